Context: an optimization exercise on an open-source flow, tuned for a short achievable clock period and few clock cycles per item. The choices shown serve that exercise and are no tape-out recipe. RTL that was checked went through simulation tests only; none was proved equivalent to the original. Runs are listed by start time; runs that overlapped did not see each other's results, and the first one shown may already differ from the original design. Not every run is shown, and edits may drop behaviour that the tests do not exercise. For run 2, only the layout was checked, not whether the RTL still works. No activity file was given, so power comes from the tool's default toggle rates.

### design.v
module alu(op1,op2,alu_op,zero,result);
    parameter [3:0]ALUOP_AND        = 4'b0000,  
                   ALUOP_OR         = 4'b0001,  
                   ALUOP_ADD        = 4'b0010,  
                   ALUOP_SUB        = 4'b0110,  
                   ALUOP_LESS       = 4'b0100,  
                   ALUOP_SHIFTR     = 4'b1000,  
                   ALUOP_SHIFTL     = 4'b1001,  
                   ALUOP_AR_SHIFTR  = 4'b1010,  
                   ALUOP_XOR        = 4'b0101;  
    output zero;
    output reg[31:0]result;
    input [31:0] op1,op2;
    input [3:0]alu_op;
    always @(*) begin
        case (alu_op)
            ALUOP_AND:      result = op1 & op2;
            ALUOP_OR:       result = op1 | op2;
            ALUOP_ADD:      result = op1 + op2;
            ALUOP_SUB:      result = op1 - op2;
            ALUOP_LESS:     result = ($signed(op1) < $signed(op2)) ? 32'b1 : 32'b0;
            ALUOP_SHIFTR:   result = op1 >> op2[4:0];
            ALUOP_SHIFTL:   result = op1 << op2[4:0];
            ALUOP_AR_SHIFTR: result = $signed(op1) >>> op2[4:0];
            ALUOP_XOR:      result = op1 ^ op2;
            default:        result = 32'b0;
        endcase
    end    
    assign zero = (result == 0) ? 1'b1 : 1'b0;
endmodule
module regfile (clk,readReg1,readReg2,writeReg,writeData,write,readData1,readData2);
    parameter DATAWIDTH = 32;
    input clk,write;
    input[4:0] readReg1,readReg2,writeReg;
    input[DATAWIDTH-1:0] writeData;
    output reg[DATAWIDTH-1:0] readData1,readData2;
    reg[DATAWIDTH-1:0] registers [31:0]; 
    always @(posedge clk)
        begin
            if(write && readReg1 == writeReg)begin
                registers[writeReg] <= writeData;
                readData1 <= writeData;
                readData2 <= registers[readReg2];
            end
            else if(write && readReg2 == writeReg)begin
                registers[writeReg] <= writeData;
                readData1 <= registers[readReg1];
                readData2 <= writeData;
            end
            else if(write)begin
                registers[writeReg] <= writeData;
                readData1 <= registers[readReg1];
                readData2 <= registers[readReg2];
            end
            else begin
                readData1 <= registers[readReg1];
                readData2 <= registers[readReg2];
            end
        end
endmodule
module datapath (clk,rst,instr,PCSrc,ALUSrc,RegWrite,MemToReg,ALUCtrl,
                loadPC,PC,Zero,dAddress,dWriteData,dReadData,WriteBackData);
    parameter INITIAL_PC = 32'h00400000;
    parameter instr_Rtype = 7'b0110011,
              instr_Itype = 7'b0010011,
              instr_Stype = 7'b0100011,
              instr_Btype = 7'b1100011;
    input clk,rst,PCSrc,ALUSrc,RegWrite,MemToReg,loadPC;
    input[31:0] instr,dReadData;
    input[3:0] ALUCtrl;
    output Zero;
    output[31:0] dAddress,dWriteData,WriteBackData;
    output reg[31:0] PC;
    wire[4:0] rs1,rs2,rd;
    wire[6:0] opcode;
    wire[31:0] read_data1,read_data2,ext_imm,alu_result,op2_alu;
    wire[11:0] imm;
    wire[31:0] branch_offset;
    always@(posedge clk)begin
        if(rst)
            PC <= INITIAL_PC; 
        else if(loadPC && PCSrc)
            PC <= PC + branch_offset  ; 
        else if(loadPC)
            PC <= PC + 4;
    end
    assign opcode = instr[6:0];
    assign rd = instr[11:7];
    assign rs1 = instr[19:15];
    assign rs2 = instr[24:20];
    assign imm = (opcode == instr_Stype) ? {instr[31:25],instr[11:7]} :
                 (opcode == instr_Itype || opcode == 7'b0000011) ? instr[31:20] :
                 (opcode == instr_Btype) ? {instr[31],instr[7],instr[30:25],instr[11:8]}:
                 12'b0;
    assign ext_imm = {{20{imm[11]}}, imm};
    assign branch_offset = ext_imm << 1;
    regfile regfile(.clk(clk),
               .readReg1(rs1),
               .readReg2(rs2),
               .writeReg(rd),
               .writeData(WriteBackData),
               .write(RegWrite),
               .readData1(read_data1),
               .readData2(read_data2));
    assign op2_alu = (ALUSrc == 0) ? read_data2 : ext_imm;
    alu alu(.op1(read_data1),
           .op2(op2_alu),
           .alu_op(ALUCtrl),
           .zero(Zero),
           .result(alu_result));
    assign dAddress = alu_result;
    assign dWriteData = read_data2;
    assign WriteBackData = (MemToReg == 0) ? alu_result : dReadData;
endmodule
module top_proc(clk,rst,instr,dReadData,PC,dAddress,dWriteData,MemRead,MemWrite,WriteBackData,RegWrite);
    parameter INITIAL_PC = 32'h00400000;
    parameter IF = 3'b000,
              ID = 3'b001,
              EX = 3'b010,
              MEM = 3'b100,
              WB = 3'b101;
    reg[2:0] current_state,next_state; 
    input clk,rst;
    input[31:0] instr,dReadData;
    output MemRead,MemWrite,RegWrite;
    output[31:0] PC,dAddress,dWriteData,WriteBackData;
    reg loadPC,RegWrite,MemToReg,MemRead,MemWrite,PCSrc;
    wire[3:0] ALUCtrl;
    wire ALUSrc;
    wire[4:0] rs1,rs2,rd;
    wire[2:0] funct3;
    wire[6:0] funct7;
    wire[6:0] opcode;
    wire zero;
    always@(posedge clk) 
        begin : STATE_MEMORY
            if(rst)
                current_state <= IF;
            else
                current_state <= next_state;
        end
    always@(*)
        begin : NEXT_STATE_LOGIC
            case (current_state)
                IF : next_state = ID;
                ID : next_state = EX;
                EX : next_state = MEM;
                MEM : next_state = WB;
                WB : next_state = IF; 
                default : next_state = IF;
            endcase
        end
    always @(*) 
        begin : OUTPUT_LOGIC
            loadPC = 0;
            RegWrite = 0;
            MemToReg = 0;
            MemRead = 0;
            MemWrite = 0;
            PCSrc = 0;
            case (current_state)
                MEM :begin
                        if(opcode == 7'b0000011)
                            MemRead = 1;
                        else if(opcode == 7'b0100011)
                            MemWrite = 1;
                        PCSrc =  (opcode == 7'b1100011 && funct3 == 3'b000 && zero == 1'b1) ? 1'b1:
                                  1'b0;
                     end 
                WB :begin 
                        loadPC = 1;
                        if(!(opcode == 7'b0100011 && funct3 == 3'b010)&&
                           !(opcode == 7'b1100011 && funct3 == 3'b000))
                                RegWrite = 1;
                        if(opcode == 7'b0000011 && funct3 == 3'b010)
                            MemToReg = 1;
                        PCSrc =  (opcode == 7'b1100011 && funct3 == 3'b000 && zero == 1'b1) ? 1'b1:
                                  1'b0;
                    end
                default : ;
            endcase
        end
    assign opcode = instr[6:0];
    assign rd = instr[11:7];
    assign funct3 = instr[14:12];
    assign rs1 = instr[19:15];
    assign rs2 = instr[24:20];
    assign funct7 = instr[31:25];
    assign ALUCtrl = (funct3 == 3'b111 && 
                     (opcode == 7'b0010011 || (opcode == 7'b0110011 && funct7 == 7'b0000000))) ? 4'b0000:  
                     (funct3 == 3'b110 &&
                     (opcode == 7'b0010011 || (opcode == 7'b0110011 && funct7 == 7'b0000000))) ? 4'b0001:  
                     (funct3 == 3'b000 &&  
                     (opcode == 7'b0010011 || (opcode == 7'b0110011 && funct7 == 7'b0000000))) ? 4'b0010:  
                     (funct3 == 3'b000 &&
                     (opcode == 7'b1100011 || (opcode == 7'b0110011 && funct7 == 7'b0100000))) ? 4'b0110:  
                     (funct3 == 3'b010 &&
                     (opcode == 7'b0010011 || (opcode == 7'b0110011 && funct7 == 7'b0000000))) ? 4'b0100:  
                     (funct3 == 3'b101 && funct7 == 7'b0000000 &&
                     (opcode == 7'b0010011 || opcode == 7'b0110011)) ? 4'b1000:  
                     (funct3 == 3'b001 && funct7 == 7'b0000000 &&
                     (opcode == 7'b0010011 || opcode == 7'b0110011)) ? 4'b1001:  
                     (funct3 == 3'b101 && funct7 == 7'b0100000 &&
                     (opcode == 7'b0010011 || opcode == 7'b0110011)) ? 4'b1010:  
                     (funct3 == 3'b100  &&
                     (opcode == 7'b0010011 || (opcode == 7'b0110011 && funct7 == 7'b0000000))) ? 4'b0101:  
                     (funct3 == 3'b010 &&
                     (opcode == 7'b0000011 || opcode == 7'b0100011)) ? 4'b0010:  
                     4'b1111;
    assign ALUSrc = (opcode == 7'b0000011 ||
                     opcode == 7'b0100011 ||
                     opcode == 7'b0010011) ? 1'b1:
                    1'b0;
    datapath #(INITIAL_PC) datapath (
                .clk(clk),
                .rst(rst),
                .instr(instr),
                .PCSrc(PCSrc),
                .ALUSrc(ALUSrc),
                .RegWrite(RegWrite),
                .MemToReg(MemToReg),
                .ALUCtrl(ALUCtrl),
                .loadPC(loadPC),
                .PC(PC),
                .Zero(zero),
                .dAddress(dAddress),
                .dReadData(dReadData),
                .dWriteData(dWriteData),
                .WriteBackData(WriteBackData));
endmodule
### run.sh
#!/bin/bash
# synth_recipe.tcl (not shown) runs the flow's synth.tcl, then flattens the netlist and writes it again
# the make line also repeats each setting of config.mk as NAME=value (left out here)
make -C /OpenROAD-flow-scripts/flow DESIGN_CONFIG=/design/flow/config.mk WORK_HOME=/design/flow/orfs CLKGATE_MAP_FILE= SYNTH_SCRIPT=/design/flow/synth_recipe.tcl finish
### config.mk
export PLATFORM = sky130hd
export DESIGN_NAME = top_proc
export DESIGN_NICKNAME = top_proc
export VERILOG_FILES = /design/flow/design.v
export SDC_FILE = /design/flow/constraint.sdc
export NUM_CORES = 4
export LEC_CHECK = 0
export CAP_MARGIN = 20
export CORE_MARGIN = 2
export CORE_UTILIZATION = 40
export SLEW_MARGIN = 20
### constraint.sdc
create_clock -name core_clock -period 12.0 [get_ports {clk}]
set_input_delay 2.4000 -clock core_clock [delete_from_list [all_inputs] [get_ports {clk}]]
set_output_delay 2.4000 -clock core_clock [all_outputs]
set_load 0.01 [all_outputs]
==> results.json, run 1 <==
{
  "numPortBuffers": 195,
  "ys_async_sr_fraction_pct": 0,
  "drv_slew": 0,
  "cts_setup_buffers": 0,
  "die_w_um": 408,
  "fin_worst_skew_ns": 0.0558,
  "synth_compound_area_share_pct": 12.3,
  "wl_met1_um": 103000,
  "clock-root-buffer": "clkbuf_16",
  "grt_use_total_pct": 32.7,
  "gr-total-overflow": 0,
  "status": "complete, no violations",
  "area.growth.synth_to_final_pct": 13.2,
  "hpwl_um": 188000,
  "period_needed_ns": 11.85,
  "crit_start": "instr[2]",
  "setup_viol": 0,
  "clk_path_buf_depth": 3,
  "finalHoldViolCount": 0,
  "crit_fanout": 19,
  "p_leak_nw": 26.2,
  "netlist_area_mm2": 0.0652,
  "wl_met3_um": 34400,
  "yosys.area_share.simple_pct": 9.29,
  "pin_count": 197,
  "cts.clk_slew.worst_paths_ns": 0.07,
  "period_share_pct": 98.8,
  "first_global_vias": 49800,
  "tns_ns": 0,
  "grt_first_pass_wirelength_um": 388000,
  "vias": 51600,
  "drive_gt1_share_pct": 19.1,
  "critPathRequiredTime_ns": 9.60,
  "h-tree-depth": 3,
  "drtPass1Iterations": 10,
  "tightestPinTransition_ns": 1.28,
  "gp_congestion": 1.06,
  "clock-sinks": 1095,
  "die_area_mm2": 0.166,
  "register_area_mm2": 0.0322,
  "syn_avg_cell_area_um2": 12.8,
  "initial_core_util_pct": 40.2,
  "synth_top_family_by_area": "multiplexers",
  "fill_cells": 14500,
  "cts_inserted_buffers": 108,
  "wl_per_cell_um": 37.2,
  "yosys_warnings": 4,
  "chipHeight_um": 408,
  "cp-start-kind": "input port",
  "clk_latency_ns": 0.77,
  "slew_headroom_pct": 14.4,
  "core-area_mm2": 0.162,
  "synth.area.mux_share_pct": 22.3,
  "drt-initial-drc-count": 8411,
  "arrival_ns": 9.45,
  "maxCapViolCount": 0,
  "yosysSeqAreaShare_pct": 49.4,
  "rows": 148,
  "highest_layer": "met5",
  "hold_path_class": "reg -> reg",
  "vdd_drop_max_mv": 0.115,
  "fmax_mhz": 84.4,
  "drc": 0,
  "synth_ff_type": "edfxtp_1",
  "synth_most_common_cell": "edfxtp_1",
  "antenna_found_initial": 7,
  "ys_ff_latch": 1095,
  "finalNetCount": 5426,
  "critPathKind": "in -> out",
  "multi_input_area_mm2": 0.0311,
  "grt_max_degree": 83,
  "vias_per_cell": 6.88,
  "yosysUniqueCellTypes": 108,
  "cellPowerDensity_mw_per_mm2": 134,
  "synth_edf_count": 1024,
  "end_kind": "primary output",
  "hold_start": "current_state[2]$_SDFF_PP0_",
  "totalWireLength_um": 279000,
  "rsz0062_at_grt": "no",
  "yosysTopAreaCell": "edfxtp_1",
  "holdWs_ns": 0.513,
  "synth-xor-area-share_pct": 0.672,
  "synth_area_leaders": "edfxtp_1, mux4_2, mux2i_1, ha_1, dfxtp_1",
  "syn_inst": 5084,
  "synth_top_area_share_pct": 47.2,
  "postRouteAntennaNets": 0,
  "wl_met2_um": 123000,
  "synth-adder-area-share_pct": 2.54,
  "cts_tree": "yes",
  "synth_common_cells": "edfxtp_1, mux4_2, mux2i_1, nor2_1, nand2_1"
}
==> report_power, final <==
| part | internal, W | leakage (nW) | switching [W] |
|---|---|---|---|
| Combinational | 0.000693 | 14.0 | 0.00138 |
| Clock | 0.00196 | 1.73 | 0.00151 |
| Sequential | 0.00429 | 10.5 | 0.0000537 |
==> critical path: stages <==
cell             delay (ns)
clkdlybuf4s50_1        0.47
nand4bb_1              0.54
nor3_4                 0.58
buf_4                  0.32
and2_1                 0.24
buf_4                  0.33
a21oi_1                0.14
ha_1                   0.46
inv_1                  0.14
nor2_1                 0.22
nand2_1                0.12
or4_1                  0.45
a211oi_1               0.64
o31ai_1                0.25
a31oi_1                0.24
a221oi_1               0.12
o21ai_0                0.35
nor2_1                 0.12
nor2_2                 0.63
clkdlybuf4s50_1        0.68
==> logic make-up after synthesis <==
logic type,Yosys count
AOI/OAI and AO/OA,1159
xor gates and xnor gates,50
adders and majority gates,131
buffers and inverters,516
DFF,1095
muxes,899
other,1
and+or+nand+nor,1233
==> cell type report <==
cell class | count | share of cell area (%)
Sequential cell | 1095 | 43.6
Multi-Input combinational cell | 3473 | 42.2
Timing Repair Buffer | 425 | 5.02
Clock buffer | 137 | 3.96
Tap cell | 2175 | 3.69
Clock inverter | 63 | 0.868
Inverter | 128 | 0.651
Antenna cell | 4 | 0.0136
==> registers in the layout, indices dropped and copies added, names as in the netlist, named ones only <==
register	flops
datapath.regfile.registers	1024
datapath.regfile.readData2	32
datapath.PC	31
current_state	3
==> layer usage <==
metal	vias to the layer above	global-route usage (%)
met4	4	18.9
met2	3849	49.9
met5	-	0
met3	879	8.76
li1	20800	-
met1	26100	42.1
==> metrics by stage <==
stage | util [%] | setup slack [ns] | total power (W) | instances | instance area, µm²
after floorplan | - | 0.872 | 0.00559 | 5084 | 65200
after global placement | 43.3 | 0.335 | 0.00642 | 7296 | 70200
after detailed placement | 43.3 | 0.170 | 0.00642 | 7296 | 70200
after CTS | 45.5 | 0.145 | 0.00985 | 7496 | 73800
after global routing | 45.5 | 0.0269 | 0.0102 | 7496 | 73800
final | 45.5 | 0.146 | 0.00989 | 7500 | 73800
==> cell usage in the layout (no fill, tap or decap), types with 66 or more instances in the layout <==
cell,n
a21o_1,66
a21oi_1,188
a22oi_1,137
buf_4,230
clkbuf_16,111
clkdlybuf4s50_1,189
dfxtp_1,66
edfxtp_1,1024
ha_1,126
inv_1,121
mux2i_1,425
mux4_2,437
nand2_1,283
nand3_1,148
nor2_1,321
nor3_1,88
o21ai_0,159
o22ai_1,102
==> worst paths after layout <==
path	slack, ns	depth (start not counted)	endpoint
max	0.15	20	WriteBackData[27]
min	0.51	1	current_state[1]$_SDFF_PP0_
min reg2reg	0.51	1	current_state[1]$_SDFF_PP0_
max reg2reg	2.66	26	datapath.PC[24]$_SDFFE_PP0P_
==> repair_timing <==
item,4_1_cts,5_1_grt
hold buffers,0,0
resized for setup,0,1
endpoints found under the setup margin,0,5
Testbench counts, summed over its fixed seeds: cycles 125,162, instrs 25,042.
==> run 2, diff against run 1 <==
==> design.v (replaced) <==
module alu (op1, op2, sel_xor, sel_or, sel_and, sel_sra,
            sum, diff, shl, shr, lres, lt);
    input  [31:0] op1, op2;
    input         sel_xor, sel_or, sel_and, sel_sra;
    output [31:0] sum, diff, shl, shr, lres;
    output        lt;
    assign sum   = ks32(op1, op2, 1'b0);
    assign diff  = ks32(op1, ~op2, 1'b1);
    assign lt    = (op1[31] ^ op2[31]) ? op1[31] : diff[31];
    assign shl   = op1 << op2[4:0];
    wire [32:0] ext = {sel_sra & op1[31], op1};
    wire [32:0] sh  = $signed(ext) >>> op2[4:0];
    assign shr   = sh[31:0];
    assign lres = ({32{sel_xor}} & (op1 ^ op2))
                 | ({32{sel_or}}  & (op1 | op2))
                 | ({32{sel_and}} & (op1 & op2));
    function [31:0] ks32;
        input [31:0] a, b;
        input        cin;
        reg [31:0] g, p, gg, pp;
        integer i, d;
        begin
            g = a & b;
            p = a | b;
            g[0] = g[0] | (p[0] & cin);
            gg = g;
            pp = p;
            for (d = 1; d < 32; d = d * 2) begin
                for (i = 31; i >= d; i = i - 1) begin
                    gg[i] = gg[i] | (pp[i] & gg[i-d]);
                    pp[i] = pp[i] & pp[i-d];
                end
            end
            ks32 = (a ^ b) ^ {gg[30:0], cin};
        end
    endfunction
endmodule
module regfile (clk, raddr1, raddr2, rdata1, rdata2,
                wea, waddra, wdataa, web, waddrb, wdatab);
    input          clk;
    input  [2:0]   raddr1, raddr2;
    output [127:0] rdata1, rdata2;    
    input          wea, web;
    input  [4:0]   waddra, waddrb;
    input  [31:0]  wdataa, wdatab;
    reg [31:0] registers [0:31];
    integer i;
    always @(posedge clk) begin
        for (i = 0; i < 32; i = i + 1) begin
            if (wea && waddra == i)
                registers[i] <= wdataa;
            else if (web && waddrb == i)
                registers[i] <= wdatab;
        end
    end
    genvar g;
    generate
        for (g = 0; g < 4; g = g + 1) begin : grp
            assign rdata1[32*g +: 32] = registers[{g[1:0], raddr1}];
            assign rdata2[32*g +: 32] = registers[{g[1:0], raddr2}];
        end
    endgenerate
endmodule
module datapath (clk, rst, instr, dReadData, PC, dAddress, dWriteData,
                 MemRead, MemWrite, WriteBackData, RegWrite);
    parameter INITIAL_PC = 32'h00400000;
    input             clk, rst;
    input      [31:0] instr, dReadData;
    output reg [31:0] PC;
    output reg [31:0] dAddress, dWriteData, WriteBackData;
    output reg        MemRead, MemWrite, RegWrite;
    reg        vD;
    reg [31:0] pcD, pc4D;
    wire [4:0] rs1 = instr[19:15];
    wire [4:0] rs2 = instr[24:20];
    wire [4:0] rd  = instr[11:7];
    wire [2:0] f3  = instr[14:12];
    wire       f7b = instr[30];
    wire d_br  = instr[6];
    wire d_ld  = ~instr[6] & ~instr[5] & ~instr[4];
    wire d_st  = ~instr[6] &  instr[5] & ~instr[4];
    wire d_r   = ~instr[6] &  instr[5] &  instr[4];
    wire d_alu = ~instr[6] & instr[4];
    wire d_wr  = ~instr[6] & ~(instr[5] & ~instr[4]);
    wire use2  = d_r | d_st | d_br;
    wire [31:0] imm_i = {{20{instr[31]}}, instr[31:20]};
    wire [31:0] imm_s = {{20{instr[31]}}, instr[31:25], instr[11:7]};
    wire [12:0] imm_b = {instr[31], instr[7], instr[30:25], instr[11:8], 1'b0};
    wire         wea, web;
    wire [4:0]   waddra, waddrb;
    wire [31:0]  wdataa;
    wire [127:0] rf1, rf2;
    regfile rf (.clk(clk), .raddr1(rs1[2:0]), .raddr2(rs2[2:0]), .rdata1(rf1), .rdata2(rf2),
                .wea(wea), .waddra(waddra), .wdataa(wdataa),
                .web(web), .waddrb(waddrb), .wdatab(dReadData));
    reg        vE, ldE, wrE, stE, brE, ptE;
    reg [4:0]  rdE;
    reg        redirE;
    reg [31:0] tgtE;
    reg        vM, ldM, wrM;
    reg [4:0]  rdM;
    reg        vW, ldW, wrW;
    reg [4:0]  rdW;
    wire ldE_hit = vE & ldE & ((rdE == rs1) | (use2 & (rdE == rs2)));
    wire ldM_hit = vM & ldM & ((rdM == rs1) | (use2 & (rdM == rs2)));
    wire haz     = ldE_hit | ldM_hit;
    wire pt      = d_br & (instr[31] | (rs1 == rs2));
    wire go      = vD & ~redirE;
    localparam NB = 4;
    reg [NB-1:0] bv;
    reg [29:0]   btag [0:NB-1];
    reg [31:0]   btgt [0:NB-1];
    reg [1:0]    bptr;
    reg          bD;             
    reg          ins;
    reg [29:0]   insPC;
    reg [31:0]   insTgt;
    reg          hit;
    reg [31:0]   hit_tgt;
    integer k;
    always @(*) begin
        hit = 1'b0;
        hit_tgt = 32'd0;
        for (k = 0; k < NB; k = k + 1)
            if (bv[k] && btag[k] == PC[31:2]) begin
                hit = 1'b1;
                hit_tgt = hit_tgt | btgt[k];
            end
    end
    reg        rpE, bE;
    reg [31:0] pcE, bimmE, pc4E;
    wire [31:0] tgtB;
    wire        insE;
    always @(posedge clk) begin
        pcD   <= PC;
        pc4D  <= PC + 32'd4;
        if (rst) begin
            PC <= INITIAL_PC;
            vD <= 1'b0;
            bD <= 1'b0;
            bv <= {NB{1'b0}};
            bptr <= 2'd0;
            ins <= 1'b0;
        end else begin
            vD <= ~redirE;
            bD <= hit & ~redirE;
            if (redirE)      PC <= tgtE;
            else if (hit)    PC <= hit_tgt;
            else             PC <= PC + 32'd4;
            ins <= insE;
            if (ins) begin
                bv[bptr] <= 1'b1;
                bptr <= bptr + 2'd1;
            end
        end
        insPC  <= pcE[31:2];
        insTgt <= tgtB;
        if (ins) begin
            btag[bptr] <= insPC;
            btgt[bptr] <= insTgt;
        end
    end
    reg [127:0] G1, G2;
    reg [31:0]  IE;
    reg [11:0]  selA, selS, selB;
    reg         immB;
    reg [5:0]   tE, tM;
    reg         s_xor, s_or, s_and, s_sra;
    reg [31:0]  PA, PS, PL, PR, PX;
    reg         PT;
    reg [31:0]  RW;
    wire m1a = vE & wrE & (rdE == rs1);
    wire m2a = vM & wrM & (rdM == rs1);
    wire m3a = vW & wrW & (rdW == rs1);
    wire m1s = vE & wrE & (rdE == rs2);
    wire m2s = vM & wrM & (rdM == rs2);
    wire m3s = vW & wrW & (rdW == rs2);
    wire [3:0] g1 = 4'b0001 << rs1[4:3];
    wire [3:0] g2 = 4'b0001 << rs2[4:3];
    wire [11:0] nsA = {g1 & {4{~m1a & ~m2a & ~m3a}}, m3a & ~m1a & ~m2a, m2a & ~m1a, tE & {6{m1a}}};
    wire [11:0] nsS = {g2 & {4{~m1s & ~m2s & ~m3s}}, m3s & ~m1s & ~m2s, m2s & ~m1s, tE & {6{m1s}}};
    wire d_add = ~d_alu | (f3 == 3'b000 & ~(d_r & f7b));
    wire d_sub = d_alu & f3 == 3'b000 & d_r & f7b;
    wire d_sll = d_alu & f3 == 3'b001;
    wire d_sr  = d_alu & f3 == 3'b101;
    wire d_log = d_alu & f3[2] & (f3[1] | ~f3[0]);
    wire d_slt = d_alu & f3 == 3'b010;
    always @(posedge clk) begin
        if (rst) begin
            vE  <= 1'b0;
            rpE <= 1'b0;
        end else begin
            vE  <= go & ~haz;
            rpE <= go & haz;
        end
        bE    <= bD;
        pcE   <= pcD;
        bimmE <= {{19{instr[31]}}, instr[31], instr[7], instr[30:25], instr[11:8], 1'b0};
        ldE  <= d_ld;
        stE  <= d_st;
        brE  <= d_br;
        wrE  <= d_wr;
        ptE  <= pt;
        rdE  <= rd;
        G1   <= rf1;
        G2   <= rf2;
        IE   <= d_st ? imm_s : imm_i;
        immB <= ~d_r;
        selA <= nsA;
        selS <= nsS;
        selB <= nsS & {12{d_r}};
        pc4E  <= pc4D;
        tE    <= {d_slt, d_log, d_sr, d_sll, d_sub, d_add};
        s_xor <= f3 == 3'b100;
        s_or  <= f3 == 3'b110;
        s_and <= f3 == 3'b111;
        s_sra <= f7b;
    end
    function [31:0] pick;
        input [11:0]  sel;
        input [127:0] g;
        input [31:0]  a, s, l, r, x;
        input         t;
        input [31:0]  r2, r3;
        pick = ({32{sel[0]}} & a) | ({32{sel[1]}} & s) | ({32{sel[2]}} & l)
             | ({32{sel[3]}} & r) | ({32{sel[4]}} & x) | {31'b0, sel[5] & t}
             | ({32{sel[6]}} & r2) | ({32{sel[7]}} & r3)
             | ({32{sel[8]}} & g[31:0])  | ({32{sel[9]}}  & g[63:32])
             | ({32{sel[10]}} & g[95:64]) | ({32{sel[11]}} & g[127:96]);
    endfunction
    wire [31:0] opA = pick(selA, G1, PA, PS, PL, PR, PX, PT, RW, WriteBackData);
    wire [31:0] opS = pick(selS, G2, PA, PS, PL, PR, PX, PT, RW, WriteBackData);
    wire [31:0] opB = pick(selB, G2, PA, PS, PL, PR, PX, PT, RW, WriteBackData) | ({32{immB}} & IE);
    wire [31:0] sum, diff, shl, shr, lres;
    wire        lt;
    alu alu (.op1(opA), .op2(opB), .sel_xor(s_xor), .sel_or(s_or), .sel_and(s_and),
             .sel_sra(s_sra), .sum(sum), .diff(diff), .shl(shl), .shr(shr),
             .lres(lres), .lt(lt));
    wire eq = (opA == opS);
    assign tgtB = ks32(pcE, bimmE, 1'b0);
    assign insE = vE & brE & eq & ptE & ~bE;
    always @(*) begin
        redirE = rpE | (vE & (brE ? (eq ^ bE) : bE));
        tgtE   = rpE ? pcE : (brE & eq) ? tgtB : pc4E;
    end
    always @(posedge clk) begin
        if (rst) begin
            vM <= 1'b0;
            MemRead <= 1'b0;
            MemWrite <= 1'b0;
        end else begin
            vM <= vE;
            MemRead <= vE & ldE;
            MemWrite <= vE & stE;
        end
        ldM <= ldE;
        wrM <= wrE;
        rdM <= rdE;
        tM  <= tE;
        PA  <= sum;
        PS  <= diff;
        PL  <= shl;
        PR  <= shr;
        PX  <= lres;
        PT  <= lt;
        dAddress <= sum;
        dWriteData <= opS;
    end
    wire [31:0] RM = ({32{tM[0]}} & PA) | ({32{tM[1]}} & PS) | ({32{tM[2]}} & PL)
                   | ({32{tM[3]}} & PR) | ({32{tM[4]}} & PX) | {31'b0, tM[5] & PT};
    assign wea    = vM & wrM & ~ldM;
    assign waddra = rdM;
    assign wdataa = RM;
    always @(posedge clk) begin
        if (rst) vW <= 1'b0;
        else     vW <= vM;
        ldW <= ldM;
        wrW <= wrM;
        rdW <= rdM;
        RW  <= RM;
    end
    assign web    = vW & ldW;
    assign waddrb = rdW;
    always @(posedge clk) begin
        if (rst) RegWrite <= 1'b0;
        else     RegWrite <= vW & wrW;
        WriteBackData <= ldW ? dReadData : RW;
    end
    function [31:0] ks32;
        input [31:0] a, b;
        input        cin;
        reg [31:0] g, p, gg, pp;
        integer i, d;
        begin
            g = a & b;
            p = a | b;
            g[0] = g[0] | (p[0] & cin);
            gg = g;
            pp = p;
            for (d = 1; d < 32; d = d * 2) begin
                for (i = 31; i >= d; i = i - 1) begin
                    gg[i] = gg[i] | (pp[i] & gg[i-d]);
                    pp[i] = pp[i] & pp[i-d];
                end
            end
            ks32 = (a ^ b) ^ {gg[30:0], cin};
        end
    endfunction
endmodule
module top_proc(clk,rst,instr,dReadData,PC,dAddress,dWriteData,MemRead,MemWrite,WriteBackData,RegWrite);
    parameter INITIAL_PC = 32'h00400000;
    input clk,rst;
    input[31:0] instr,dReadData;
    output MemRead,MemWrite,RegWrite;
    output[31:0] PC,dAddress,dWriteData,WriteBackData;
    datapath #(INITIAL_PC) datapath (
                .clk(clk),
                .rst(rst),
                .instr(instr),
                .dReadData(dReadData),
                .PC(PC),
                .dAddress(dAddress),
                .dWriteData(dWriteData),
                .MemRead(MemRead),
                .MemWrite(MemWrite),
                .WriteBackData(WriteBackData),
                .RegWrite(RegWrite));
endmodule
==> flow/run.sh (new file) <==
#!/bin/bash
set -euo pipefail
export SETUP_SLACK_MARGIN=${MARGIN:-8.5}
bash standard.sh > flow_make.log 2>&1
==> standard.sh (new file) <==
#!/bin/bash
# synth_recipe.tcl (not shown) runs the flow's synth.tcl, then flattens the netlist and writes it again
# the make line also repeats each setting of config.mk as NAME=value (left out here)
make -C /OpenROAD-flow-scripts/flow DESIGN_CONFIG=/design/flow/config.mk WORK_HOME=/design/flow/orfs CLKGATE_MAP_FILE= SYNTH_SCRIPT=/design/flow/synth_recipe.tcl "${@:-finish}"
--- a/config.mk
+++ b/config.mk
@@ -6,4 +6,5 @@
 export NUM_CORES = 4
 export LEC_CHECK = 0
+export ABC_CLOCK_PERIOD_IN_PS = 3500
 export CAP_MARGIN = 20
 export CORE_MARGIN = 2
removed: run.sh
==> results.json, run 2 <==
{
  "cp-start-kind": "flop",
  "end_kind": "flop",
  "dp_slack_ns": 5.82,
  "cts_inserted_buffers": 213,
  "clk_latency_ns": 0.93,
  "tns_ns": 0,
  "yosysUniqueCellTypes": 84,
  "gp_congestion": 1.01,
  "die_w_um": 500,
  "fin_total_pwr_w": 0.0198,
  "fin_worst_skew_ns": 0.0717,
  "yosysSeqAreaShare_pct": 55.7,
  "layout_common_cells": "edfxtp_1, a22oi_1, nand2_1, nor2_1, dfxtp_1",
  "drv_slew": 0,
  "drtPass1Iterations": 14,
  "synth_ff_type": "edfxtp_1",
  "grt_use_total_pct": 37.6,
  "path_cells": "buf_12, a222oi_1, nand2_8, inv_6, ha_4, inv_2, a21oi_2, o21bai_1, a221o_1, nor2_1, nand3_2, o21ai_4, buf_12, o21ai_4, a31oi_4, o21ai_4, a31oi_4, o21ba_4, fa_1, inv_1",
  "cts.clk_slew.worst_paths_ns": 0.07,
  "placed_cell_area_mm2": 0.104,
  "wl_per_cell_um": 37.1,
  "crit_fanout": 6,
  "final_common_cell": "edfxtp_1",
  "cts_tree": "yes",
  "finalNetCount": 9991,
  "cellPowerDensity_mw_per_mm2": 166,
  "holdWs_ns": 0.323,
  "drt-initial-drc-count": 16200,
  "period_needed_ns": 4.44,
  "netlist_area_mm2": 0.0986,
  "clock-sinks": 2107,
  "ys_ff_latch": 2107,
  "yosys_warnings": 4,
  "period_share_pct": 37.0,
  "postRouteAntennaNets": 0,
  "clock-root-buffer": "clkbuf_16",
  "critPathRequiredTime_ns": 12.79,
  "tightestPinTransition_ns": 1.23,
  "synth_most_common_cell": "edfxtp_1",
  "area.growth.synth_to_final_pct": 21.5,
  "numPortBuffers": 192,
  "synth_common_cells": "edfxtp_1, a22oi_1, nand2_1, nor2_1, dfxtp_1",
  "vias_per_cell": 6.67,
  "chipHeight_um": 500,
  "h-tree-depth": 4,
  "fmax_mhz": 225,
  "largest_register_ff_count": 1024,
  "critPathKind": "reg -> reg",
  "totalWireLength_um": 490000,
  "finalHoldViolCount": 0,
  "syn_inst": 9657,
  "worst-r2r-setup-slack_ns": 7.56,
  "clk_path_buf_depth": 3,
  "gr-total-overflow": 0,
  "pin_count": 197,
  "die_area_mm2": 0.250,
  "cp_common_cell": "o21ai_4",
  "grt_max_degree": 89,
  "vdd_drop_max_mv": 0.172,
  "synth_area_leaders": "edfxtp_1, dfxtp_1, a22oi_1, a21oi_1, nand2_1",
  "regMostFlops": "datapath.rf.registers",
  "antenna_found_initial": 62,
  "syn_avg_cell_area_um2": 10.2,
  "hpwl_um": 286000,
  "initial_core_util_pct": 40.2,
  "worst_slack_ns": 7.56,
  "fin_area_mm2": 0.120,
  "grt_first_pass_wirelength_um": 660000,
  "vias": 87900,
  "rows": 182,
  "p_leak_nw": 43.2,
  "crit_slowest_cell": "a222oi_1",
  "rsz0062_at_grt": "yes",
  "drive_gt1_share_pct": 19.5,
  "drc": 0,
  "worst_path_largest_cell_delay_ns": 0.84,
  "status": "complete, no violations",
  "yosysTopAreaCell": "edfxtp_1",
  "hold_path_class": "reg -> reg",
  "slew_headroom_pct": 18.2,
  "synth_edf_count": 1272,
  "ys_async_sr_fraction_pct": 0,
  "core-area_mm2": 0.245,
  "maxCapViolCount": 0,
  "first_global_vias": 80800,
  "synth_top_area_share_pct": 38.7,
  "setup_viol": 0,
  "arrival_ns": 5.24
}
==> run 2: power by group <==
group	internal, W	switching (W)	leakage, nW	total, W
Clock	0.00414	0.00309	3.72	0.00723
Combinational	0.00125	0.00246	21.0	0.00371
Sequential	0.00809	0.000806	18.5	0.00889
Total	0.0135	0.00635	43.2	0.0198
==> run 2: path summary, 6_finish.rpt <==
kind	end	startpoint	depth (start not counted)
worst max-delay path	datapath.PS[31]$_DFF_P_	datapath.selA[1]$_DFF_P_	20
worst min-delay path	datapath.pc4E[20]$_DFF_P_	datapath.pc4D[20]$_DFF_P_	0
worst max register to register	datapath.PS[31]$_DFF_P_	datapath.selA[1]$_DFF_P_	20
worst min register to register	datapath.pc4E[20]$_DFF_P_	datapath.pc4D[20]$_DFF_P_	0
==> run 2: worst max-delay path: cells and delay by family (launching register included) <==
| kind | cells | cell delay [ns] |
|---|---|---|
| buf+inv | 5 | 0.55 |
| fa+ha+maj | 2 | 0.62 |
| compound gates | 10 | 2.41 |
| flops | 1 | 0.36 |
| simple gates | 3 | 0.37 |
==> run 2: routing by layer <==
metal  track usage (%)  routed length [µm]  vias up
met2              52.2              196000     7545
met3              15.3               78000     1849
met1              47.1              173000    42300
met5             0.270                 204        -
met4              26.2               43100       26
li1                  -                   -    36100
==> run 2: logic make-up after synthesis <==
logic type                 count (synthesis)  share of synthesized area [%]
DFF                                     2107                           55.7
xor gates and xnor gates                 306                           2.73
buffers and inverters                   1181                           4.56
and+or+nand+nor                         2512                           11.1
muxes                                    222                           2.51
adders and majority gates                191                           2.43
AOI/OAI and AO/OA                       3138                           21.0
==> run 2: timing repair <==
item | in CTS | in global routing
gates cloned | 43 | 8
endpoints found under the setup margin | 822 | 492
pin swaps | 119 | 118
setup buffers | 264 | 90
hold endpoints to repair | 0 | 0
gates resized for setup | 1375 | 245
hold buffers | 0 | 0
==> run 2: layout make-up <==
| class | count | area [µm²] |
|---|---|---|
| repair buffers | 816 | 9100 |
| diodes | 41 | 103 |
| fillers | 21700 | 126000 |
| well taps | 3220 | 4030 |
| inverters | 222 | 875 |
| multi-input cells | 6377 | 42700 |
| clock buffers | 300 | 6130 |
| clock inverters | 104 | 1480 |
| flip-flops and latches | 2107 | 55300 |
==> run 2: through the flow <==
step | utilization (%) | cells
after floorplan | - | 9657
after global placement | 42.4 | 12300
after detailed placement | 42.4 | 12300
after CTS | 47.9 | 13000
after global routing | 48.8 | 13200
final | 48.8 | 13200
==> run 3, diff against run 2 <==
--- a/design.v
+++ b/design.v
@@ -36,4 +36,12 @@
     endfunction
 endmodule
+module brtarget (pc, hip1, him1, imm, tgt);
+    input  [31:0] pc;
+    input  [18:0] hip1, him1;
+    input  [12:0] imm;
+    output [31:0] tgt;
+    wire [13:0] lo = {1'b0, pc[12:0]} + {1'b0, imm};
+    assign tgt = {(lo[13] == imm[12]) ? pc[31:13] : (lo[13] ? hip1 : him1), lo[12:0]};
+endmodule
 module regfile (clk, raddr1, raddr2, rdata1, rdata2,
                 wea, waddra, wdataa, web, waddrb, wdatab);
@@ -94,8 +102,8 @@
                 .wea(wea), .waddra(waddra), .wdataa(wdataa),
                 .web(web), .waddrb(waddrb), .wdatab(dReadData));
-    reg        vE, ldE, wrE, stE, brE, ptE;
+    reg        vEr, kE, ldE, wrE, stE, brE, ptE;
+    wire       vE;
     reg [4:0]  rdE;
     reg        redirE;
-    reg [31:0] tgtE;
     reg        vM, ldM, wrM;
     reg [4:0]  rdM;
@@ -106,5 +114,8 @@
     wire haz     = ldE_hit | ldM_hit;
     wire pt      = d_br & (instr[31] | (rs1 == rs2));
-    wire go      = vD & ~redirE;
+    reg  [18:0] hiP1D, hiM1D;
+    wire [31:0] tgtD;
+    brtarget brt (.pc(pcD), .hip1(hiP1D), .him1(hiM1D),
+                  .imm({instr[31], instr[7], instr[30:25], instr[11:8], 1'b0}), .tgt(tgtD));
     localparam NB = 4;
     reg [NB-1:0] bv;
@@ -128,11 +139,18 @@
             end
     end
-    reg        rpE, bE;
-    reg [31:0] pcE, bimmE, pc4E;
-    wire [31:0] tgtB;
+    reg        bE;
+    wire       eq;
+    reg [31:0] pcE, tgtTE, pc4E;
     wire        insE;
+    wire d_rp  = vD & haz;
+    wire d_tk  = vD & ~haz & pt & ~bD;
+    wire d_bad = vD & ~haz & ~pt & bD;
+    wire [31:0] seqD = d_rp ? pcD : d_bad ? pc4D : hit ? hit_tgt : PC + 32'd4;
+    wire dred = d_rp | d_tk | d_bad;
     always @(posedge clk) begin
         pcD   <= PC;
         pc4D  <= PC + 32'd4;
+        hiP1D <= PC[31:13] + 19'd1;
+        hiM1D <= PC[31:13] - 19'd1;
         if (rst) begin
             PC <= INITIAL_PC;
@@ -143,9 +161,7 @@
             ins <= 1'b0;
         end else begin
-            vD <= ~redirE;
-            bD <= hit & ~redirE;
-            if (redirE)      PC <= tgtE;
-            else if (hit)    PC <= hit_tgt;
-            else             PC <= PC + 32'd4;
+            vD <= (eq ? ~red1 : ~red0) & ~dred;
+            bD <= hit;
+            PC <= (d_tk & ~redirE) ? tgtD : (eq ? pcn1 : pcn0);
             ins <= insE;
             if (ins) begin
@@ -155,5 +171,5 @@
         end
         insPC  <= pcE[31:2];
-        insTgt <= tgtB;
+        insTgt <= tgtTE;
         if (ins) begin
             btag[bptr] <= insPC;
@@ -169,5 +185,5 @@
     reg [31:0]  PA, PS, PL, PR, PX;
     reg         PT;
-    reg [31:0]  RW;
+    reg [31:0]  RW, RO;
     wire m1a = vE & wrE & (rdE == rs1);
     wire m2a = vM & wrM & (rdM == rs1);
@@ -188,13 +204,13 @@
     always @(posedge clk) begin
         if (rst) begin
-            vE  <= 1'b0;
-            rpE <= 1'b0;
+            vEr  <= 1'b0;
+            kE   <= 1'b0;
         end else begin
-            vE  <= go & ~haz;
-            rpE <= go & haz;
+            vEr  <= vD & ~haz;
+            kE   <= redirE;
         end
         bE    <= bD;
         pcE   <= pcD;
-        bimmE <= {{19{instr[31]}}, instr[31], instr[7], instr[30:25], instr[11:8], 1'b0};
+        tgtTE <= tgtD;
         ldE  <= d_ld;
         stE  <= d_st;
@@ -229,7 +245,7 @@
              | ({32{sel[10]}} & g[95:64]) | ({32{sel[11]}} & g[127:96]);
     endfunction
-    wire [31:0] opA = pick(selA, G1, PA, PS, PL, PR, PX, PT, RW, WriteBackData);
-    wire [31:0] opS = pick(selS, G2, PA, PS, PL, PR, PX, PT, RW, WriteBackData);
-    wire [31:0] opB = pick(selB, G2, PA, PS, PL, PR, PX, PT, RW, WriteBackData) | ({32{immB}} & IE);
+    wire [31:0] opA = pick(selA, G1, PA, PS, PL, PR, PX, PT, RW, RO);
+    wire [31:0] opS = pick(selS, G2, PA, PS, PL, PR, PX, PT, RW, RO);
+    wire [31:0] opB = pick(selB, G2, PA, PS, PL, PR, PX, PT, RW, RO) | ({32{immB}} & IE);
     wire [31:0] sum, diff, shl, shr, lres;
     wire        lt;
@@ -237,11 +253,14 @@
              .sel_sra(s_sra), .sum(sum), .diff(diff), .shl(shl), .shr(shr),
              .lres(lres), .lt(lt));
-    wire eq = (opA == opS);
-    assign tgtB = ks32(pcE, bimmE, 1'b0);
+    assign vE  = vEr & ~kE;
+    assign eq  = (opA == opS);
     assign insE = vE & brE & eq & ptE & ~bE;
     always @(*) begin
-        redirE = rpE | (vE & (brE ? (eq ^ bE) : bE));
-        tgtE   = rpE ? pcE : (brE & eq) ? tgtB : pc4E;
+        redirE = vE & brE & (eq ^ ptE);
     end
+    wire        red1 = vE & brE & ~ptE;
+    wire        red0 = vE & brE & ptE;
+    wire [31:0] pcn1 = red1 ? tgtTE : seqD;
+    wire [31:0] pcn0 = red0 ? pc4E : seqD;
     always @(posedge clk) begin
         if (rst) begin
@@ -264,6 +283,6 @@
         PX  <= lres;
         PT  <= lt;
-        dAddress <= sum;
-        dWriteData <= opS;
+        if (ldE | stE) dAddress <= sum;
+        if (stE)       dWriteData <= opS;
     end
     wire [31:0] RM = ({32{tM[0]}} & PA) | ({32{tM[1]}} & PS) | ({32{tM[2]}} & PL)
@@ -285,5 +304,6 @@
         if (rst) RegWrite <= 1'b0;
         else     RegWrite <= vW & wrW;
-        WriteBackData <= ldW ? dReadData : RW;
+        RO <= ldW ? dReadData : RW;
+        if (wrW) WriteBackData <= ldW ? dReadData : RW;
     end
     function [31:0] ks32;
==> flow/run.sh (replaced) <==
#!/bin/bash
# The standard layout with two changes to how it is made:
#  - timing repair aims at a period well below the 12 ns constraint
#    (SETUP_SLACK_MARGIN), so that the achieved period shrinks;
#  - synthesis leaves adders to ABC instead of extracting full/half-adder
#    cells first (ADDER_MAP_FILE empty), which gives faster carry logic.
# Registers are untouched: same synthesis script, names and cell types.
set -euo pipefail
export SETUP_SLACK_MARGIN=${MARGIN:-8.5}
bash standard.sh ADDER_MAP_FILE= finish > flow_make.log 2>&1
--- a/config.mk
+++ b/config.mk
@@ -6,7 +6,8 @@
 export NUM_CORES = 4
 export LEC_CHECK = 0
-export ABC_CLOCK_PERIOD_IN_PS = 3500
 export CAP_MARGIN = 20
 export CORE_MARGIN = 2
 export CORE_UTILIZATION = 40
 export SLEW_MARGIN = 20
+export SYNTH_HIERARCHICAL = 1
+export SYNTH_MINIMUM_KEEP_SIZE = 0
==> results.json, run 3 <==
{
  "status": "complete, no violations",
  "drc": 0,
  "crit_start": "datapath.selA[6]$_DFF_P_",
  "p_leak_nw": 47.3,
  "rsz0062_at_grt": "yes",
  "first_global_vias": 83000,
  "drv_slew": 0,
  "fin_worst_skew_ns": 0.132,
  "chipHeight_um": 526,
  "drive_gt1_share_pct": 38.5,
  "area.growth.synth_to_final_pct": 22.3,
  "antenna_found_initial": 92,
  "finalNetCount": 9042,
  "clk_path_buf_depth": 4,
  "cts.clk_slew.worst_paths_ns": 0.07,
  "final_common_cell": "edfxtp_1",
  "synth_ff_type": "edfxtp_1",
  "core-area_mm2": 0.271,
  "grt_max_degree": 96,
  "fin_total_pwr_w": 0.0206,
  "fin_area_mm2": 0.133,
  "synth_edf_count": 1368,
  "layout_common_cells": "edfxtp_1, mux2_2, dfxtp_1, nand2_1, buf_4",
  "pin_count": 197,
  "yosysSeqAreaShare_pct": 53.8,
  "ys_async_sr_fraction_pct": 0,
  "cp-start-kind": "flop",
  "crit_fanout": 7,
  "initial_core_util_pct": 40.2,
  "dp.cells": 11800,
  "h-tree-depth": 4,
  "fmax_mhz": 232,
  "die_w_um": 526,
  "tightestPinTransition_ns": 1.11,
  "yosysTopAreaCell": "edfxtp_1",
  "placed_cell_area_mm2": 0.115,
  "synth_most_common_cell": "edfxtp_1",
  "tns_ns": 0,
  "synth-adder-area-share_pct": 0.428,
  "grt_first_pass_wirelength_um": 683000,
  "wl_per_cell_um": 40.2,
  "synth_common_cells": "edfxtp_1, mux2_2, dfxtp_1, nand2_1, clkbuf_1",
  "syn_inst": 8669,
  "clock-root-buffer": "clkbuf_16",
  "slew_headroom_pct": 26.0,
  "drt-initial-drc-count": 15900,
  "synth_area_leaders": "edfxtp_1, dfxtp_1, mux2_2, mux4_2, a221oi_1",
  "fin_util_pct": 49.1,
  "synth_top_family_by_area": "multiplexers",
  "gp_congestion": 0.984,
  "finalHoldViolCount": 0,
  "fill_cells": 23200,
  "numPortBuffers": 192,
  "end_kind": "flop",
  "stdcell_count": 12800,
  "largest_register_ff_count": 1024,
  "cts_tree": "yes",
  "regMostFlops": "datapath.rf.registers",
  "ys_ff_latch": 2241,
  "vdd_drop_max_mv": 0.148,
  "synth_compound_area_share_pct": 13.6,
  "drtPass1Iterations": 17,
  "synth.area.mux_share_pct": 18.9,
  "period_needed_ns": 4.32,
  "totalWireLength_um": 514000,
  "arrival_ns": 4.98,
  "setup_viol": 0,
  "yosys.area_share.simple_pct": 6.48,
  "clk_latency_ns": 0.96,
  "die_area_mm2": 0.276,
  "critPathRequiredTime_ns": 12.66,
  "vias": 88800,
  "clock-sinks": 2241,
  "gr-total-overflow": 0,
  "yosysUniqueCellTypes": 111,
  "hpwl_um": 296000,
  "vias_per_cell": 6.94,
  "r2r-start": "datapath.selA[6]$_DFF_P_",
  "synth-xor-area-share_pct": 2.82,
  "grt_use_total_pct": 35.1,
  "syn_avg_cell_area_um2": 12.6,
  "cellPowerDensity_mw_per_mm2": 155,
  "synth_top_area_share_pct": 37.8,
  "hold_start": "datapath.pcE[31]$_DFF_P_",
  "netlist_area_mm2": 0.109,
  "yosys_warnings": 10,
  "critPathKind": "reg -> reg",
  "cts_inserted_buffers": 237,
  "hold_path_class": "reg -> reg",
  "period_share_pct": 36.0,
  "postRouteAntennaNets": 0,
  "maxCapViolCount": 0,
  "rows": 191
}
-- run 3: cell count changes after synthesis, moves of 175 or more --
cell,before,now
nand4_1,257,79
nor2_1,911,327
o21ai_0,678,183
buf_2,23,208
mux4_2,13,188
a221oi_1,125,464
a21oi_1,735,182
mux2_2,69,1219
ha_1,186,0
nand2_1,934,542
clkbuf_1,833,541
a22oi_1,1102,291
-- run 3: per-stage QoR --
stage	worst slack [ns]	hold WS [ns]
after global routing	7.62	0.276
after global placement	5.37	0.312
after CTS	7.85	0.266
after detailed placement	5.72	0.312
final	7.68	0.259
after floorplan	7.22	0.310
-- run 3: path summary, 6_finish.rpt --
path	to	slack, ns	cells after the start
max reg2reg	datapath.dAddress[28]$_DFFE_PP_	7.68	16
min	datapath.insPC[29]$_DFF_P_	0.26	0
min reg2reg	datapath.insPC[29]$_DFF_P_	0.26	0
max	datapath.dAddress[28]$_DFFE_PP_	7.68	16
-- run 3: where the power goes --
group	internal (W)	switching, W
Sequential	0.00864	0.000664
Clock	0.00437	0.00328
Combinational	0.00128	0.00234
-- run 3: area by class of cell --
cell class / instances / area (µm²) / area share, %
Antenna cell: 36 / 90.1 / 0.0677
Clock buffer: 315 / 6670 / 5.01
Clock inverter: 124 / 1240 / 0.934
Inverter: 74 / 330 / 0.248
Multi-Input combinational cell: 5476 / 50900 / 38.2
Sequential cell: 2241 / 58700 / 44.1
Tap cell: 3570 / 4470 / 3.36
Timing Repair Buffer: 946 / 10600 / 7.99
-- run 3: Yosys stat by module (local to each module, per instance), excerpt --
module	flops+latches	area [µm²]
brtarget	0	1440
alu	0	6640
regfile	1024	59100
-- run 3: critical path: stages (launching register included) --
cell and delay (ns):
dfxtp_4 0.43, buf_16 0.18, a22o_2 0.26, a221oi_2 0.17, and3_1 0.23, nand2_4 0.10
nor2_1 0.39, or3_4 0.22, o32ai_4 0.12, and4b_1 0.24, o311a_1 0.38, a311oi_4 0.25
buf_12 0.17, o21ai_4 0.07, maj3_2 0.33, maj3_2 0.31, xor2_1 0.15
-- run 3: cell families after synthesis --
family / Yosys count
buf+inv: 964
xor+xnor: 350
flops: 2241
simple gates: 1482
other cells: 1
mux: 1668
fa+ha+maj: 45
compound gates: 1918
-- run 3: layer usage --
layer / vias up / GRT usage [%] / part of all wire [%]
met3: 2175 / 15.1 / 16
li1: 34500 / - / -
met5: - / 0.0693 / 0.079
met1: 44000 / 44.5 / 35
met4: 58 / 20.8 / 7.8
met2: 8034 / 49.3 / 40
-- run 3: what timing repair did --
action | 4_1_cts | 5_1_grt
pin swaps | 187 | 132
buffers inserted | 291 | 131
gates resized for setup | 1332 | 375
hold buffers | 0 | 0
endpoints found under the hold margin | 0 | 0
endpoints found under the setup margin | 780 | 701
gates cloned | 48 | 25
Testbench counts for the RTL of run 3, summed over its fixed seeds: cycles 27,480, instrs 25,042.
==> run 4, diff against run 3 <==
--- a/design.v
+++ b/design.v
@@ -5,6 +5,6 @@
     output [31:0] sum, diff, shl, shr, lres;
     output        lt;
-    assign sum   = ks32(op1, op2, 1'b0);
-    assign diff  = ks32(op1, ~op2, 1'b1);
+    adder32 add (.a(op1), .b(op2), .cin(1'b0), .s(sum));
+    adder32 sub (.a(op1), .b(~op2), .cin(1'b1), .s(diff));
     assign lt    = (op1[31] ^ op2[31]) ? op1[31] : diff[31];
     assign shl   = op1 << op2[4:0];
@@ -44,4 +44,22 @@
     assign tgt = {(lo[13] == imm[12]) ? pc[31:13] : (lo[13] ? hip1 : him1), lo[12:0]};
 endmodule
+module adder32 (a, b, cin, s);
+    input  [31:0] a, b;
+    input         cin;
+    output [31:0] s;
+    reg [31:0] g, p;
+    integer i, d;
+    always @(*) begin
+        g = a & b;
+        p = a | b;
+        g[0] = g[0] | (p[0] & cin);
+        for (d = 1; d < 32; d = d * 2)
+            for (i = 31; i >= d; i = i - 1) begin
+                g[i] = g[i] | (p[i] & g[i-d]);
+                p[i] = p[i] & p[i-d];
+            end
+    end
+    assign s = (a ^ b) ^ {g[30:0], cin};
+endmodule
 module regfile (clk, raddr1, raddr2, rdata1, rdata2,
                 wea, waddra, wdataa, web, waddrb, wdatab);
@@ -283,5 +301,5 @@
         PX  <= lres;
         PT  <= lt;
-        if (ldE | stE) dAddress <= sum;
+        dAddress <= sum;
         if (stE)       dWriteData <= opS;
     end
==> flow/run.sh (replaced) <==
#!/bin/bash
set -euo pipefail
export SETUP_SLACK_MARGIN=${MARGIN:-8.5}
bash standard.sh > flow_make.log 2>&1
--- a/config.mk
+++ b/config.mk
@@ -8,5 +8,6 @@
 export CAP_MARGIN = 20
 export CORE_MARGIN = 2
-export CORE_UTILIZATION = 40
+export CORE_UTILIZATION = 50
+export PLACE_DENSITY = 0.65
 export SLEW_MARGIN = 20
 export SYNTH_HIERARCHICAL = 1
==> results.json, run 4 <==
{
  "p_int_w": 0.0146,
  "cellPowerDensity_mw_per_mm2": 157,
  "antenna_found_initial": 55,
  "worst_slack_ns": 7.95,
  "postRouteAntennaNets": 0,
  "path_cells": "clkbuf_16, a222oi_1, nand2_8, xnor2_4, nand4_1, nor4_2, buf_6, nand2_8, buf_12, a2111o_2, buf_12, buf_12, buf_16, o311a_1, a21oi_2",
  "cts_tree": "yes",
  "maxCapViolCount": 0,
  "yosysSeqAreaShare_pct": 51.4,
  "die_area_mm2": 0.228,
  "netlist_area_mm2": 0.112,
  "drt-initial-drc-count": 16200,
  "initial_core_util_pct": 50.4,
  "yosysTopAreaCell": "edfxtp_1",
  "vdd_drop_max_mv": 0.154,
  "synth_most_common_cell": "edfxtp_1",
  "p_clk_share_pct": 35.5,
  "finalNetCount": 9689,
  "hold_path_class": "reg -> reg",
  "arrival_ns": 4.89,
  "fmax_mhz": 247,
  "yosys_warnings": 10,
  "die_w_um": 478,
  "gr-total-overflow": 0,
  "syn_inst": 9019,
  "syn_avg_cell_area_um2": 12.4,
  "synth_common_cells": "edfxtp_1, mux2_2, dfxtp_1, clkbuf_1, nand2_1",
  "cp_common_cell": "buf_12",
  "worst_path_largest_cell_delay_ns": 0.77,
  "totalWireLength_um": 521000,
  "drtPass1Iterations": 11,
  "largest_register_ff_count": 1024,
  "dp_slack_ns": 5.77,
  "synth_area_leaders": "edfxtp_1, dfxtp_1, mux2_2, mux4_2, a221oi_1",
  "core-area_mm2": 0.223,
  "cts.clk_slew.worst_paths_ns": 0.06,
  "tns_ns": 0,
  "grt_max_degree": 63,
  "stdcell_count": 12600,
  "chipHeight_um": 478,
  "switchingPower_w": 0.00691,
  "critPathRequiredTime_ns": 12.83,
  "fin_worst_skew_ns": 0.0989,
  "critPathKind": "reg -> reg",
  "drv_slew": 0,
  "holdWs_ns": 0.319,
  "tightestPinTransition_ns": 1.12,
  "grt_first_pass_wirelength_um": 691000,
  "end_kind": "flop",
  "clk_latency_ns": 0.95,
  "clock-root-buffer": "clkbuf_16",
  "worst-r2r-setup-slack_ns": 7.95,
  "vias": 92300,
  "rows": 173,
  "drc": 0,
  "synth_edf_count": 1336,
  "finalHoldViolCount": 0,
  "ys_async_sr_fraction_pct": 0,
  "synth_ff_type": "edfxtp_1",
  "regMostFlops": "datapath.rf.registers",
  "crit_slowest_cell": "a222oi_1",
  "clk_path_buf_depth": 3,
  "period_share_pct": 33.8,
  "dp.cells": 11600,
  "ys_ff_latch": 2209,
  "rsz0062_at_grt": "yes",
  "combPwrFrac_pct": 21.3,
  "cts_inserted_buffers": 228,
  "first_global_vias": 85600,
  "p_leak_nw": 50.3,
  "drive_gt1_share_pct": 37.8,
  "postCtsHoldBufs": 0,
  "yosysUniqueCellTypes": 102,
  "final_common_cell": "edfxtp_1",
  "h-tree-depth": 4,
  "setup_viol": 0,
  "pin_count": 197,
  "synth_top_area_share_pct": 35.8,
  "hpwl_um": 309000,
  "status": "complete, no violations",
  "p_sw_share_pct": 32.2,
  "slew_headroom_pct": 25.3,
  "numPortBuffers": 192,
  "wl_per_cell_um": 41.3,
  "fin_util_pct": 61.6,
  "power.share.sequential_pct": 43.2,
  "grt_use_total_pct": 43.1,
  "area.growth.synth_to_final_pct": 22.3,
  "crit_fanout": 16,
  "gp_congestion": 1.04,
  "period_needed_ns": 4.05,
  "layout_common_cells": "edfxtp_1, mux2_2, dfxtp_1, buf_4, nand2_1",
  "cp-start-kind": "flop",
  "vias_per_cell": 7.32,
  "clock-sinks": 2209
}
run 4: changes by cell type in the layout (fill, tap and decap cells not counted), moves of 36 or more:
| cell | before | now |
|---|---|---|
| buf_4 | 465 | 510 |
| a22oi_1 | 284 | 326 |
| inv_1 | 54 | 243 |
| mux2_4 | 52 | 114 |
| buf_2 | 104 | 68 |
| nor2_1 | 273 | 198 |
| ha_1 | 0 | 171 |
| a221oi_1 | 302 | 236 |
| o22ai_1 | 105 | 60 |
| dfxtp_1 | 816 | 772 |
run 4: per-module statistics from Yosys, one instance, submodules excluded, excerpt:
| module | cells | times used | cell area [µm²] | flops+latches |
|---|---|---|---|---|
| regfile | 4242 | 1 | 59600 | 1024 |
| alu | 695 | 1 | 5900 | 0 |
| adder32 | 359 | 2 | 2430 | 0 |
| brtarget | 219 | 1 | 1420 | 0 |
run 4: layout make-up:
cell class / count / area [µm²]
inverters: 267 / 1070
flip-flops and latches: 2209 / 57900
clock inverters: 123 / 1610
multi-input cells: 5677 / 54600
clock buffers: 314 / 6390
diodes: 23 / 57.6
fillers: 17200 / 85300
repair inverters: 1 / 8.76
well taps: 2975 / 3720
repair buffers: 1024 / 11800
run 4: logic make-up after synthesis:
kind of cell	synth area share, %
flip-flops	51.4
AO/OA/AOI/OAI	14.3
multiplexers	19.2
AND/OR/NAND/NOR	5.87
buffers and inverters	4.40
XOR/XNOR	2.50
adder cells (fa/ha/maj)	2.43
other	0.0100
run 4: worst paths after layout:
kind,cells after the start,from,to
hold reg to reg,0,datapath.pcE[8]$_DFF_P_,datapath.insPC[6]$_DFF_P_
setup reg to reg,15,datapath.selA[9]$_DFF_P_,datapath.PC[10]$_SDFF_PP0_
setup / recovery,15,datapath.selA[9]$_DFF_P_,datapath.PC[10]$_SDFF_PP0_
hold / removal,0,datapath.pcE[8]$_DFF_P_,datapath.insPC[6]$_DFF_P_
run 4: repair_timing:
item | 4_1_cts | 5_1_grt
pin swaps | 150 | 166
gates cloned | 46 | 32
resized for setup | 1502 | 420
endpoints found under the setup margin | 1611 | 444
buffers inserted | 320 | 126
run 4: worst max-delay path: cells and delay by family (launching register included):
kind / cells / cell delay [ns]
DFF: 1 / 0.38
and+or+nand+nor: 4 / 0.67
xor gates and xnor gates: 1 / 0.43
AOI/OAI and AO/OA: 4 / 1.48
buffers and inverters: 6 / 1.00
run 4: power groups by stage:
| stage | clock network (W) | logic [W] | registers [W] |
|---|---|---|---|
| after floorplan | 0 | 0.00207 | 0.00902 |
| after global placement | 0 | 0.00340 | 0.00944 |
| after detailed placement | 0 | 0.00345 | 0.00944 |
| after CTS | 0.00760 | 0.00407 | 0.00919 |
| after global routing | 0.00790 | 0.00462 | 0.00928 |
| final | 0.00762 | 0.00457 | 0.00929 |
run 4: routing by layer:
| layer | GRT usage, % | vias up | wire length [µm] |
|---|---|---|---|
| met3 | 20.2 | 2148 | 90400 |
| met4 | 24.8 | 46 | 40700 |
| met5 | 0.0420 | - | 373 |
| met2 | 58.6 | 8332 | 206000 |
| li1 | - | 35900 | - |
| met1 | 55.7 | 45900 | 183000 |
run 4: metrics by stage:
stage               area, µm²  power [W]
floorplan              115000     0.0111
global placement       118000     0.0128
detailed placement     118000     0.0129
CTS                    133000     0.0209
global route           137000     0.0218
finish                 137000     0.0215
Testbench counts for the RTL of run 4, summed over its fixed seeds: cycles 27,480, instrs 25,042.
==> run 5, diff against run 4 <==
--- a/design.v
+++ b/design.v
@@ -62,4 +62,9 @@
     assign s = (a ^ b) ^ {g[30:0], cin};
 endmodule
+module inc30 (a, y);
+    input  [29:0] a;
+    output [29:0] y;
+    assign y = a + 30'd1;
+endmodule
 module regfile (clk, raddr1, raddr2, rdata1, rdata2,
                 wea, waddra, wdataa, web, waddrb, wdatab);
@@ -164,9 +169,12 @@
     wire d_tk  = vD & ~haz & pt & ~bD;
     wire d_bad = vD & ~haz & ~pt & bD;
-    wire [31:0] seqD = d_rp ? pcD : d_bad ? pc4D : hit ? hit_tgt : PC + 32'd4;
+    wire [31:0] pcInc;
+    inc30 pcinc (.a(PC[31:2]), .y(pcInc[31:2]));
+    assign pcInc[1:0] = PC[1:0];
+    wire [31:0] seqD = d_rp ? pcD : d_bad ? pc4D : hit ? hit_tgt : pcInc;
     wire dred = d_rp | d_tk | d_bad;
     always @(posedge clk) begin
         pcD   <= PC;
-        pc4D  <= PC + 32'd4;
+        pc4D  <= pcInc;
         hiP1D <= PC[31:13] + 19'd1;
         hiM1D <= PC[31:13] - 19'd1;
--- a/config.mk
+++ b/config.mk
@@ -8,6 +8,5 @@
 export CAP_MARGIN = 20
 export CORE_MARGIN = 2
-export CORE_UTILIZATION = 50
-export PLACE_DENSITY = 0.65
+export CORE_UTILIZATION = 40
 export SLEW_MARGIN = 20
 export SYNTH_HIERARCHICAL = 1
==> results.json, run 5 <==
{
  "path_buf_inv": 6,
  "yosys_warnings": 10,
  "holdWs_ns": 0.247,
  "maxCapViolCount": 0,
  "final_common_cell": "edfxtp_1",
  "grt_use_total_pct": 35.0,
  "p_int_w": 0.0145,
  "critPathRequiredTime_ns": 12.86,
  "finalHoldViolCount": 0,
  "clk_latency_ns": 0.96,
  "cp-start-kind": "input port",
  "yosysTopAreaCell": "edfxtp_1",
  "clk_path_buf_depth": 4,
  "critPathKind": "in -> reg",
  "synth_most_common_cell": "edfxtp_1",
  "yosysUniqueCellTypes": 105,
  "cts_tree": "yes",
  "gr-total-overflow": 0,
  "core-area_mm2": 0.280,
  "synth_top_area_share_pct": 35.6,
  "synth_edf_count": 1336,
  "synth_area_leaders": "edfxtp_1, dfxtp_1, mux2_2, mux4_2, a221oi_1",
  "rows": 194,
  "slew_headroom_pct": 23.0,
  "placed_cell_area_mm2": 0.120,
  "clock-sinks": 2209,
  "hpwl_um": 312000,
  "rsz0062_at_grt": "yes",
  "fill_cells": 23900,
  "wl_met3_um": 81200,
  "path_cells": "clkbuf_16, buf_16, xor2_2, nor3_2, nand3b_1, a21o_1, a21o_2, buf_12, nand2_8, buf_12, buf_12, buf_16, o21ai_4, nor2_2, a21oi_2, a221o_1, a21oi_2",
  "period_share_pct": 34.4,
  "p_leak_nw": 50.6,
  "numPortBuffers": 192,
  "syn_avg_cell_area_um2": 12.5,
  "h-tree-depth": 4,
  "vias": 91600,
  "fmax_mhz": 242,
  "grt_first_pass_wirelength_um": 706000,
  "hold_path_class": "reg -> reg",
  "drive_gt1_share_pct": 38.4,
  "pin_count": 197,
  "ys_async_sr_fraction_pct": 0,
  "vdd_drop_max_mv": 0.136,
  "arrival_ns": 4.99,
  "tightestPinTransition_ns": 1.16,
  "regMostFlops": "datapath.rf.registers",
  "die_w_um": 535,
  "status": "complete, no violations",
  "layout_common_cells": "edfxtp_1, mux2_2, dfxtp_1, buf_4, nand2_1",
  "cts_inserted_buffers": 237,
  "synth_common_cells": "edfxtp_1, mux2_2, dfxtp_1, clkbuf_1, nand2_1",
  "cellPowerDensity_mw_per_mm2": 153,
  "combPwrFrac_pct": 21.3,
  "power.share.sequential_pct": 43.3,
  "switchingPower_w": 0.00673,
  "fin_total_pwr_w": 0.0212,
  "period_needed_ns": 4.13,
  "drtPass1Iterations": 9,
  "cp_common_cell": "buf_12",
  "hold_start": "datapath.pcE[6]$_DFF_P_",
  "fin_area_mm2": 0.139,
  "tns_ns": 0,
  "worst_path_largest_cell_delay_ns": 0.36,
  "cts.clk_slew.worst_paths_ns": 0.07,
  "wl_met2_um": 217000,
  "setup_viol": 0,
  "postRouteAntennaNets": 0,
  "gp_congestion": 0.983,
  "initial_core_util_pct": 40.3,
  "fin_worst_skew_ns": 0.160,
  "crit_fanout": 4,
  "p_clk_share_pct": 35.3,
  "r2r-start": "datapath.PC[23]$_SDFF_PP0_",
  "highest_layer": "met5",
  "yosysSeqAreaShare_pct": 51.1,
  "drt-initial-drc-count": 15200,
  "totalWireLength_um": 528000,
  "finalNetCount": 9723,
  "area.growth.synth_to_final_pct": 22.9,
  "die_area_mm2": 0.286,
  "crit_start": "instr[20]",
  "first_global_vias": 86500,
  "antenna_found_initial": 64,
  "drv_slew": 0,
  "grt_max_degree": 65,
  "wl_per_cell_um": 39.4,
  "postCtsHoldBufs": 0,
  "crit_slowest_cell": "a221o_1",
  "stdcell_count": 13400,
  "end_kind": "flop",
  "clock-root-buffer": "clkbuf_16",
  "largest_register_ff_count": 1024,
  "dp.cells": 12400,
  "chipHeight_um": 535,
  "synth_ff_type": "edfxtp_1",
  "vias_per_cell": 6.84,
  "crit_family": "compound AO/OA/AOI/OAI gates",
  "wl_met1_um": 191000,
  "drc": 0,
  "ys_ff_latch": 2209,
  "netlist_area_mm2": 0.113,
  "p_sw_share_pct": 31.8,
  "syn_inst": 9040
}
[run 5: power by group through the flow]
| stage | sequential, W | clock, W | combinational [W] |
|---|---|---|---|
| floorplan | 0.00898 | 0 | 0.00202 |
| global placement | 0.00936 | 0 | 0.00341 |
| CTS | 0.00911 | 0.00750 | 0.00408 |
| finish | 0.00918 | 0.00749 | 0.00453 |
| detailed placement | 0.00936 | 0 | 0.00344 |
| global route | 0.00919 | 0.00778 | 0.00460 |
[run 5: cell type report]
cell class	instances	area [µm²]	share of cell area, %
antenna	30	75.1	0.0542
clock buffer	333	6770	4.89
clock inverter	103	1030	0.746
inverter	262	1080	0.781
multi-input combinational	5699	55100	39.8
sequential	2209	57900	41.8
tap	3724	4660	3.36
timing repair buffer	1030	11900	8.56
timing repair inverter	3	26.3	0.0190
[run 5: logic make-up (layout without fill, tap and decap cells)]
group	after synthesis	count (layout)	synth area share (%)
simple gates	1323	1329	5.76
compound gates	2103	2103	14.7
fa+ha+maj	215	215	2.42
mux	1730	1730	19.1
xor+xnor	319	319	2.48
other cells	3	33	0.00999
flops	2209	2209	51.1
buf+inv	1138	1731	4.39
[run 5: path summary, 6_finish.rpt]
| kind | cells past startpoint | end | slack [ns] |
|---|---|---|---|
| max | 17 | datapath.PC[28]$_SDFF_PP0_ | 7.87 |
| min | 0 | datapath.insPC[4]$_DFF_P_ | 0.25 |
| max reg2reg | 15 | datapath.PC[21]$_SDFF_PP0_ | 8.03 |
| min reg2reg | 0 | datapath.insPC[4]$_DFF_P_ | 0.25 |
[run 5: stage by stage]
stage | setup WS, ns | utilization (%)
2_1_floorplan | 7.64 | -
3_3_place_gp | 5.85 | 42.7
3_5_place_dp | 5.82 | 42.7
4_1_cts | 8.00 | 48.2
5_1_grt | 7.84 | 49.5
6_report | 7.87 | 49.5
[run 5: what timing repair did]
item / 4_1_cts / 5_1_grt
resized for setup: 1505 / 411
buffers inserted: 342 / 117
endpoints found under the setup margin: 1105 / 559
pin swaps: 179 / 142
cloned: 54 / 22
[run 5: Yosys stat by module (local to each module, per instance), excerpt]
module,cells inside,flip-flops and latches
adder32,359,0
alu,695,0
regfile,4242,1024
inc30,81,0
brtarget,219,0
[run 5: per-layer routing]
layer	track usage (%)	up-vias
met2	49.9	7659
met3	13.8	1936
met5	0	-
met1	44.9	45900
li1	-	36000
met4	20.0	34
[run 5: worst reg2reg max path, stage by stage (launching register included)]
cell,delay (ns)
dfxtp_4,0.34
buf_6,0.12
buf_4,0.19
xnor2_1,0.31
nand4_1,0.14
or4_1,0.58
nor4_4,0.45
buf_12,0.26
nor4_4,0.09
buf_6,0.24
a211o_1,0.41
o21ai_4,0.15
nor2_2,0.05
a211oi_2,0.22
a221o_1,0.14
a21oi_1,0.06
Testbench counts for the RTL of run 5, summed over its fixed seeds: cycles 27,480, instrs 25,042.
==> run 6, diff against run 5 <==
--- a/config.mk
+++ b/config.mk
@@ -8,5 +8,6 @@
 export CAP_MARGIN = 20
 export CORE_MARGIN = 2
-export CORE_UTILIZATION = 40
+export CORE_UTILIZATION = 50
+export PLACE_DENSITY = 0.65
 export SLEW_MARGIN = 20
 export SYNTH_HIERARCHICAL = 1
==> results.json, run 6 <==
{
  "numPortBuffers": 192,
  "synth_ff_type": "edfxtp_1",
  "clock-root-buffer": "clkbuf_16",
  "wl_per_cell_um": 40.5,
  "die_area_mm2": 0.229,
  "vdd_drop_max_mv": 0.149,
  "worst_path_largest_cell_delay_ns": 0.55,
  "cellPowerDensity_mw_per_mm2": 155,
  "yosysTopAreaCell": "edfxtp_1",
  "synth_area_leaders": "edfxtp_1, dfxtp_1, mux2_2, mux4_2, a221oi_1",
  "cts_tree": "yes",
  "clk_latency_ns": 0.96,
  "setup_viol": 0,
  "ys_async_sr_fraction_pct": 0,
  "yosys_warnings": 10,
  "totalWireLength_um": 510000,
  "largest_register_ff_count": 1024,
  "yosysUniqueCellTypes": 105,
  "synth-xor-area-share_pct": 2.48,
  "p_int_w": 0.0144,
  "crit_fanout": 1,
  "core-area_mm2": 0.224,
  "drt-initial-drc-count": 16100,
  "drtPass1Iterations": 14,
  "grt_first_pass_wirelength_um": 684000,
  "synth_top_area_share_pct": 35.6,
  "yosysSeqAreaShare_pct": 51.1,
  "rsz0062_at_grt": "yes",
  "synth-adder-area-share_pct": 2.42,
  "combPwrFrac_pct": 20.6,
  "rows": 174,
  "p_sw_share_pct": 31.9,
  "cts.clk_slew.worst_paths_ns": 0.06,
  "finalHoldViolCount": 0,
  "switchingPower_w": 0.00671,
  "pin_count": 197,
  "path_buf_inv": 1,
  "drive_gt1_share_pct": 36.7,
  "fin_util_pct": 60.7,
  "first_global_vias": 86500,
  "critPathRequiredTime_ns": 9.60,
  "area.growth.synth_to_final_pct": 21.0,
  "placed_cell_area_mm2": 0.118,
  "synth_common_cells": "edfxtp_1, mux2_2, dfxtp_1, clkbuf_1, nand2_1",
  "regMostFlops": "datapath.rf.registers",
  "clk_path_buf_depth": 3,
  "path_cells": "buf_2",
  "tightestPinTransition_ns": 1.14,
  "initial_core_util_pct": 50.2,
  "vias_per_cell": 7.27,
  "status": "complete, no violations",
  "critPathKind": "reg -> out",
  "tns_ns": 0,
  "synth.area.mux_share_pct": 19.1,
  "gp_congestion": 1.01,
  "period_share_pct": 33.9,
  "clock-sinks": 2209,
  "power.share.sequential_pct": 43.7,
  "fmax_mhz": 246,
  "gr-total-overflow": 0,
  "grt_max_degree": 79,
  "ys_ff_latch": 2209,
  "postRouteAntennaNets": 0,
  "synth_edf_count": 1336,
  "antenna_found_initial": 47,
  "p_clk_share_pct": 35.7,
  "synth_top_family_by_area": "multiplexers",
  "cts_inserted_buffers": 229,
  "synth_compound_area_share_pct": 14.7,
  "die_w_um": 479,
  "drc": 0,
  "h-tree-depth": 4,
  "netlist_area_mm2": 0.113,
  "cp-start-kind": "flop",
  "slew_headroom_pct": 23.8,
  "hold_path_class": "reg -> reg",
  "arrival_ns": 1.67,
  "crit_family": "flip-flops",
  "end_kind": "primary output",
  "layout_common_cells": "edfxtp_1, mux2_2, dfxtp_1, buf_4, nand2_1",
  "fill_cells": 17100,
  "p_leak_nw": 50.1,
  "period_needed_ns": 4.07,
  "fin_worst_skew_ns": 0.113,
  "finalNetCount": 9649,
  "chipHeight_um": 479,
  "yosys.area_share.simple_pct": 5.76,
  "crit_slowest_cell": "edfxtp_1",
  "hpwl_um": 297000,
  "syn_inst": 9040,
  "fin_area_mm2": 0.136,
  "syn_avg_cell_area_um2": 12.5,
  "vias": 91500,
  "grt_use_total_pct": 42.3,
  "drv_slew": 0,
  "maxCapViolCount": 0,
  "synth_most_common_cell": "edfxtp_1",
  "final_common_cell": "edfxtp_1"
}
run 6: cell type report:
class / count / area, µm² / share of cell area (%)
Antenna cell: 22 / 55.1 / 0.0404
Clock buffer: 321 / 6500 / 4.76
Clock inverter: 118 / 1500 / 1.10
Inverter: 262 / 1050 / 0.767
Multi-Input combinational cell: 5699 / 54600 / 40.0
Sequential cell: 2209 / 57800 / 42.4
Tap cell: 2992 / 3740 / 2.75
Timing Repair Buffer: 965 / 11100 / 8.14
Timing Repair inverter: 2 / 15.0 / 0.0110
run 6: power by group through the flow:
stage	registers [W]	logic [W]	clock network [W]
2_1_floorplan	0.00898	0.00202	0
3_3_place_gp	0.00935	0.00329	0
3_5_place_dp	0.00936	0.00334	0
4_1_cts	0.00912	0.00398	0.00753
5_1_grt	0.00921	0.00441	0.00781
6_report	0.00921	0.00434	0.00752
run 6: cell families after synthesis:
logic type | Yosys count
AOI/OAI and AO/OA | 2103
buffers and inverters | 1138
other | 3
DFF | 2209
muxes | 1730
and+or+nand+nor | 1323
adders and majority gates | 215
xor gates and xnor gates | 319
run 6: through the flow:
stage	setup WS, ns	std cells	power (W)	hold WS [ns]
2_1_floorplan	7.64	9040	0.0110	0.310
3_3_place_gp	5.32	11600	0.0126	0.312
4_1_cts	7.94	12400	0.0206	0.262
6_report	7.93	12600	0.0211	0.255
3_5_place_dp	5.26	11600	0.0127	0.312
5_1_grt	7.89	12600	0.0214	0.258
run 6: per-module statistics from Yosys, one instance, submodules excluded, excerpt:
module    flip-flops and latches  cells inside  cell area (µm²)
adder32                        0           359             2430
alu                            0           695             5900
inc30                          0            81              566
brtarget                       0           219             1420
regfile                     1024          4242            59600
run 6: layer usage:
layer | up-vias | global-route usage [%] | wire length (µm)
li1 | 35800 | - | -
met1 | 45400 | 52.7 | 177000
met2 | 8091 | 59.5 | 208000
met3 | 2163 | 20.7 | 88100
met4 | 28 | 23.9 | 37400
met5 | - | 0.435 | 384
run 6: worst paths after layout:
kind / start / end / slack, ns / cells past startpoint
worst min register to register: datapath.pcE[7]$_DFF_P_ / datapath.insPC[5]$_DFF_P_ / 0.26 / 0
worst min-delay path: datapath.pcE[7]$_DFF_P_ / datapath.insPC[5]$_DFF_P_ / 0.26 / 0
worst max register to register: datapath.selA[11]$_DFF_P_ / datapath.PT$_DFF_P_ / 7.99 / 16
worst max-delay path: datapath.WriteBackData[4]$_DFFE_PP_ / WriteBackData[4] / 7.93 / 1
run 6: timing repair:
action,CTS,global route
hold buffers,0,0
endpoints found under the setup margin,1089,635
resized for setup,1405,295
pin swaps,187,116
buffers inserted,305,105
gates cloned,59,18
==> run 7, diff against run 6 <==
--- a/design.v
+++ b/design.v
@@ -167,10 +167,10 @@
     wire        insE;
     wire d_rp  = vD & haz;
-    wire d_tk  = vD & ~haz & pt & ~bD;
-    wire d_bad = vD & ~haz & ~pt & bD;
+    wire d_tk  = vD & pt & ~bD;      
+    wire d_bad = vD & ~pt & bD;
     wire [31:0] pcInc;
     inc30 pcinc (.a(PC[31:2]), .y(pcInc[31:2]));
     assign pcInc[1:0] = PC[1:0];
-    wire [31:0] seqD = d_rp ? pcD : d_bad ? pc4D : hit ? hit_tgt : pcInc;
+    wire [31:0] seqD = d_bad ? pc4D : hit ? hit_tgt : pcInc;
     wire dred = d_rp | d_tk | d_bad;
     always @(posedge clk) begin
@@ -189,5 +189,6 @@
             vD <= (eq ? ~red1 : ~red0) & ~dred;
             bD <= hit;
-            PC <= (d_tk & ~redirE) ? tgtD : (eq ? pcn1 : pcn0);
+            PC <= (d_rp & ~redirE) ? pcD :
+                  (d_tk & ~redirE) ? tgtD : (eq ? pcn1 : pcn0);
             ins <= insE;
             if (ins) begin
--- a/config.mk
+++ b/config.mk
@@ -8,6 +8,5 @@
 export CAP_MARGIN = 20
 export CORE_MARGIN = 2
-export CORE_UTILIZATION = 50
-export PLACE_DENSITY = 0.65
+export CORE_UTILIZATION = 40
 export SLEW_MARGIN = 20
 export SYNTH_HIERARCHICAL = 1
==> results.json, run 7 <==
{
  "status": "complete, no violations",
  "clock-root-buffer": "clkbuf_16",
  "initial_core_util_pct": 40.3,
  "synth_ff_type": "edfxtp_1",
  "postCtsHoldBufs": 0,
  "arrival_ns": 4.98,
  "grt_first_pass_wirelength_um": 706000,
  "setup_viol": 0,
  "critPathRequiredTime_ns": 12.80,
  "ys_async_sr_fraction_pct": 0,
  "chipHeight_um": 535,
  "path_cells": "buf_4, buf_8, a221oi_1, nand3_2, clkinvlp_4, inv_1, ha_1, inv_1, a211oi_4, a211oi_2, o311ai_4, nand4bb_1, a221oi_2, xnor2_1, mux2_4",
  "period_share_pct": 34.8,
  "clock-sinks": 2209,
  "worst_path_largest_cell_delay_ns": 0.55,
  "drc": 0,
  "vdd_drop_max_mv": 0.147,
  "vias_per_cell": 6.81,
  "tightestPinTransition_ns": 1.37,
  "clk_path_buf_depth": 4,
  "cp-start-kind": "flop",
  "p_leak_nw": 50.5,
  "layout_common_cells": "edfxtp_1, mux2_2, dfxtp_1, buf_4, nand2_1",
  "grt_max_degree": 79,
  "finalHoldViolCount": 0,
  "synth_top_area_share_pct": 35.6,
  "clk_latency_ns": 0.97,
  "die_area_mm2": 0.286,
  "period_needed_ns": 4.18,
  "totalWireLength_um": 525000,
  "cts.clk_slew.worst_paths_ns": 0.07,
  "drt-initial-drc-count": 15800,
  "tns_ns": 0,
  "synth-adder-area-share_pct": 2.42,
  "largest_register_ff_count": 1024,
  "numPortBuffers": 192,
  "cts_inserted_buffers": 238,
  "synth_compound_area_share_pct": 14.2,
  "crit_fanout": 25,
  "postRouteAntennaNets": 0,
  "syn_avg_cell_area_um2": 12.4,
  "finalNetCount": 9712,
  "netlist_area_mm2": 0.113,
  "pin_count": 197,
  "synth_top_family_by_area": "multiplexers",
  "fill_cells": 24200,
  "fin_worst_skew_ns": 0.138,
  "yosysSeqAreaShare_pct": 51.1,
  "antenna_found_initial": 63,
  "core-area_mm2": 0.280,
  "die_w_um": 535,
  "gp_congestion": 1.01,
  "fmax_mhz": 239,
  "drive_gt1_share_pct": 36.9,
  "cp_common_cell": "inv_1",
  "dp.cells": 12500,
  "gr-total-overflow": 0,
  "maxCapViolCount": 0,
  "end_kind": "flop",
  "cellPowerDensity_mw_per_mm2": 157,
  "synth.area.mux_share_pct": 19.4,
  "area.growth.synth_to_final_pct": 22.0,
  "vias": 91200,
  "syn_inst": 9093,
  "wl_per_cell_um": 39.2,
  "yosys.area_share.simple_pct": 6.06,
  "rsz0062_at_grt": "yes",
  "critPathKind": "reg -> reg",
  "register_area_mm2": 0.0578,
  "crit_slowest_cell": "o311ai_4",
  "synth-xor-area-share_pct": 2.46,
  "h-tree-depth": 4,
  "yosysTopAreaCell": "edfxtp_1",
  "first_global_vias": 86500,
  "synth_area_leaders": "edfxtp_1, dfxtp_1, mux2_2, mux4_2, a221oi_1",
  "hold_path_class": "reg -> reg",
  "regMostFlops": "datapath.rf.registers",
  "synth_most_common_cell": "edfxtp_1",
  "stdcell_count": 13400,
  "grt_use_total_pct": 35.0,
  "synth_edf_count": 1336,
  "final_common_cell": "edfxtp_1",
  "ys_ff_latch": 2209,
  "synth_common_cells": "edfxtp_1, mux2_2, dfxtp_1, clkbuf_1, nand2_1",
  "rows": 194,
  "multi_input_area_mm2": 0.0550,
  "slew_headroom_pct": 8.50,
  "yosysUniqueCellTypes": 106,
  "hpwl_um": 316000,
  "drv_slew": 0,
  "yosys_warnings": 10,
  "drtPass1Iterations": 17,
  "cts_tree": "yes"
}
[run 7: changes by cell type after synthesis, moves of 19 or more]
| cell | delta |
|---|---|
| nand4b_1 | +19 |
| a211oi_2 | -23 |
| a211o_1 | -28 |
| o22ai_1 | +38 |
| xor2_1 | +61 |
| mux2i_1 | +24 |
| o22a_1 | -28 |
| a22o_1 | -23 |
| xnor2_1 | -63 |
| nor2_1 | -27 |
| nand3_1 | -37 |
| nand2_1 | +113 |
| o21ai_2 | -25 |
[run 7: kinds of logic after synthesis]
logic type               count (synthesis)
XOR/XNOR                               317
multiplexers                          1753
AND/OR/NAND/NOR                       1398
adder cells (fa/ha/maj)                215
flip-flops                            2209
other                                    3
buffers and inverters                 1134
AO/OA/AOI/OAI                         2064
[run 7: critical path, delay by kind of cell (launching register included)]
family	cells	cell delay [ns]
mux	1	0.28
buf+inv	5	1.03
fa+ha+maj	1	0.18
simple gates	2	0.51
flops	1	0.31
xor+xnor	1	0.14
compound gates	5	1.59
[run 7: report_power, final]
group	switching, W	internal (W)
logic	0.00290	0.00165
registers	0.000682	0.00857
clock network	0.00323	0.00451
total	0.00682	0.0147
[run 7: layout make-up]
class	instances	area share (%)
Clock inverter	106	0.946
Antenna cell	32	0.0583
Clock buffer	337	4.98
Multi-Input combinational cell	5762	40.0
Sequential cell	2209	42.1
Timing Repair Buffer	951	7.74
Inverter	269	0.790
Tap cell	3724	3.39
[run 7: worst paths after layout]
check	slack [ns]	from	cells after the start	end
min reg2reg	0.30	datapath.PC[6]$_SDFF_PP0_	0	datapath.pcD[6]$_DFF_P_
max reg2reg	7.82	datapath.selB[3]$_DFF_P_	15	datapath.PT$_DFF_P_
min	0.30	datapath.PC[6]$_SDFF_PP0_	0	datapath.pcD[6]$_DFF_P_
max	7.82	datapath.selB[3]$_DFF_P_	15	datapath.PT$_DFF_P_
[run 7: routing by layer]
layer | wire, µm | GRT usage [%] | vias up | part of all wire, %
met2 | 216000 | 49.9 | 7571 | 41
li1 | - | - | 36000 | -
met5 | 265 | 0 | - | 0.050
met1 | 193000 | 45.2 | 45800 | 37
met4 | 36300 | 19.2 | 38 | 6.9
met3 | 79500 | 13.9 | 1753 | 15
[run 7: through the flow]
step	hold slack (ns)	total power [W]	utilization [%]	setup WS [ns]	instance area (µm²)
finish	0.295	0.0215	49.2	7.82	137000
global route	0.306	0.0219	49.1	7.82	137000
CTS	0.309	0.0211	48.2	7.87	135000
detailed placement	0.312	0.0129	42.8	5.39	120000
global placement	0.312	0.0129	42.8	5.44	120000
floorplan	0.310	0.0111	-	7.81	115000
[run 7: per-module statistics from Yosys, one instance, submodules excluded, a selection]
module / copies in the design / area, µm² / flip-flops and latches
inc30: 1 / 566 / 0
brtarget: 1 / 1420 / 0
regfile: 1 / 59600 / 1024
alu: 1 / 5900 / 0
adder32: 2 / 2430 / 0
[run 7: what timing repair did]
item / in CTS / in global routing
cloned: 52 / 13
gates resized for setup: 1487 / 308
pin swaps: 121 / 129
setup buffers: 277 / 96
setup endpoints to repair: 652 / 519
Testbench counts for the RTL of run 7, summed over its fixed seeds: cycles 27,480, instrs 25,042.
==> run 8, diff against run 7 <==
--- a/config.mk
+++ b/config.mk
@@ -8,5 +8,6 @@
 export CAP_MARGIN = 20
 export CORE_MARGIN = 2
-export CORE_UTILIZATION = 40
+export CORE_UTILIZATION = 50
+export PLACE_DENSITY = 0.65
 export SLEW_MARGIN = 20
 export SYNTH_HIERARCHICAL = 1
==> results.json, run 8 <==
{
  "postRouteAntennaNets": 0,
  "die_area_mm2": 0.229,
  "clk_latency_ns": 0.95,
  "final_common_cell": "edfxtp_1",
  "setup_viol": 0,
  "regMostFlops": "datapath.rf.registers",
  "core-area_mm2": 0.224,
  "pin_count": 197,
  "ys_ff_latch": 2209,
  "cp-start-kind": "flop",
  "fmax_mhz": 242,
  "drc": 0,
  "layout_common_cells": "edfxtp_1, mux2_2, dfxtp_1, buf_4, nand2_1",
  "yosysTopAreaCell": "edfxtp_1",
  "drt-initial-drc-count": 15800,
  "yosysUniqueCellTypes": 106,
  "totalWireLength_um": 524000,
  "tightestPinTransition_ns": 1.19,
  "rsz0062_at_grt": "yes",
  "cellPowerDensity_mw_per_mm2": 156,
  "maxCapViolCount": 0,
  "cts_tree": "yes",
  "p_leak_nw": 50.5,
  "slew_headroom_pct": 19.6,
  "rows": 174,
  "cts.clk_slew.worst_paths_ns": 0.06,
  "clk_path_buf_depth": 3,
  "fin_total_pwr_w": 0.0214,
  "clock-root-buffer": "clkbuf_16",
  "syn_inst": 9093,
  "critPathKind": "reg -> reg",
  "largest_register_ff_count": 1024,
  "arrival_ns": 4.97,
  "hpwl_um": 309000,
  "drive_gt1_share_pct": 37.1,
  "grt_max_degree": 80,
  "drtPass1Iterations": 13,
  "period_share_pct": 34.4,
  "fin_worst_skew_ns": 0.0931,
  "area.growth.synth_to_final_pct": 21.4,
  "fin_util_pct": 60.9,
  "synth_edf_count": 1336,
  "synth_ff_type": "edfxtp_1",
  "status": "complete, no violations",
  "vias": 92500,
  "crit_fanout": 32,
  "initial_core_util_pct": 50.2,
  "clock-sinks": 2209,
  "yosysSeqAreaShare_pct": 51.1,
  "vias_per_cell": 7.28,
  "dp.cells": 11700,
  "grt_use_total_pct": 43.7,
  "ys_async_sr_fraction_pct": 0,
  "tns_ns": 0,
  "yosys_warnings": 10,
  "vdd_drop_max_mv": 0.175,
  "numPortBuffers": 192,
  "wl_per_cell_um": 41.3,
  "placed_cell_area_mm2": 0.119,
  "cts_inserted_buffers": 228,
  "stdcell_count": 12700,
  "hold_path_class": "reg -> reg",
  "first_global_vias": 86300,
  "syn_avg_cell_area_um2": 12.4,
  "synth_top_area_share_pct": 35.6,
  "synth_common_cells": "edfxtp_1, mux2_2, dfxtp_1, clkbuf_1, nand2_1",
  "postCtsHoldBufs": 0,
  "gr-total-overflow": 0,
  "die_w_um": 479,
  "grt_first_pass_wirelength_um": 703000,
  "fin_area_mm2": 0.137,
  "antenna_found_initial": 63,
  "finalHoldViolCount": 0,
  "period_needed_ns": 4.13,
  "chipHeight_um": 479,
  "synth_area_leaders": "edfxtp_1, dfxtp_1, mux2_2, mux4_2, a221oi_1",
  "critPathRequiredTime_ns": 12.84,
  "gp_congestion": 1.02,
  "finalNetCount": 9755,
  "netlist_area_mm2": 0.113,
  "h-tree-depth": 4,
  "end_kind": "flop",
  "drv_slew": 0,
  "synth_most_common_cell": "edfxtp_1"
}
==> run 8: cell count changes in the layout (fill, tap and decap cells not counted), moves of 8 or more <==
cell	change
ha_1	-15
clkinv_2	+8
buf_6	+10
buf_12	+15
ha_2	+10
a21oi_2	-8
inv_2	+10
buf_2	+10
o21ai_2	-8
clkbuf_16	-9
buf_4	+35
nand3_1	+12
nand3_2	-13
==> run 8: cell type report <==
cell class | count | area, µm²
fillers | 17300 | 87800
flip-flops and latches | 2209 | 57900
multi-input cells | 5762 | 54900
repair buffers | 1003 | 11100
clock buffers | 324 | 6510
well taps | 2992 | 3740
clock inverters | 113 | 1370
inverters | 269 | 1090
diodes | 31 | 77.6
repair inverters | 1 | 8.76
==> run 8: what timing repair did <==
action                                  4_1_cts  5_1_grt
cloned                                       53       19
resized for setup                          1469      326
pin swaps                                   131      180
endpoints found under the setup margin      683      366
setup buffers                               299      134
==> run 8: report_power, final <==
group,leakage [nW],switching (W),total [W],internal [W]
combinational,27.3,0.00294,0.00463,0.00169
sequential,19.4,0.000709,0.00928,0.00857
clock,3.83,0.00325,0.00746,0.00421
total,50.5,0.00690,0.0214,0.0145
==> run 8: final timing paths <==
| check | start | end | slack, ns | cells past startpoint |
|---|---|---|---|---|
| max reg2reg | datapath.selS[7]$_DFF_P_ | datapath.PC[23]$_SDFF_PP0_ | 7.87 | 14 |
| max | datapath.selS[7]$_DFF_P_ | datapath.PC[23]$_SDFF_PP0_ | 7.87 | 14 |
| min | datapath.pcE[11]$_DFF_P_ | datapath.insPC[9]$_DFF_P_ | 0.29 | 0 |
| min reg2reg | datapath.pcE[11]$_DFF_P_ | datapath.insPC[9]$_DFF_P_ | 0.29 | 0 |
==> run 8: per-module statistics from Yosys, one instance, submodules excluded, a selection <==
module    flip-flops and latches  cells inside
brtarget                       0           219
regfile                     1024          4242
alu                            0           695
inc30                          0            81
adder32                        0           359
==> run 8: critical path, cell delays in order, from the launching register on <==
cell and delay (ns):
dfxtp_1 0.31, buf_4 0.31, a22o_1 0.30, a221oi_1 0.26
nand3_2 0.33, xor2_1 0.95, nor4_4 0.12, nand4_1 0.14
buf_6 0.16, o21ai_4 0.08, buf_12 0.16, buf_12 0.14
and3_4 0.24, a221o_1 0.29, a21oi_1 0.17
==> run 8: cell families (layout without fill, tap and decap cells) <==
kind of cell	Yosys count	count (layout)	synth area share, %
XOR/XNOR	317	317	2.46
AO/OA/AOI/OAI	2064	2064	14.2
AND/OR/NAND/NOR	1398	1410	6.06
other	3	34	0.0100
adder cells (fa/ha/maj)	215	215	2.42
buffers and inverters	1134	1710	4.39
flip-flops	2209	2209	51.1
multiplexers	1753	1753	19.4
==> run 8: per-layer routing <==
| layer | GRT usage [%] | part of all wire, % |
|---|---|---|
| met5 | 0.497 | 0.064 |
| met4 | 23.4 | 7.3 |
| met3 | 21.7 | 18 |
| met2 | 60.5 | 40 |
| met1 | 55.4 | 35 |
==> run 8: through the flow <==
stage,worst slack (ns),hold WS (ns)
after floorplan,7.81,0.310
after global placement,5.99,0.312
after detailed placement,5.96,0.312
after CTS,7.96,0.288
after global routing,7.97,0.303
final,7.87,0.290

[what the ideal ports hide]
The flow's constraints put no driver on any port. The routed layouts listed below were extracted and timed again, unchanged, in two steps. Step 1 (the two cells are an assumption about what drives the block):
set clk [get_ports {clk}]
set_driving_cell -lib_cell sky130_fd_sc_hd__clkbuf_16 $clk
set_driving_cell -lib_cell sky130_fd_sc_hd__buf_2 [delete_from_list [all_inputs] $clk]
Step 2 also shifts input and output timing later by t, the mid clock arrival at the registers, as if the neighbouring blocks saw the same clock. a / b / c = no drivers / after step 1 / after step 2; a / b = the first two.
| run | t, ns | setup slack, ns | worst data-port slew with drivers (ns) |
|---|---|---|---|
| run 1 | 0.824 | 0.146 / 0.125 / 0.125 | 0.16 |
| run 2 | 0.995 | 7.556 / 7.556 / 7.378 | 0.23 |
| run 3 | 0.994 | 7.683 / 7.683 / 6.779 | 0.42 |
| run 4 | 0.990 | 7.949 / 7.831 / 6.840 | 0.38 |
| run 5 | 0.983 | 7.871 / 7.650 / 6.667 | 0.61 |
| run 6 | 0.998 | 7.933 / 7.730 / 6.732 | 0.43 |
| run 7 | 1.004 | 7.821 / 7.794 / 6.958 | 0.36 |
| run 8 | 1.010 | 7.871 / 7.871 / 6.929 | 0.40 |
After both steps setup and hold are still met in every run listed. The setup slack of run 5, which loses most, moves by -0.221 ns with the drivers and by -1.204 ns with both steps.
